From an optimization exercise on the open Yosys and OpenROAD flow, aimed at small area; shortcuts taken in it are not production practice.
In this exercise RTL edits were held to simulation tests only and were not proved equivalent to the original.
Order is by start time. A run may have started before the one above it ended, and the first run may already hold edits.
Not every run is shown, and edits may drop behaviour that the tests do not exercise.

<file path="flow/config.mk">
export PLATFORM = sky130hd
export DESIGN_NAME = Datapath
export DESIGN_NICKNAME = Datapath
export VERILOG_FILES = /design/flow/design.v
export SDC_FILE = /design/flow/constraint.sdc
export NUM_CORES = 4
export LEC_CHECK = 0
export CAP_MARGIN = 20
export CORE_MARGIN = 2
export CORE_UTILIZATION = 40
export SLEW_MARGIN = 20
</file>
<file path="flow/constraint.sdc">
create_clock -name core_clock -period 55.0 [get_ports {clk}]
set_input_delay 11.0000 -clock core_clock [delete_from_list [all_inputs] [get_ports {clk}]]
set_output_delay 11.0000 -clock core_clock [all_outputs]
set_load 0.01 [all_outputs]
</file>
<file path="flow/design.v">
`timescale 1ns / 1ps
module Mul16(
input [15:0] a,
input [15:0] b,
output [15:0] p
);
assign p = a * b;
endmodule
module Div16(
input [15:0] a,
input [15:0] b,
output [15:0] q
);
assign q = (b == 16'd0) ? 16'hFFFF : (a / b);
endmodule
`timescale 1ns / 1ps
module Datapath(
input clk,
input reset,
output [15:0] PC_F,
output [15:0] PC_D,
output [15:0] PC_Alu,
output [3:0] rd,
output [15:0] ALU_Result,Mem_Output,Data_Write,
input [18:0] imem_data,
input [15:0] dmem_rdata,
output [7:0] dmem_addr,
output [15:0] dmem_wdata,
output [1:0] dmem_be,
output dmem_re
);
localparam [18:0] BUBBLE = 19'h0000A;    
reg [15:0] pcf;                  
reg [18:0] ir_d;                 
reg        dv;                   
reg [18:0] ir_e;                 
reg        xv;                   
reg [15:0] res_m;                
reg [7:0]  addr_m;
reg [3:0]  rd_m;
reg        we_m, ld_m, st_m;
reg [1:0]  var_m;
reg [15:0] wd_w;                 
reg [3:0]  rd_w;
reg        w0_w;                 
reg [15:0] r0;
wire [15:0] pcm3 = pcf - 16'd3;
wire [15:0] pcm6 = pcm3 - 16'd3;
wire [2:0] op_d = ir_d[18:16];
wire [3:0] fn_d = ir_d[3:0];
wire re1_d = (op_d == 3'd0 && !(fn_d == 4'd10 || fn_d == 4'd11 || fn_d == 4'd12)) ||
             (op_d == 3'd1 && ir_d[0]) || op_d == 3'd2 || op_d == 3'd3 || op_d == 3'd5;
wire re2_d = (op_d == 3'd0 && !(fn_d == 4'd4 || fn_d == 4'd5 || fn_d == 4'd9)) ||
             op_d == 3'd2 || op_d == 3'd3 || op_d == 3'd5;
wire [2:0] op_e  = ir_e[18:16];
wire [3:0] fn_e  = ir_e[3:0];
wire [3:0] rs2_e = ir_e[15:12];
wire [3:0] rs1_e = ir_e[11:8];
wire [3:0] rdx_e = ir_e[7:4];
wire r_e    = (op_e == 3'd0);
wire ld_e   = (op_e == 3'd1) && !ir_e[0];
wire st_e   = (op_e == 3'd1) && ir_e[0];
wire beq_e  = (op_e == 3'd2);
wire bne_e  = (op_e == 3'd3);
wire j_e    = (op_e == 3'd4);
wire call_e = j_e && (ir_e[1:0] == 2'b01);
wire ret_e  = j_e && (ir_e[1:0] == 2'b10);
wire re1_e = (r_e && !(fn_e == 4'd10 || fn_e == 4'd11 || fn_e == 4'd12)) ||
             st_e || beq_e || bne_e || op_e == 3'd5;
wire re2_e = (r_e && !(fn_e == 4'd4 || fn_e == 4'd5 || fn_e == 4'd9)) ||
             beq_e || bne_e || op_e == 3'd5;
wire stall = ld_e && ((re1_d && ir_d[11:8] == rdx_e) || (re2_d && ir_d[15:12] == rdx_e));
wire taken;
wire [15:0] target;
wire [255:0] rf;                 
wire [15:0] wbv;                 
assign rf[15:0] = 16'd0;
genvar k;
generate
for (k = 1; k < 16; k = k + 1) begin : g_rf
    reg [15:0] q;
    reg        v;                
    always @(posedge clk)
        if (we_m && rd_m == k)
            q <= wbv;
    always @(posedge clk or posedge reset)
        if (reset)
            v <= 1'b0;
        else if (we_m && rd_m == k)
            v <= 1'b1;
    assign rf[16*k +: 16] = v ? q : k;
end
endgenerate
always @(posedge clk or posedge reset)
    if (reset)
        r0 <= 16'd0;
    else if (w0_w)
        r0 <= wd_w;
wire [15:0] rd1 = (rs1_e == 4'd0) ? r0 : rf[16*rs1_e +: 16];
wire [15:0] rd2 = (rs2_e == 4'd0) ? r0 : rf[16*rs2_e +: 16];
wire fm1 = we_m && (rd_m == rs1_e) && (rs1_e != 4'd0);
wire fm2 = we_m && (rd_m == rs2_e) && (rs2_e != 4'd0);
wire [15:0] a = re1_e ? (fm1 ? res_m : rd1) : 16'd0;
wire [15:0] b = re2_e ? (fm2 ? res_m : rd2) : 16'd0;
wire sub = (fn_e == 4'd1) || (fn_e == 4'd5);
wire cin = (fn_e == 4'd1) || (fn_e == 4'd4);
wire [15:0] sum = a + (sub ? ~b : b) + {15'd0, cin};
wire [15:0] prod, quot;
Mul16 MU(a, b, prod);
Div16 DU(a, b, quot);
reg [15:0] rres;
always @(*)
    case (fn_e)
    4'd0, 4'd1, 4'd4, 4'd5: rres = sum;
    4'd2:  rres = prod;
    4'd3:  rres = quot;
    4'd6:  rres = a & b;
    4'd7:  rres = a | b;
    4'd8:  rres = a ^ b;
    4'd9:  rres = ~a;
    4'd11: rres = {b[7:6],b[3:2],b[9:8],b[13:12],b[1:0],b[15:14],b[5:4],b[11:10]};
    4'd12: rres = {b[5:4],b[9:8],b[1:0],b[11:10],b[15:14],b[3:2],b[13:12],b[7:6]};
    default: rres = 16'd0;
    endcase
wire [15:0] result = r_e ? rres : (call_e ? pcm3 : 16'd0);
wire eq = (a == b);
assign taken = (beq_e && eq) || (bne_e && !eq) || j_e;
reg  [3:0]  sp;
reg         emp, ful;
wire [255:0] sk;                 
assign sk[15:0] = 16'd0;
wire push = call_e && !ful;
wire pop  = ret_e && !emp;
wire [3:0] tp = sp + 4'd1;
wire [15:0] sout = (pop && sp != 4'd15) ? sk[16*tp +: 16] : 16'd0;
always @(posedge clk or posedge reset)
    if (reset) begin
        sp <= 4'd15; emp <= 1'b1; ful <= 1'b0;
    end else if (push) begin
        sp <= sp - 4'd1; emp <= 1'b0; ful <= (sp == 4'd0);
    end else if (pop) begin
        sp <= sp + 4'd1; emp <= (sp == 4'd0); ful <= 1'b0;
    end
generate
for (k = 1; k < 16; k = k + 1) begin : g_sk
    reg [15:0] q;
    reg        v;                
    always @(posedge clk)
        if (push && sp == k)
            q <= pcm3;
    always @(posedge clk or posedge reset)
        if (reset)
            v <= 1'b0;
        else if (push && sp == k)
            v <= 1'b1;
    assign sk[16*k +: 16] = v ? q : 16'd0;
end
endgenerate
assign target = ret_e ? sout : (j_e ? {2'b00, ir_e[15:2]} : {8'd0, ir_e[7:0]});
always @(posedge clk or posedge reset)
    if (reset) begin
        pcf <= 16'd0;
        ir_d <= 19'd0; dv <= 1'b0;
        ir_e <= 19'd0; xv <= 1'b0;
    end else begin
        if (!stall)
            pcf <= taken ? target : pcf + 16'd3;
        if (taken) begin
            ir_d <= 19'd0; dv <= 1'b0;
        end else if (!stall) begin
            ir_d <= imem_data; dv <= 1'b1;
        end
        if (taken || stall) begin
            ir_e <= BUBBLE; xv <= 1'b0;
        end else begin
            ir_e <= ir_d; xv <= dv;
        end
    end
always @(posedge clk or posedge reset)
    if (reset) begin
        rd_m <= 4'd0; we_m <= 1'b0; ld_m <= 1'b0; st_m <= 1'b0;
        wd_w <= 16'd0; rd_w <= 4'd0; w0_w <= 1'b0;
    end else begin
        rd_m <= rdx_e; we_m <= r_e || ld_e; ld_m <= ld_e; st_m <= st_e;
        wd_w <= we_m ? wbv : 16'd0; rd_w <= rd_m; w0_w <= we_m && (rd_m == 4'd0);
    end
always @(posedge clk) begin
    res_m  <= st_e ? a : result;
    addr_m <= st_e ? {ir_e[15:12], ir_e[7:4]} : ir_e[15:8];
    var_m  <= ir_e[2:1];
end
reg [15:0] mout;
always @(*)
    if (!ld_m)
        mout = 16'd0;
    else
        case (var_m)
        2'b00: mout = {8'd0, dmem_rdata[7:0]};
        2'b01: mout = {{8{dmem_rdata[7]}}, dmem_rdata[7:0]};
        2'b10: mout = dmem_rdata;
        default: mout = 16'd0;
        endcase
assign wbv = ld_m ? mout : res_m;
assign PC_F = pcf;
assign PC_D = dv ? pcm3 : 16'd0;
assign PC_Alu = xv ? pcm6 : 16'd0;
assign rd = rd_w;
assign ALU_Result = result;
assign Mem_Output = mout;
assign Data_Write = wd_w;
assign dmem_addr = addr_m;
assign dmem_wdata = res_m;
assign dmem_be = st_m ? ((var_m == 2'b00) ? 2'b01 : (var_m == 2'b10) ? 2'b11 : 2'b00) : 2'b00;
assign dmem_re = ld_m;
endmodule
</file>
<file path="flow/run.sh">
#!/bin/bash
# synth_recipe.tcl (not shown) runs the flow's synth.tcl, then flattens the netlist and writes it again
# the make line also repeats each setting of config.mk as NAME=value (left out here)
make -C /OpenROAD-flow-scripts/flow DESIGN_CONFIG=/design/flow/config.mk WORK_HOME=/design/flow/orfs CLKGATE_MAP_FILE= SYNTH_SCRIPT=/design/flow/synth_recipe.tcl finish
</file>
==> out/metrics.yaml, run 1 <==
logic_synthesis:
  yosysWarnings: 1
  synthArstFlopShare_pct: 21.2
  syn-num-nets: 4535
  synth.area.top_cells: "edfxtp_1 33%, dfrtp_1 7.6%, ha_1 7.1%"
  synth_edf_count: 480
  syn_inst: 4173
  synth_cell_types: 121
  syn_area_per_cell_sq_um: 10.3
  netlist_area_sq_um: 43100
  synth_top_family_by_area: "compound AO/OA/AOI/OAI gates"
  synth-seq-cells: 642
  yosys.area.top_type: "edfxtp_1"
  synthAdderAreaFrac_pct: 10.9
  ys.flop_type: "edfxtp_1"
  synthXorXnorAreaFrac_pct: 3.43
  synth-compound-area-share_pct: 17.8
  synth_simple_gate_area_share_pct: 15.3
  seq_area_frac_synth_pct: 42.6
  post-synth-top-area-fraction_pct: 33.5
  synthMuxAreaShare_pct: 5.29
finish:
  mostFrequentLayoutCells: "480 x edfxtp_1, 428 x nand2_1, 257 x nor2_1"
  area_growth_pct: 12.5
  nets: 4611
  layout_commonest_cell: "edfxtp_1"
  drive_gt1_share_pct: 11.4
  fillCellCount: 10051
critical_path:
  crit_path_start_kind: "register"
  crit_type: "reg2out"
  worst_r2r_path_depth: 156
  required_ps: 44000
  crit_buf_inv: 9
  slowest_delay_ps: 820
  cp_slowest_cell: "and4_1"
  rr_startpoint: "ir_e[12]"
  timing.rr.end: "res_m[0]"
  crit_path_end_kind: "output pin"
  crit_arrival_ps: 41010
  crit_top_cell: "o21a_1"
  reg2reg_slack_ps: 14700
  cpLargestDelayFamily: "compound AO/OA/AOI/OAI gates"
  crit_path_max_fanout: 70
route:
  drtPass1Iterations: 8
  drtIter0Drc: 4230
  avgRoutedWirePerCell_um: 28.1
  via_count: 35898
  via_per_inst: 6.29
  wl_mm: 160
  antenna_left: 0
  drc: 0
floorplanning:
  placeableCoreArea_sq_um: 107000
  num_rows: 120
  io_pins: 164
  start_util_pct: 40.3
  die_w_um: 332
  die-area_sq_um: 110000
  die_y_um: 332
worst_hold_path:
  hold_end: "addr_m[7]"
  hold_path.class: "reg2reg"
  whs_path_depth: 0
  min_from: "ir_e[15]"
sta:
  tns_ps: 0
  fmax_mhz: 19.2
  tightest_slew_ps: 1240
  rsz0062_at_grt: "no"
  finalHoldViolCount: 0
  fin_crit_sh_pct: 94.6
  fin_skew_ps: 32.7
  finalCriticalPeriod_ps: 52010
  slew_viol_final: 0
  slew_headroom_pct: 17.0
  setup_violations: 0
clocking:
  clock_latency_ps: 660
  clk_path_buf_depth: 3
  h-tree-depth: 2
  clk_pin_slew_ps: 70
  ctsHoldBuffers: 0
  cts_tree: "done"
  cts_buffers: 59
  clock_sinks: 642
  root_buffer: "clkbuf_16"
  cts_setup_buffers: 0
  cts_resized: 0
global_routing:
  grt_first_pass_wirelength_mm: 234
  grt_max_degree: 82
  grt_usage_pct: 28.4
  antenna_found_initial: 12
  grt.overflow.total: 0
  grt_pass1_vias: 34297
placement:
  dp_hpwl_mm: 113
  io_buffers: 163
  routabilityCongestion: 0.984
run_status:
  run_status: "complete, no violations"
job:
  cap_violations: 0
[state kept, by name (all words and copies together) (netlist names), 2 cells and up]
signal  cells
rd_w        4
addr_m      8
ir_e       19
sp          4
g_sk.q    240
pcf        16
ir_d       19
var_m       2
g_sk.v     15
rd_m        4
res_m      16
r0         16
g_rf.q    240
g_rf.v     15
wd_w       16
[cell families after synthesis]
| kind of cell | count (synthesis) |
|---|---|
| AO/OA/AOI/OAI | 1102 |
| multiplexers | 138 |
| XOR/XNOR | 159 |
| flip-flops | 642 |
| buffers and inverters | 480 |
| adder cells (fa/ha/maj) | 325 |
| AND/OR/NAND/NOR | 1327 |
[metrics by stage]
step                utilization [%]  setup WS, ps  std cells  cell area [sq um]  hold WS [ps]
finish                         45.3          2990       5704              48500           391
global route                   45.3          7.84       5702              48500           400
CTS                            45.3          3410       5701              48400           389
detailed placement             43.3          4270       5590              46300           378
global placement               43.3          5040       5590              46300           359
floorplan                         -         12350       4173              43100           342
[worst max-delay path by stage]
stage                     depth (start not counted)      from             to  slack [ps]
after global placement                          157  ir_e[12]  ALU_Result[0]        5040
final                                           156  ir_e[12]  ALU_Result[0]        2990
after floorplan                                 159  ir_e[12]  ALU_Result[0]       12350
after detailed placement                        157  ir_e[12]  ALU_Result[0]        4270
after global routing                            155  ir_e[12]  ALU_Result[0]           8
after CTS                                       157  ir_e[12]  ALU_Result[0]        3410
[final cells by class]
cell class	instances	area, sq um	area share, %
timing repair buffer	276	2500	5.16
inverter	219	837	1.73
clock buffer	75	1630	3.36
multi-input combinational	3051	22900	47.2
tap	1403	1760	3.62
antenna	2	5.00	0.0103
clock inverter	36	498	1.03
sequential	642	18400	37.9
[Yosys cell counts, types with 82 or more instances]
cell type / count
edfxtp_1: 480
ha_1: 243
inv_1: 204
xnor2_1: 98
dfrtp_1: 131
a21oi_1: 207
and2_1: 87
nor3_1: 88
fa_1: 82
a221oi_1: 89
nor2_1: 265
o21ai_0: 199
nand2_1: 428
clkbuf_1: 155
nand3_1: 108
[routing by layer]
metal / track usage (%) / routed length (um)
met1: 39.8 / 66900
met2: 41.8 / 67700
met3: 7.77 / 19200
met4: 9.99 / 6180
met5: 0.738 / 143
Power of run 1 is not shown: default switching activity piles up to over one toggle a cycle in this logic, so the estimate is an artifact.
==> run 2: changes to the inputs <==
--- a/flow/design.v
+++ b/flow/design.v
@@ -96,8 +96,22 @@
         r0 <= 16'd0;
     else if (w0_w)
         r0 <= wd_w;
-wire [15:0] rd1 = (rs1_e == 4'd0) ? r0 : rf[16*rs1_e +: 16];
-wire [15:0] rd2 = (rs2_e == 4'd0) ? r0 : rf[16*rs2_e +: 16];
+wire [3:0]  rs2_d = ir_d[15:12];
+wire [15:0] sel1 = 16'd1 << rs1_e;
+wire [15:0] sel2 = 16'd1 << rs2_d;
+reg  [15:0] rd1, rd2_rf, rd2;
+integer ri;
+always @(*) begin
+    rd1 = {16{sel1[0]}} & r0;
+    rd2_rf = {16{sel2[0]}} & (w0_w ? wd_w : r0);
+    for (ri = 1; ri < 16; ri = ri + 1) begin
+        rd1 = rd1 | ({16{sel1[ri]}} & rf[16*ri +: 16]);
+        rd2_rf = rd2_rf | ({16{sel2[ri]}} & rf[16*ri +: 16]);
+    end
+end
+wire bm2 = we_m && (rd_m == rs2_d) && (rs2_d != 4'd0);
+always @(posedge clk)
+    rd2 <= bm2 ? wbv : rd2_rf;
 wire fm1 = we_m && (rd_m == rs1_e) && (rs1_e != 4'd0);
 wire fm2 = we_m && (rd_m == rs2_e) && (rs2_e != 4'd0);
 wire [15:0] a = re1_e ? (fm1 ? res_m : rd1) : 16'd0;
@@ -132,7 +146,14 @@
 wire push = call_e && !ful;
 wire pop  = ret_e && !emp;
 wire [3:0] tp = sp + 4'd1;
-wire [15:0] sout = (pop && sp != 4'd15) ? sk[16*tp +: 16] : 16'd0;
+wire [15:0] selt = pop ? (16'd1 << tp) : 16'd0;     
+reg  [15:0] sout;
+integer si;
+always @(*) begin
+    sout = 16'd0;
+    for (si = 1; si < 16; si = si + 1)
+        sout = sout | ({16{selt[si]}} & sk[16*si +: 16]);
+end
 always @(posedge clk or posedge reset)
     if (reset) begin
         sp <= 4'd15; emp <= 1'b1; ful <= 1'b0;
@@ -144,16 +165,20 @@
 generate
 for (k = 1; k < 16; k = k + 1) begin : g_sk
     reg [15:0] q;
-    reg        v;                
     always @(posedge clk)
         if (push && sp == k)
             q <= pcm3;
-    always @(posedge clk or posedge reset)
-        if (reset)
-            v <= 1'b0;
-        else if (push && sp == k)
-            v <= 1'b1;
-    assign sk[16*k +: 16] = v ? q : 16'd0;
+    if (k == 1) begin : g_v
+        reg v;
+        always @(posedge clk or posedge reset)
+            if (reset)
+                v <= 1'b0;
+            else if (push && sp == k)
+                v <= 1'b1;
+        assign sk[16*k +: 16] = v ? q : 16'd0;
+    end else begin : g_nv
+        assign sk[16*k +: 16] = q;
+    end
 end
 endgenerate
 assign target = ret_e ? sout : (j_e ? {2'b00, ir_e[15:2]} : {8'd0, ir_e[7:0]});
@@ -161,7 +186,7 @@
     if (reset) begin
         pcf <= 16'd0;
         ir_d <= 19'd0; dv <= 1'b0;
-        ir_e <= 19'd0; xv <= 1'b0;
+        ir_e <= BUBBLE; xv <= 1'b0;
     end else begin
         if (!stall)
             pcf <= taken ? target : pcf + 16'd3;
==> run 2 against run 1 <==
Against the previous run: worst hold slack improved by 88 ps; non-clock buffer count rose by 29; die area fell by 4.9%; routed wire length rose by 4.8%; sequential share of layout area rose by 1.3 points; sequential cell count rose by 2; critical endpoint unchanged; largest cell class unchanged.
==> out/metrics.yaml, run 2 <==
sta:
  tightest_slew_ps: 1170  # -67.4 ps
  tns_ps: 0  # unchanged
  fin_crit_sh_pct: 86.9  # -7.7 points
  finalCriticalPeriod_ps: 47790  # -4220 ps
  rsz0062_at_grt: "no"
  slew_headroom_pct: 22.0  # +5.1 points
  fin_skew_ps: 26.8  # -5.82 ps
  setup_violations: 0  # unchanged
  fmax_mhz: 20.9  # +8.8%
  slew_viol_final: 0  # unchanged
  finalHoldViolCount: 0  # unchanged
floorplanning:
  num_rows: 117  # -2.5%
  io_pins: 164  # unchanged
  placeableCoreArea_sq_um: 102000  # -5.0%
  die-area_sq_um: 105000  # -4.9%
  die_w_um: 324  # -2.5%
  start_util_pct: 40.3  # about the same
  die_y_um: 324  # -2.5%
route:
  via_count: 35940  # +0.12%
  wl_mm: 168  # +4.8%
  drc: 0  # unchanged
  avgRoutedWirePerCell_um: 29.8  # +6.0%
  drtIter0Drc: 5252  # +24%
  via_per_inst: 6.37  # +1.3%
  drtPass1Iterations: 8  # unchanged
  antenna_left: 0  # unchanged
logic_synthesis:
  synth_edf_count: 480  # unchanged
  synth_cell_types: 109  # -9.9%
  synth-seq-cells: 644  # +0.31%
  netlist_area_sq_um: 40900  # -5.0%
  syn_inst: 4064  # -2.6%
  synth_most_common_cell: "edfxtp_1"
  syn-num-nets: 4427  # -2.4%
  ys.flop_type: "edfxtp_1"
  synth.top_cells.by_count: "480 x edfxtp_1, 461 x nand2_1, 276 x nor2_1"
  seq_area_frac_synth_pct: 44.7  # +2.2 points
  synthArstFlopShare_pct: 18.9  # -2.2 points
  synth.area.top_cells: "edfxtp_1 35%, ha_1 7.5%, dfrtp_1 7.0%"
  yosysWarnings: 1  # unchanged
  syn_area_per_cell_sq_um: 10.1  # -2.4%
  yosys.area.top_type: "edfxtp_1"
  post-synth-top-area-fraction_pct: 35.2  # +1.8 points
critical_path:
  crit_path_end_kind: "output pin"
  cp_slowest_cell: "dfrtp_1"
  rr_startpoint: "we_m"
  path_depth: 136  # -13%
  crit_path_max_fanout: 26  # -63%
  timing.rr.end: "res_m[0]"
  worst_r2r_path_depth: 135  # -13%
  crit_buf_inv: 6  # -3
  crit_arrival_ps: 36790  # -4220 ps
  crit_type: "reg2out"
  required_ps: 44000  # about the same
  crit_path_start_kind: "register"
  cpLargestDelayFamily: "compound AO/OA/AOI/OAI gates"
  slowest_delay_ps: 1090  # +270 ps
  reg2reg_slack_ps: 19430  # +4730 ps
  crit_top_cell: "o21a_1"
placement:
  io_buffers: 163  # unchanged
  dp_hpwl_mm: 114  # +0.35%
  routabilityCongestion: 0.980  # -0.44%
finish:
  seqCellArea_sq_um: 18300  # -0.22%
  drive_gt1_share_pct: 9.81  # -1.6 points
  multi_input_area_sq_um: 20900  # -8.6%
  area_growth_pct: 14.3
  layout_commonest_cell: "edfxtp_1"
  mostFrequentLayoutCells: "480 x edfxtp_1, 461 x nand2_1, 260 x nor2_1"
  fillCellCount: 9604  # -4.4%
  nets: 4582  # -0.63%
  fin_util_pct: 46.1  # +0.73 points
  reg_top3: "g_rf.q (240), g_sk.q (240)"
global_routing:
  grt.overflow.total: 0  # unchanged
  antenna_found_initial: 9  # -3
  grt_max_degree: 64  # -22%
  grt_first_pass_wirelength_mm: 239  # +2.0%
  grt_pass1_vias: 33765  # -1.6%
  grt_usage_pct: 31.4  # +3.0 points
run_status:
  run_status: "complete, no violations"
worst_hold_path:
  min_from: "g_sk[1].g_v.v"
  hold_end: "g_sk[1].g_v.v"
  whs_path_depth: 1  # +1
  hold_path.class: "reg2reg"
clocking:
  clock_sinks: 644  # +0.31%
  cts_setup_buffers: 0  # unchanged
  clk_path_buf_depth: 3  # unchanged
  cts_tree: "done"
  root_buffer: "clkbuf_16"
  clk_pin_slew_ps: 70  # about the same
  cts_buffers: 66  # +12%
  ctsHoldBuffers: 0  # unchanged
  h-tree-depth: 3  # +1
  clock_latency_ps: 630  # -30 ps
  cts_resized: 0  # unchanged
job:
  cap_violations: 0  # unchanged
## run 2: area by class of cell
class                           count  area share, %
Tap cell                         1368           3.66
Inverter                          243           1.96
Timing Repair Buffer              305           5.76
Clock buffer                       81           3.80
Antenna cell                        2         0.0107
Sequential cell                   644           39.1
Clock inverter                     37          0.992
Multi-Input combinational cell   2959           44.7
## run 2: kinds of logic after synthesis
family / synth area share [%]
xor+xnor: 3.58
compound gates: 18.3
fa+ha+maj: 11.5
simple gates: 15.5
mux: 1.84
buf+inv: 4.57
flops: 44.7
## run 2: worst reg2reg max path: cells and delay by family, from the launching register on
family,cells,cell delay [ps]
compound gates,76,18230
simple gates,33,7910
fa+ha+maj,16,4940
mux,5,1870
buf+inv,5,1350
flops,1,1090
## run 2: layer usage
| layer | share of wire [%] | track usage (%) |
|---|---|---|
| met5 | 0.034 | 0 |
| met4 | 4.9 | 13.4 |
| met3 | 13 | 8.42 |
| met2 | 42 | 46.5 |
| met1 | 40 | 43.2 |
## run 2: how the worst max path moves through the flow
stage,start,endpoint,slack (ps)
2_1_floorplan,ir_e[3],ALU_Result[0],15560
3_3_place_gp,we_m,ALU_Result[0],9670
3_5_place_dp,we_m,ALU_Result[0],8750
4_1_cts,we_m,ALU_Result[0],7990
5_1_grt,we_m,ALU_Result[0],4830
6_report,we_m,ALU_Result[0],7210
## run 2: through the flow
stage                     cells  hold WS [ps]  area (sq um)  setup WS, ps
after floorplan            4064           355         40900         15560
after global placement     5519           454         44600          9670
after detailed placement   5519           459         44600          8750
after CTS                  5637           475         46800          7990
after global routing       5637           488         46800          4830
final                      5639           479         46800          7210
Power of run 2 is left out for the same reason.
==> run 3: changes to the inputs <==
--- a/flow/config.mk
+++ b/flow/config.mk
@@ -7,5 +7,5 @@
 export LEC_CHECK = 0
 export CAP_MARGIN = 20
 export CORE_MARGIN = 2
-export CORE_UTILIZATION = 40
+export CORE_UTILIZATION = 60
 export SLEW_MARGIN = 20
==> run 3 against run 2 <==
Against the previous run: still clean; non-clock buffer count decreased by 20; utilization increased by 22 points; global-route usage increased by 15 points; clock-buffer cell count increased by 6; sequential share of layout area increased by 0.68 points; critical path depth unchanged; register-to-register slack improved by 450 ps; worst hold slack got worse by 11 ps; area after synthesis unchanged; largest cell class unchanged.
==> out/metrics.yaml, run 3 <==
logic_synthesis:
  syn-num-nets: 4427  # unchanged
  synth_edf_count: 480  # unchanged
  synth_most_common_cell: "edfxtp_1"
  seq_area_frac_synth_pct: 44.7  # unchanged
  syn_area_per_cell_sq_um: 10.1  # unchanged
  ys.flop_type: "edfxtp_1"
  synth.top_cells.by_count: "480 x edfxtp_1, 461 x nand2_1, 276 x nor2_1"
  post-synth-top-area-fraction_pct: 35.2  # unchanged
  synthArstFlopShare_pct: 18.9  # unchanged
  yosysWarnings: 1  # unchanged
  netlist_area_sq_um: 40900  # unchanged
  syn_inst: 4064  # unchanged
  yosys.area.top_type: "edfxtp_1"
  synth_cell_types: 109  # unchanged
  synth-seq-cells: 644  # unchanged
  synth.area.top_cells: "edfxtp_1 35%, ha_1 7.5%, dfrtp_1 7.0%"
route:
  wl_mm: 164  # -2.2%
  drtIter0Drc: 6197  # +18%
  drtPass1Iterations: 12  # +4
  avgRoutedWirePerCell_um: 32.0  # +7.6%
  antenna_left: 0  # unchanged
  via_per_inst: 7.29  # +14%
  drc: 0  # unchanged
  via_count: 37365  # +4.0%
sta:
  tightest_slew_ps: 1300  # +132 ps
  slew_headroom_pct: 13.0  # -9.0 points
  finalCriticalPeriod_ps: 47270  # -521 ps
  finalHoldWorstSlack_ps: 469  # -10.6 ps
  finalHoldViolCount: 0  # unchanged
  rsz0062_at_grt: "no"
  tns_ps: 0  # unchanged
  setup_violations: 0  # unchanged
  fin_skew_ps: 40.2  # +13.4 ps
  layout_setup_ws_ps: 7730  # +521 ps
  fmax_mhz: 21.2  # +1.1%
  slew_viol_final: 0  # unchanged
  fin_crit_sh_pct: 85.9  # -0.95 points
floorplanning:
  die-area_sq_um: 70300  # -33%
  die_y_um: 265  # -18%
  placeableCoreArea_sq_um: 67400  # -34%
  io_pins: 164  # unchanged
  start_util_pct: 60.7  # +20 points
  die_w_um: 265  # -18%
  num_rows: 95  # -19%
finish:
  area_growth_pct: 12.4
  mostFrequentLayoutCells: "480 x edfxtp_1, 460 x nand2_1, 256 x nor2_1"
  layoutNonFillerInstCount: 5126  # -9.1%
  layout_commonest_cell: "edfxtp_1"
  reg_top3: "g_rf.q (240), g_sk.q (240)"
  drive_gt1_share_pct: 9.48  # -0.33 points
  nets: 4562  # -0.44%
critical_path:
  crit_type: "reg2out"
  crit_path_start_kind: "register"
  slowest_delay_ps: 1100  # about the same
  cp_slowest_cell: "dfrtp_1"
  required_ps: 44000  # about the same
  cpLargestDelayFamily: "compound AO/OA/AOI/OAI gates"
  crit_path_end_kind: "output pin"
  crit_top_cell: "o21a_1"
  crit_arrival_ps: 36270  # -520 ps
  crit_path_max_fanout: 28  # +7.7%
  crit_buf_inv: 7  # +1
global_routing:
  grt.overflow.total: 0  # unchanged
  grt_usage_pct: 45.9  # +15 points
  grt_pass1_vias: 36562  # +8.3%
  grt_max_degree: 73  # +14%
  antenna_found_initial: 6  # -3
  grt_first_pass_wirelength_mm: 237  # -0.92%
clocking:
  clock_latency_ps: 650  # +20 ps
  cts_resized: 0  # unchanged
  cts_buffers: 66  # unchanged
  cts_tree: "done"
  root_buffer: "clkbuf_16"
  clock_sinks: 644  # unchanged
  ctsHoldBuffers: 0  # unchanged
  cts_setup_buffers: 0  # unchanged
  h-tree-depth: 3  # unchanged
  clk_path_buf_depth: 3  # unchanged
  clk_pin_slew_ps: 60  # about the same
placement:
  routabilityCongestion: 1.06  # +7.8%
  io_buffers: 163  # unchanged
  placed_cells: 5002  # -9.4%
  dp_hpwl_mm: 110  # -3.3%
  pre_cts_ws_ps: 9520  # +771 ps
run_status:
  run_status: "complete, no violations"
worst_hold_path:
  hold_path.class: "reg2reg"
job:
  cap_violations: 0  # unchanged
run 3: per-layer routing:
layer,GRT usage (%),up-vias,part of all wire [%],routed length [um]
met2,68.0,3378,42,69100
met3,17.5,981,16,26700
met1,56.6,17627,34,55000
met5,0,-,0.019,32
li1,-,15373,-,-
met4,29.2,6,8.1,13300
run 3: layout make-up:
type | count | area [sq um]
fill | 5114 | 21400
multi-input combinational | 2959 | 20900
sequential | 644 | 18300
timing repair buffer | 285 | 2560
clock buffer | 87 | 1800
tap | 873 | 1090
inverter | 243 | 917
clock inverter | 31 | 384
antenna | 4 | 10.0
run 3: logic make-up (layout without fill, tap and decap cells):
| logic type | after synthesis | count (layout) | share of synthesized area, % |
|---|---|---|---|
| XOR/XNOR | 161 | 161 | 3.58 |
| AND/OR/NAND/NOR | 1323 | 1323 | 15.5 |
| other | 0 | 4 | 0 |
| buffers and inverters | 461 | 646 | 4.57 |
| AO/OA/AOI/OAI | 1081 | 1081 | 18.3 |
| multiplexers | 68 | 68 | 1.84 |
| adder cells (fa/ha/maj) | 326 | 326 | 11.5 |
| flip-flops | 644 | 644 | 44.7 |
run 3: worst paths after layout:
kind / start / to / slack [ps] / cells past startpoint
max in group asynchronous: reset / pcf[7] / 42730 / 3
hold reg to reg: g_sk[1].g_v.v / g_sk[1].g_v.v / 470 / 1
setup / recovery: we_m / ALU_Result[0] / 7730 / 136
setup reg to reg: we_m / res_m[0] / 19880 / 135
hold / removal: g_sk[1].g_v.v / g_sk[1].g_v.v / 470 / 1
min in group asynchronous: reset / g_rf[9].v / 10830 / 2
run 3: through the flow:
step                      utilization (%)  instance area, sq um
after global placement               64.9                 43800
after floorplan                         -                 40900
after CTS                            68.2                 46000
after detailed placement             64.9                 43800
after global routing                 68.3                 46000
final                                68.3                 46000
Power of run 3 is left out for the same reason.
==> run 4: changes to the inputs <==
==> flow/flow/run.sh (new file) <==
#!/bin/bash
# The standard layout (standard.sh, standard synthesis unchanged) with two
# changes to how it is made:
#  * port buffers use the smallest buffer, sky130_fd_sc_hd__buf_1, instead of the
#    resizer's default choice (every input and output port still gets a buffer);
#  * clock tree synthesis inserts no dummy loads.
# make's full output goes to flow_make.log in this folder; the ORFS step logs are
# under orfs/logs/.
set -euo pipefail
bash standard.sh \
  "BUFFER_PORTS_ARGS=-buffer_cell sky130_fd_sc_hd__buf_1" \
  "CTS_ARGS=-sink_clustering_enable -repair_clock_nets -dont_use_dummy_load" \
  finish > flow_make.log 2>&1
==> flow/standard.sh (new file) <==
#!/bin/bash
# synth_recipe.tcl (not shown) runs the flow's synth.tcl, then flattens the netlist and writes it again
# the make line also repeats each setting of config.mk as NAME=value (left out here)
make -C /OpenROAD-flow-scripts/flow DESIGN_CONFIG=/design/flow/config.mk WORK_HOME=/design/flow/orfs CLKGATE_MAP_FILE= SYNTH_SCRIPT=/design/flow/synth_recipe.tcl "${@:-finish}"
--- a/flow/config.mk
+++ b/flow/config.mk
@@ -7,5 +7,5 @@
 export LEC_CHECK = 0
 export CAP_MARGIN = 20
 export CORE_MARGIN = 2
-export CORE_UTILIZATION = 60
+export CORE_UTILIZATION = 40
 export SLEW_MARGIN = 20
removed: flow/run.sh
==> run 4 against run 3 <==
Against the previous run: synthesized cell count unchanged; critical path type unchanged; largest cell class unchanged; area after synthesis did not move; setup slack better by 450 ps; still clean on timing, DRC and antenna; via count fell by 3.6%; fmax rose by 0.96%; clock skew up 20 ps; critical path depth fell by 2; sequential share of layout area grew 0.70 points; first-iteration DRC count is 13% lower.
==> out/metrics.yaml, run 4 <==
finish:
  mostFrequentLayoutCells: "480 x edfxtp_1, 461 x nand2_1, 260 x nor2_1"
  area_growth_pct: 10.5
  drive_gt1_share_pct: 9.26  # -0.22 points
  fillCellCount: 9793  # +91%
  nets: 4587  # +0.55%
  reg_top3: "g_rf.q (240), g_sk.q (240)"
  layout_commonest_cell: "edfxtp_1"
  antenna_cells: 0  # -4
logic_synthesis:
  syn_inst: 4064  # unchanged
  yosys.area.top_type: "edfxtp_1"
  synth_edf_count: 480  # unchanged
  syn-num-nets: 4427  # unchanged
  synth_cell_types: 109  # unchanged
  synthArstFlopShare_pct: 18.9  # unchanged
  post-synth-top-area-fraction_pct: 35.2  # unchanged
  netlist_area_sq_um: 40900  # unchanged
  synth-seq-cells: 644  # unchanged
  synth.area.top_cells: "edfxtp_1 35%, ha_1 7.5%, dfrtp_1 7.0%"
  ys.flop_type: "edfxtp_1"
  seq_area_frac_synth_pct: 44.7  # unchanged
  synth_most_common_cell: "edfxtp_1"
  yosysWarnings: 1  # unchanged
  syn_area_per_cell_sq_um: 10.1  # unchanged
  synth.top_cells.by_count: "480 x edfxtp_1, 461 x nand2_1, 276 x nor2_1"
floorplanning:
  start_util_pct: 40.3  # -20 points
  die_w_um: 324  # +22%
  num_rows: 117  # +23%
  die-area_sq_um: 105000  # +49%
  io_pins: 164  # unchanged
  placeableCoreArea_sq_um: 102000  # +51%
  die_y_um: 324  # +22%
worst_hold_path:
  min_from: "ir_d[6]"
  hold_path.class: "reg2reg"
clocking:
  cts_buffers: 66  # unchanged
  clock_sinks: 644  # unchanged
  cts_tree: "done"
  ctsHoldBuffers: 0  # unchanged
  h-tree-depth: 3  # unchanged
  cts_setup_buffers: 0  # unchanged
  clock_latency_ps: 630  # -20 ps
  cts_resized: 0  # unchanged
  clk_path_buf_depth: 3  # unchanged
  clk_pin_slew_ps: 60  # about the same
  root_buffer: "clkbuf_16"
global_routing:
  grt_pass1_vias: 33485  # -8.4%
  grt.overflow.total: 0  # unchanged
  grt_max_degree: 67  # -8.2%
  grt_first_pass_wirelength_mm: 238  # +0.44%
  antenna_found_initial: 14  # +8
  grt_usage_pct: 31.5  # -14 points
route:
  drc: 0  # unchanged
  antenna_left: 0  # unchanged
  drtPass1Iterations: 8  # -4
  via_count: 36028  # -3.6%
  drtIter0Drc: 5411  # -13%
  wl_mm: 169  # +2.7%
  avgRoutedWirePerCell_um: 30.2  # -5.8%
  met3_length_mm: 20.9  # -22%
  via_per_inst: 6.45  # -12%
  highest_layer: "met5"
  drt-met1-wl_mm: 66.8  # +21%
  route.met2.wl_mm: 71.3  # +3.1%
critical_path:
  crit_path_end_kind: "output pin"
  rr_startpoint: "we_m"
  crit_type: "reg2out"
  crit_path_max_fanout: 28  # unchanged
  crit_buf_inv: 7  # unchanged
  required_ps: 44000  # about the same
  cpLargestDelayFamily: "compound AO/OA/AOI/OAI gates"
  crit_path_start_kind: "register"
  slowest_delay_ps: 1040  # -60 ps
  startpoint: "we_m"
  cp_slowest_cell: "dfrtp_1"
  crit_top_cell: "o21a_1"
  crit_arrival_ps: 35820  # -450 ps
sta:
  fin_crit_sh_pct: 85.1  # -0.82 points
  tightest_slew_ps: 1180  # -120 ps
  setup_violations: 0  # unchanged
  tns_ps: 0  # unchanged
  finalHoldViolCount: 0  # unchanged
  slew_headroom_pct: 21.0  # +8.1 points
  slew_viol_final: 0  # unchanged
  rsz0062_at_grt: "no"
  finalCriticalPeriod_ps: 46820  # -449 ps
  fmax_mhz: 21.4  # +0.96%
  fin_skew_ps: 59.8  # +19.6 ps
placement:
  routabilityCongestion: 0.980  # -7.3%
  io_buffers: 163  # unchanged
  dp_hpwl_mm: 114  # +3.8%
run_status:
  run_status: "complete, no violations"
job:
  cap_violations: 0  # unchanged
run 4: cell count changes in the layout (fill, tap and decap cells not counted), moves of 5 or more:
cell             previous run  this run
buf_4                     120       145
buf_1                       0       163
clkdlybuf4s50_1           163         0
clkinv_1                   12         5
clkbuf_1                   17         0
bufinv_16                   5         0
clkinv_2                    7         0
run 4: path summary, 6_finish.rpt:
check / depth (start not counted) / endpoint / slack (ps)
max: 134 / ALU_Result[0] / 8180
min: 1 / ir_e[6] / 450
max reg2reg: 133 / res_m[0] / 20070
min reg2reg: 1 / ir_e[6] / 450
max in group asynchronous: 3 / pcf[14] / 43050
min in group asynchronous: 2 / ir_d[17] / 10470
run 4: layer usage:
layer	up-vias	GRT usage, %
met4	8	15.3
met5	-	0.417
li1	15372	-
met3	580	7.50
met2	2518	46.6
met1	17550	43.1
run 4: kinds of logic after synthesis:
| logic type | count (synthesis) | share of synthesized area [%] |
|---|---|---|
| and+or+nand+nor | 1323 | 15.5 |
| AOI/OAI and AO/OA | 1081 | 18.3 |
| DFF | 644 | 44.7 |
| buffers and inverters | 461 | 4.57 |
| adders and majority gates | 326 | 11.5 |
| xor gates and xnor gates | 161 | 3.58 |
| muxes | 68 | 1.84 |
run 4: final cells by class:
| cell class | count | area [sq um] | share of cell area, % |
|---|---|---|---|
| Timing Repair Buffer | 310 | 1720 | 3.81 |
| Tap cell | 1368 | 1710 | 3.78 |
| Clock buffer | 66 | 1650 | 3.65 |
| Sequential cell | 644 | 18300 | 40.5 |
| Multi-Input combinational cell | 2959 | 20900 | 46.2 |
| Inverter | 243 | 917 | 2.03 |
run 4: per-stage QoR:
stage               util, %  hold slack (ps)  setup slack, ps  instance area (sq um)  cells
global route           44.5              475             5370                  45200   5590
finish                 44.5              447             8180                  45200   5590
global placement       42.8              452            10490                  43500   5521
floorplan                 -              355            15560                  40900   4064
CTS                    44.5              448             8920                  45200   5587
detailed placement     42.8              456             9700                  43500   5521
run 4: worst register-to-register path: cells and delay by family (launching register included):
family                   cells  cell delay (ps)
AO/OA/AOI/OAI               80            18090
buffers and inverters        6             1400
multiplexers                 6             2320
adder cells (fa/ha/maj)     16             5050
AND/OR/NAND/NOR             25             6840
flip-flops                   1             1040
Power of run 4 is left out for the same reason.
==> run 5: changes to the inputs <==
--- a/flow/design.v
+++ b/flow/design.v
@@ -120,6 +120,7 @@
 wire cin = (fn_e == 4'd1) || (fn_e == 4'd4);
 wire [15:0] sum = a + (sub ? ~b : b) + {15'd0, cin};
 wire [15:0] prod, quot;
+wire [15:0] axb = a ^ b;      
 Mul16 MU(a, b, prod);
 Div16 DU(a, b, quot);
 reg [15:0] rres;
@@ -130,14 +131,14 @@
     4'd3:  rres = quot;
     4'd6:  rres = a & b;
     4'd7:  rres = a | b;
-    4'd8:  rres = a ^ b;
+    4'd8:  rres = axb;
     4'd9:  rres = ~a;
     4'd11: rres = {b[7:6],b[3:2],b[9:8],b[13:12],b[1:0],b[15:14],b[5:4],b[11:10]};
     4'd12: rres = {b[5:4],b[9:8],b[1:0],b[11:10],b[15:14],b[3:2],b[13:12],b[7:6]};
     default: rres = 16'd0;
     endcase
 wire [15:0] result = r_e ? rres : (call_e ? pcm3 : 16'd0);
-wire eq = (a == b);
+wire eq = ~|axb;
 assign taken = (beq_e && eq) || (bne_e && !eq) || j_e;
 reg  [3:0]  sp;
 reg         emp, ful;
==> flow/flow/run.sh (replaced) <==
#!/bin/bash
# The standard layout (standard.sh, standard synthesis unchanged) with two
# changes to how it is made:
#  * port buffers use the smallest buffer, sky130_fd_sc_hd__buf_1, instead of the
#    resizer's default choice (every input and output port still gets a buffer);
#  * clock tree synthesis inserts no dummy loads and uses clkbuf_8 below a clkbuf_16 root.
# make's full output goes to flow_make.log in this folder; the ORFS step logs are
# under orfs/logs/.
set -euo pipefail
bash standard.sh \
  "BUFFER_PORTS_ARGS=-buffer_cell sky130_fd_sc_hd__buf_1" \
  "CTS_ARGS=-sink_clustering_enable -repair_clock_nets -dont_use_dummy_load -buf_list sky130_fd_sc_hd__clkbuf_8 -root_buf sky130_fd_sc_hd__clkbuf_16" \
  finish > flow_make.log 2>&1
==> run 5 against run 4 <==
Against the previous run: first-iteration DRC count is 10% lower; final area is 0.99% lower; die area is 0.91% lower; worst hold slack better by 9.8 ps; clock-buffer cell count grew 32; area after synthesis is 0.92% lower; cell count fell by 1.1%; utilization increased by 0.13 points; critical endpoint unchanged; fmax is 1.7% lower; critical path type unchanged; clock skew shrank 19 ps; largest cell class unchanged; still clean; setup slack worse by 800 ps.
==> out/metrics.yaml, run 5 <==
placement:
  io_buffers: 163  # unchanged
  pre_cts_ws_ps: 8660  # -1040 ps
  dp_hpwl_mm: 112  # -1.7%
  placed_cells: 5430  # -1.6%
  routabilityCongestion: 1.02  # +3.6%
run_status:
  run_status: "complete, no violations"
finish:
  mostFrequentLayoutCells: "480 x edfxtp_1, 442 x nand2_1, 244 x ha_1"
  nets: 4536  # -1.1%
  area_growth_pct: 10.4  # about the same
  layoutNonFillerInstCount: 5531  # -1.1%
  drive_gt1_share_pct: 10.7  # +1.5 points
  fillCellCount: 9534  # -2.6%
  reg_top3: "g_rf.q (240), g_sk.q (240)"
  layout_commonest_cell: "edfxtp_1"
worst_hold_path:
  whs_path_depth: 0  # -1
  hold_path.class: "reg2reg"
  min_from: "ir_e[15]"
  hold_end: "addr_m[7]"
logic_synthesis:
  synth.top_cells.by_count: "480 x edfxtp_1, 443 x nand2_1, 246 x nor2_1"
  syn-num-nets: 4351  # -1.7%
  synth_edf_count: 480  # unchanged
  yosys.area.top_type: "edfxtp_1"
  synth-seq-cells: 644  # unchanged
  synth.area.top_cells: "edfxtp_1 36%, ha_1 7.5%, dfrtp_1 7.1%"
  ys.flop_type: "edfxtp_1"
  synth_most_common_cell: "edfxtp_1"
  netlist_area_sq_um: 40600  # -0.92%
  synthArstFlopShare_pct: 18.9  # unchanged
  seq_area_frac_synth_pct: 45.2  # +0.41 points
  post-synth-top-area-fraction_pct: 35.5  # +0.33 points
  yosysWarnings: 1  # unchanged
  syn_area_per_cell_sq_um: 10.2  # +0.97%
  synth_cell_types: 105  # -3.7%
  syn_inst: 3988  # -1.9%
clocking:
  clk_pin_slew_ps: 60  # about the same
  root_buffer: "clkbuf_16"
  clock_latency_ps: 620  # about the same
  h-tree-depth: 3  # unchanged
  clk_path_buf_depth: 3  # unchanged
  clock_sinks: 644  # unchanged
  cts_resized: 0  # unchanged
  cts_setup_buffers: 0  # unchanged
  ctsHoldBuffers: 0  # unchanged
  cts_buffers: 98  # +48%
  cts_tree: "done"
sta:
  finalCriticalPeriod_ps: 47610  # +797 ps
  setup_violations: 0  # unchanged
  slew_viol_final: 0  # unchanged
  fin_skew_ps: 41.2  # -18.7 ps
  rsz0062_at_grt: "no"
  fin_crit_sh_pct: 86.6  # +1.4 points
  tightest_slew_ps: 1220  # +35.4 ps
  slew_headroom_pct: 18.1  # -2.9 points
  fmax_mhz: 21.0  # -1.7%
  tns_ps: 0  # unchanged
  layout_setup_ws_ps: 7390  # -797 ps
  finalHoldViolCount: 0  # unchanged
critical_path:
  crit_path_end_kind: "output pin"
  crit_arrival_ps: 36610  # +790 ps
  crit_path_max_fanout: 27  # -3.6%
  crit_type: "reg2out"
  crit_top_cell: "o21a_1"
  crit_path_start_kind: "register"
  timing.rr.end: "res_m[0]"
  slowest_delay_ps: 900  # -140 ps
  worst_r2r_path_depth: 140  # +5.3%
  reg2reg_slack_ps: 18720  # -1350 ps
  rr_startpoint: "ir_e[0]"
  cp_slowest_cell: "o311ai_4"
  required_ps: 44000  # about the same
floorplanning:
  die_y_um: 322  # -0.45%
  die_w_um: 322  # -0.45%
  start_util_pct: 40.4  # +0.15 points
  io_pins: 164  # unchanged
  placeableCoreArea_sq_um: 100000  # -1.3%
  die-area_sq_um: 104000  # -0.91%
  num_rows: 116  # -0.85%
route:
  drtIter0Drc: 4857  # -10%
  wl_mm: 167  # -0.88%
  via_per_inst: 6.42  # -0.42%
  via_count: 35498  # -1.5%
  avgRoutedWirePerCell_um: 30.2  # +0.17%
  antenna_left: 0  # unchanged
  drc: 0  # unchanged
  drtPass1Iterations: 10  # +2
global_routing:
  antenna_found_initial: 8  # -6
  grt_pass1_vias: 34225  # +2.2%
  grt.overflow.total: 0  # unchanged
  grt_max_degree: 64  # -4.5%
  grt_first_pass_wirelength_mm: 238  # about the same
  grt_usage_pct: 31.6  # +0.13 points
job:
  cap_violations: 0  # unchanged
-- run 5: cell types whose count changed after synthesis, sizes merged, moves of 17 or more --
cell,change
a211oi,-18
nor3,+31
clkbuf,+22
nor2b,+20
nand2,-17
nor2,-34
nor4,+17
buf,-17
nand3,-17
-- run 5: worst max-delay path by stage --
| stage | from | end | slack, ps | depth (start not counted) |
|---|---|---|---|---|
| finish | ir_e[0] | ALU_Result[0] | 7390 | 140 |
| CTS | ir_e[0] | ALU_Result[0] | 7870 | 140 |
| floorplan | rd_m[3] | ALU_Result[0] | 13410 | 146 |
| global route | ir_e[0] | ALU_Result[0] | 4220 | 141 |
| global placement | ir_e[3] | ALU_Result[0] | 9660 | 140 |
| detailed placement | ir_e[3] | ALU_Result[0] | 8660 | 140 |
-- run 5: cell type report --
type / instances / area [sq um] / share of cell area (%)
inverters: 232 / 876 / 1.96
clock buffers: 98 / 1450 / 3.24
multi-input cells: 2889 / 20700 / 46.3
diodes: 3 / 7.51 / 0.0168
well taps: 1357 / 1700 / 3.79
repair buffers: 308 / 1700 / 3.80
flip-flops and latches: 644 / 18300 / 40.9
-- run 5: per-layer routing --
layer	share of wire, %	global-route usage (%)	up-vias
met3	12	9.62	697
li1	-	-	15123
met1	39	41.1	17185
met5	0.085	0.556	-
met2	43	47.5	2483
met4	5.9	16.0	10
-- run 5: worst max-delay path: cells and delay by family, from the launching register on --
family	cells	cell delay, ps
muxes	6	2010
buffers and inverters	7	1600
AOI/OAI and AO/OA	85	20810
adders and majority gates	16	5010
and+or+nand+nor	26	5820
DFF	1	710
-- run 5: cells by family (layout without fill, tap and decap cells) --
family                   count (synthesis)  after routing  share of synthesized area, %
AND/OR/NAND/NOR                       1310           1310                          15.7
AO/OA/AOI/OAI                         1000           1000                          17.1
flip-flops                             644            644                          45.2
buffers and inverters                  455            638                          4.44
adder cells (fa/ha/maj)                326            326                          11.6
XOR/XNOR                               161            161                          3.54
multiplexers                            92             92                          2.49
other                                    0              3                             0
-- run 5: stage by stage --
stage	utilization (%)	hold WS, ps	cell area, sq um
CTS	44.6	459	44800
detailed placement	43.2	452	43300
global route	44.6	473	44800
global placement	43.2	438	43300
floorplan	-	349	40600
finish	44.6	457	44800
Power of run 5 is left out for the same reason.
==> run 6: changes to the inputs <==
==> flow/flow/run.sh (replaced) <==
#!/bin/bash
# The standard layout (standard.sh, standard synthesis unchanged) with these
# changes to how it is made:
#  * port buffers use the smallest buffer, sky130_fd_sc_hd__buf_1, instead of the
#    resizer's default choice (every input and output port still gets a buffer);
#  * clock tree synthesis inserts no dummy loads and uses clkbuf_8 below a clkbuf_16 root;
#  * timing-driven global placement does not keep its trial buffering (GPL_KEEP_OVERFLOW=0),
#    and after global routing non-critical gates are downsized (RECOVER_POWER=100).
# make's full output goes to flow_make.log in this folder; the ORFS step logs are
# under orfs/logs/.
set -euo pipefail
bash standard.sh \
  "BUFFER_PORTS_ARGS=-buffer_cell sky130_fd_sc_hd__buf_1" \
  "CTS_ARGS=-sink_clustering_enable -repair_clock_nets -dont_use_dummy_load -buf_list sky130_fd_sc_hd__clkbuf_8 -root_buf sky130_fd_sc_hd__clkbuf_16" \
  "GPL_KEEP_OVERFLOW=0" \
  "RECOVER_POWER=100" \
  finish > flow_make.log 2>&1
==> run 6 against run 5 <==
Against the previous run: the layout now fails its checks (max-capacitance violations, max-slew violations); clock-buffer cell count down 2; first-iteration DRC count increased by 14%; worst hold slack got worse by 8.7 ps; sequential share of layout area is 0.35 points higher; highest routed layer unchanged.
==> out/metrics.yaml, run 6 <==
logic_synthesis:
  synth.top_cells.by_count: "480 x edfxtp_1, 443 x nand2_1, 246 x nor2_1"
  synth-seq-cells: 644  # unchanged
  syn_inst: 3988  # unchanged
  syn-num-nets: 4351  # unchanged
  synth_most_common_cell: "edfxtp_1"
  synth-compound-area-share_pct: 17.1  # unchanged
  post-synth-top-area-fraction_pct: 35.5  # unchanged
  synth_top_family_by_area: "compound AO/OA/AOI/OAI gates"
  ys.flop_type: "edfxtp_1"
  synth.area.top_cells: "edfxtp_1 36%, ha_1 7.5%, dfrtp_1 7.1%"
  synthArstFlopShare_pct: 18.9  # unchanged
  synthXorXnorAreaFrac_pct: 3.54  # unchanged
  syn_area_per_cell_sq_um: 10.2  # unchanged
  yosys.area.top_type: "edfxtp_1"
  synthMuxAreaShare_pct: 2.49  # unchanged
  synth_simple_gate_area_share_pct: 15.7  # unchanged
  yosysWarnings: 1  # unchanged
  synthAdderAreaFrac_pct: 11.6  # unchanged
  synth_edf_count: 480  # unchanged
  synth_cell_types: 105  # unchanged
  seq_area_frac_synth_pct: 45.2  # unchanged
  netlist_area_sq_um: 40600  # unchanged
critical_path:
  cpLargestDelayFamily: "compound AO/OA/AOI/OAI gates"
  cp_slowest_cell: "a211oi_1"
  slowest_delay_ps: 1500  # +600 ps
  crit_top_cell: "o21a_1"
  crit_path_end_kind: "output pin"
  crit_path_start_kind: "register"
  crit_arrival_ps: 39480  # +2870 ps
  crit_path_max_fanout: 24  # -11%
  crit_buf_inv: 8  # +1
  required_ps: 44000  # about the same
  reg2reg_slack_ps: 15910  # -2810 ps
  crit_type: "reg2out"
placement:
  io_buffers: 163  # unchanged
  dp_hpwl_mm: 113  # +0.97%
  dpl_cell_area_sq_um: 43700  # +0.81%
  pre_cts_ws_ps: 7800  # -864 ps
  routabilityCongestion: 1.02  # +0.22%
global_routing:
  grt_use_met1_pct: 40.7  # -0.41 points
  use_met2_pct: 45.8  # -1.7 points
  grt_usage_pct: 30.7  # -0.85 points
  grt_pass1_vias: 33665  # -1.6%
  use_met3_pct: 9.41  # -0.21 points
  antenna_found_initial: 6  # -2
  grt.overflow.total: 0  # unchanged
  grt_first_pass_wirelength_mm: 233  # -2.0%
  top_usage_layer: "met2"
  grt_max_degree: 90  # +41%
clocking:
  clk_path_buf_depth: 3  # unchanged
  ctsHoldBuffers: 0  # unchanged
  cts_resized: 0  # unchanged
  h-tree-depth: 3  # unchanged
  cts_setup_buffers: 0  # unchanged
  clk_pin_slew_ps: 50  # about the same
  clock_sinks: 644  # unchanged
  clock_latency_ps: 630  # about the same
  root_buffer: "clkbuf_16"
  cts_buffers: 96  # -2.0%
  cts_tree: "done"
floorplanning:
  num_rows: 116  # unchanged
  start_util_pct: 40.4  # unchanged
  die_w_um: 322  # unchanged
  die-area_sq_um: 104000  # unchanged
  placeableCoreArea_sq_um: 100000  # unchanged
  io_pins: 164  # unchanged
  die_y_um: 322  # unchanged
finish:
  multi_input_area_sq_um: 20800  # +0.18%
  area_growth_pct: 9.45
  fin_util_pct: 44.3  # -0.38 points
  seqCellArea_sq_um: 18300  # about the same
  fin_area_sq_um: 44400  # -0.84%
  nets: 4492  # -0.97%
  fillCellCount: 9548  # +0.15%
  mostFrequentLayoutCells: "480 x edfxtp_1, 440 x nand2_1, 244 x ha_1"
  reg_top3: "g_rf.q (240), g_sk.q (240)"
  drive_gt1_share_pct: 8.09  # -2.6 points
  layout_commonest_cell: "edfxtp_1"
job:
  cap_violations: 15  # +15
sta:
  tns_ps: 0  # unchanged
  setup_violations: 0  # unchanged
  rsz0062_at_grt: "no"
  tightest_slew_ps: 5710  # +4490 ps
  fin_skew_ps: 54.0  # +12.8 ps
  finalHoldViolCount: 0  # unchanged
  slew_viol_final: 336  # +336
  layout_setup_ws_ps: 4520  # -2870 ps
  slew_headroom_pct: -280  # -300 points
  fmax_mhz: 19.8  # -5.7%
  fin_crit_sh_pct: 91.8  # +5.2 points
  finalCriticalPeriod_ps: 50480  # +2870 ps
route:
  drc: 0  # unchanged
  wl_mm: 163  # -2.4%
  antenna_left: 0  # unchanged
  drtIter0Drc: 5552  # +14%
  via_count: 35363  # -0.38%
  drtPass1Iterations: 9  # -1
  avgRoutedWirePerCell_um: 29.7  # -1.6%
  via_per_inst: 6.45  # +0.44%
worst_hold_path:
  hold_path.class: "reg2reg"
run_status:
  run_status: "finished with violations"
  so_faults: "max-capacitance violations, max-slew violations"
run 6: area by class of cell:
type / instances / share of cell area (%)
inverters: 232 / 1.96
flip-flops and latches: 644 / 41.3
diodes: 2 / 0.0113
clock buffers: 96 / 3.20
repair buffers: 266 / 2.97
well taps: 1357 / 3.82
multi-input cells: 2889 / 46.8
run 6: through the flow:
step                std cells  hold WS, ps
floorplan                3988          349
global placement         5285          407
detailed placement       5387          426
CTS                      5483          441
global route             5484          469
finish                   5486          448
run 6: logic make-up after synthesis:
logic type | count (synthesis)
xor+xnor | 161
simple gates | 1310
fa+ha+maj | 326
buf+inv | 455
compound gates | 1000
flops | 644
mux | 92
run 6: routing by layer:
metal / wire (um) / vias up
met2: 69300 / 2627
met1: 62900 / 17011
li1: - / 15025
met5: 71 / -
met3: 21700 / 690
met4: 9170 / 10
run 6: worst reg2reg max path, delay by kind of cell (launching register included):
kind                       cells  cell delay (ps)
buffers and inverters          7             1770
DFF                            1              850
adders and majority gates     15             4710
and+or+nand+nor               24             7010
AOI/OAI and AO/OA             85            22980
muxes                          5             1660
run 6: worst paths after layout:
path,endpoint,depth (start not counted),startpoint
min reg2reg,addr_m[7],0,ir_e[15]
max in group asynchronous,pcf[2],3,reset
min,addr_m[7],0,ir_e[15]
min in group asynchronous,ir_d[11],2,reset
max,ALU_Result[0],136,we_m
max reg2reg,res_m[0],136,we_m
Power of run 6 is left out for the same reason.
==> run 7: changes to the inputs <==
==> flow/flow/run.sh (replaced) <==
#!/bin/bash
# The standard layout (standard.sh, standard synthesis unchanged) with these
# changes to how it is made:
#  * port buffers use the smallest buffer, sky130_fd_sc_hd__buf_1, instead of the
#    resizer's default choice (every input and output port still gets a buffer);
#  * clock tree synthesis inserts no dummy loads and uses clkbuf_8 below a clkbuf_16 root;
#  * after global routing, non-critical gates are downsized (RECOVER_POWER=100).
# make's full output goes to flow_make.log in this folder; the ORFS step logs are
# under orfs/logs/.
set -euo pipefail
bash standard.sh \
  "BUFFER_PORTS_ARGS=-buffer_cell sky130_fd_sc_hd__buf_1" \
  "CTS_ARGS=-sink_clustering_enable -repair_clock_nets -dont_use_dummy_load -buf_list sky130_fd_sc_hd__clkbuf_8 -root_buf sky130_fd_sc_hd__clkbuf_16" \
  "RECOVER_POWER=100" \
  finish > flow_make.log 2>&1
==> run 7 against run 6 <==
Against the previous run: still fails the layout checks on max-capacitance violations, max-slew violations; utilization is 0.062 points higher; worst hold slack hardly changed; register-to-register slack better by 720 ps; fmax is 1.6% higher; cell count is 0.78% higher; sequential share of layout area is 0.064 points lower; critical path type unchanged; highest routed layer unchanged.
==> out/metrics.yaml, run 7 <==
run_status:
  run_status: "finished with violations"
  so_faults: "max-capacitance violations, max-slew violations"
floorplanning:
  die-area_sq_um: 104000  # unchanged
  die_y_um: 322  # unchanged
  die_w_um: 322  # unchanged
  placeableCoreArea_sq_um: 100000  # unchanged
  start_util_pct: 40.4  # unchanged
  num_rows: 116  # unchanged
  io_pins: 164  # unchanged
clocking:
  cts_setup_buffers: 0  # unchanged
  cts_buffers: 98  # +2.1%
  clock_sinks: 644  # unchanged
  root_buffer: "clkbuf_16"
  cts_tree: "done"
  clk_pin_slew_ps: 50  # about the same
  clock_latency_ps: 620  # about the same
  h-tree-depth: 3  # unchanged
  clk_path_buf_depth: 3  # unchanged
  cts_resized: 0  # unchanged
  ctsHoldBuffers: 0  # unchanged
route:
  drtIter0Drc: 4912  # -12%
  drtPass1Iterations: 10  # +1
  via_per_inst: 6.39  # -0.83%
  antenna_left: 0  # unchanged
  drc: 0  # unchanged
  wl_mm: 167  # +2.4%
  avgRoutedWirePerCell_um: 30.2  # +1.6%
  via_count: 35345  # -0.051%
sta:
  setup_violations: 0  # unchanged
  finalCriticalPeriod_ps: 49710  # -775 ps
  finalHoldViolCount: 0  # unchanged
  fin_crit_sh_pct: 90.4  # -1.4 points
  tightest_slew_ps: 4030  # -1680 ps
  fin_skew_ps: 42.4  # -11.6 ps
  fmax_mhz: 20.1  # +1.6%
  slew_headroom_pct: -168  # +110 points
  tns_ps: 0  # unchanged
  slew_viol_final: 680  # +100%
  rsz0062_at_grt: "no"
critical_path:
  crit_arrival_ps: 38710  # -770 ps
  crit_top_cell: "o21a_1"
  required_ps: 44000  # about the same
  crit_path_max_fanout: 27  # +13%
  crit_buf_inv: 8  # unchanged
  crit_type: "reg2out"
  crit_path_end_kind: "output pin"
  cp_slowest_cell: "or2_0"
  crit_path_start_kind: "register"
  slowest_delay_ps: 1610  # +110 ps
  cpLargestDelayFamily: "compound AO/OA/AOI/OAI gates"
global_routing:
  grt_usage_pct: 31.6  # +0.85 points
  grt_first_pass_wirelength_mm: 238  # +2.0%
  use_met3_pct: 9.62  # +0.21 points
  antenna_found_initial: 8  # +2
  grt_pass1_vias: 34225  # +1.7%
  grt_max_degree: 64  # -29%
  use_met2_pct: 47.5  # +1.7 points
  grt_use_met1_pct: 41.1  # +0.41 points
  top_usage_layer: "met2"
  grt.overflow.total: 0  # unchanged
logic_synthesis:
  syn-num-nets: 4351  # unchanged
  post-synth-top-area-fraction_pct: 35.5  # unchanged
  yosysWarnings: 1  # unchanged
  seq_area_frac_synth_pct: 45.2  # unchanged
  synth_cell_types: 105  # unchanged
  syn_area_per_cell_sq_um: 10.2  # unchanged
  synthArstFlopShare_pct: 18.9  # unchanged
  yosys.area.top_type: "edfxtp_1"
  synth.top_cells.by_count: "480 x edfxtp_1, 443 x nand2_1, 246 x nor2_1"
  synth_most_common_cell: "edfxtp_1"
  synth_edf_count: 480  # unchanged
  netlist_area_sq_um: 40600  # unchanged
  synth.area.top_cells: "edfxtp_1 36%, ha_1 7.5%, dfrtp_1 7.1%"
  ys.flop_type: "edfxtp_1"
  syn_inst: 3988  # unchanged
  synth-seq-cells: 644  # unchanged
finish:
  nets: 4536  # +0.98%
  layout_commonest_cell: "edfxtp_1"
  mostFrequentLayoutCells: "480 x edfxtp_1, 443 x nand2_1, 244 x ha_1"
  drive_gt1_share_pct: 8.63  # +0.54 points
  reg_top3: "g_rf.q (240), g_sk.q (240)"
  area_growth_pct: 9.60
job:
  cap_violations: 34  # +19
placement:
  dp_hpwl_mm: 112  # -0.96%
  routabilityCongestion: 1.02  # -0.22%
  io_buffers: 163  # unchanged
worst_hold_path:
  hold_path.class: "reg2reg"
run 7: cell counts after synthesis:
No cell type changed its count.
run 7: logic make-up (layout without fill, tap and decap cells):
logic type               count (synthesis)  count (layout)  synth area share (%)
AND/OR/NAND/NOR                       1310            1310                  15.7
AO/OA/AOI/OAI                         1000            1000                  17.1
flip-flops                             644             644                  45.2
buffers and inverters                  455             638                  4.44
adder cells (fa/ha/maj)                326             326                  11.6
XOR/XNOR                               161             161                  3.54
multiplexers                            92              92                  2.49
other                                    0               1                     0
run 7: layout make-up:
type,instances,area (sq um)
fill,9602,55800
multi-input combinational,2889,20600
sequential,644,18300
tap,1357,1700
timing repair buffer,308,1520
clock buffer,98,1450
inverter,232,872
antenna,1,2.50
run 7: path summary, 6_finish.rpt:
check	slack (ps)	start	end	cells after the start
worst max-delay path	5290	we_m	ALU_Result[0]	139
worst min-delay path	450	ir_e[15]	addr_m[7]	0
worst max register to register	16630	we_m	res_m[0]	139
worst min register to register	450	ir_e[15]	addr_m[7]	0
max in group asynchronous	38930	reset	wd_w[5]	3
min in group asynchronous	11250	reset	rd_w[3]	2
run 7: worst register-to-register path, delay by kind of cell, from the launching register on:
kind	cells	cell delay, ps
AND/OR/NAND/NOR	30	7760
multiplexers	6	2250
adder cells (fa/ha/maj)	16	4980
buffers and inverters	7	2730
AO/OA/AOI/OAI	80	20220
flip-flops	1	320
run 7: routing by layer:
| layer | share of wire (%) | routed length [um] |
|---|---|---|
| met4 | 5.8 | 9730 |
| met5 | 0.12 | 198 |
| met3 | 12 | 20600 |
| met2 | 43 | 71300 |
| met1 | 39 | 65200 |
run 7: per-stage QoR:
stage	worst slack (ps)	utilization [%]	area, sq um	hold WS [ps]	instances
floorplan	13410	-	40600	349	3988
global placement	9660	43.2	43300	438	5430
global route	2120	44.3	44500	473	5528
detailed placement	8660	43.2	43300	452	5430
CTS	7870	44.6	44800	459	5528
finish	5290	44.3	44500	448	5529
Power of run 7 is left out for the same reason.
==> run 8: changes to the inputs <==
==> flow/flow/run.sh (replaced) <==
#!/bin/bash
# The standard layout (standard.sh, standard synthesis unchanged) with these
# changes to how it is made:
#  * port buffers use the smallest buffer, sky130_fd_sc_hd__buf_1, instead of the
#    resizer's default choice (every input and output port still gets a buffer);
#  * clock tree synthesis inserts no dummy loads and uses clkbuf_8 below a clkbuf_16 root;
#  * after global routing, non-critical gates are downsized (RECOVER_POWER=100), then
#    slew and capacitance are repaired again (flow/post_grt.tcl, run as ORFS's
#    POST_GLOBAL_ROUTE hook).
# make's full output goes to flow_make.log in this folder; the ORFS step logs are
# under orfs/logs/.
set -euo pipefail
bash standard.sh \
  "BUFFER_PORTS_ARGS=-buffer_cell sky130_fd_sc_hd__buf_1" \
  "CTS_ARGS=-sink_clustering_enable -repair_clock_nets -dont_use_dummy_load -buf_list sky130_fd_sc_hd__clkbuf_8 -root_buf sky130_fd_sc_hd__clkbuf_16" \
  "RECOVER_POWER=100" \
  "POST_GLOBAL_ROUTE_TCL=$(pwd)/flow/post_grt.tcl" \
  finish > flow_make.log 2>&1
==> flow/flow/post_grt.tcl (new file) <==
# POST_GLOBAL_ROUTE hook: power recovery (RECOVER_POWER) downsizes gates without
# regard to slew and capacitance limits, so repair those again, legalize, and
# re-route the changed nets incrementally before the guides are written again.
global_route -start_incremental
repair_design -verbose -cap_margin $::env(CAP_MARGIN) -slew_margin $::env(SLEW_MARGIN)
detailed_placement
global_route -end_incremental
estimate_parasitics -global_routing
report_check_types -max_slew -max_capacitance -violators
write_guides $::env(RESULTS_DIR)/route.guide
==> run 8 against run 7 <==
Against the previous run: now clean on timing, DRC and antenna; area after synthesis unchanged; setup slack improved by 1700 ps; sequential share of layout area is 0.35 points lower; sequential cell count unchanged; synthesized cell count stayed put; via count is the same; critical path depth unchanged; die area unchanged; non-clock buffer count is 15 higher; clock-buffer cell count is the same; register-to-register slack gained 1700 ps; critical path type unchanged; highest routed layer unchanged.
==> out/metrics.yaml, run 8 <==
worst_hold_path:
  hold_path.class: "reg2reg"
  whs_path_depth: 0  # unchanged
  hold_end: "addr_m[7]"
  min_from: "ir_e[15]"
floorplanning:
  start_util_pct: 40.4  # unchanged
  die_y_um: 322  # unchanged
  io_pins: 164  # unchanged
  die_w_um: 322  # unchanged
  placeableCoreArea_sq_um: 100000  # unchanged
  die-area_sq_um: 104000  # unchanged
  num_rows: 116  # unchanged
logic_synthesis:
  syn_area_per_cell_sq_um: 10.2  # unchanged
  synthArstFlopShare_pct: 18.9  # unchanged
  ys.flop_type: "edfxtp_1"
  synth.area.top_cells: "edfxtp_1 36%, ha_1 7.5%, dfrtp_1 7.1%"
  syn-num-nets: 4351  # unchanged
  synth-seq-cells: 644  # unchanged
  synth_most_common_cell: "edfxtp_1"
  yosysWarnings: 1  # unchanged
  synth_cell_types: 105  # unchanged
  post-synth-top-area-fraction_pct: 35.5  # unchanged
  netlist_area_sq_um: 40600  # unchanged
  synth_edf_count: 480  # unchanged
  synth.top_cells.by_count: "480 x edfxtp_1, 443 x nand2_1, 246 x nor2_1"
  yosys.area.top_type: "edfxtp_1"
  seq_area_frac_synth_pct: 45.2  # unchanged
  syn_inst: 3988  # unchanged
finish:
  nets: 4551  # +0.33%
  area_growth_pct: 10.6
  reg_top3: "g_rf.q (240), g_sk.q (240)"
  drive_gt1_share_pct: 9.91  # +1.3 points
  layoutNonFillerInstCount: 5544  # +0.27%
  mostFrequentLayoutCells: "480 x edfxtp_1, 443 x nand2_1, 244 x ha_1"
  layout_commonest_cell: "edfxtp_1"
  fin_area_sq_um: 44800  # +0.86%
  fillCellCount: 9553  # -0.51%
clocking:
  clock_sinks: 644  # unchanged
  ctsHoldBuffers: 0  # unchanged
  cts_setup_buffers: 0  # unchanged
  clk_pin_slew_ps: 60  # about the same
  clk_path_buf_depth: 3  # unchanged
  cts_resized: 0  # unchanged
  cts_tree: "done"
  cts_buffers: 98  # unchanged
  clock_latency_ps: 620  # about the same
  root_buffer: "clkbuf_16"
  h-tree-depth: 3  # unchanged
critical_path:
  reg2reg_slack_ps: 18370  # +1740 ps
  crit_path_max_fanout: 27  # unchanged
  required_ps: 44000  # about the same
  crit_path_start_kind: "register"
  crit_arrival_ps: 36970  # -1740 ps
  rr_startpoint: "ir_e[0]"
  cp_slowest_cell: "o311ai_4"
  worst_r2r_path_depth: 139  # unchanged
  slowest_delay_ps: 900  # -710 ps
  timing.rr.end: "res_m[0]"
  crit_top_cell: "o21a_1"
  crit_type: "reg2out"
  crit_path_end_kind: "output pin"
route:
  avgRoutedWirePerCell_um: 30.1  # -0.24%
  drtIter0Drc: 5048  # +2.8%
  drtPass1Iterations: 9  # -1
  antenna_left: 0  # unchanged
  drc: 0  # unchanged
  via_count: 35345  # unchanged
  wl_mm: 167  # about the same
  via_per_inst: 6.38  # -0.27%
global_routing:
  grt_pass1_vias: 34225  # unchanged
  grt.overflow.total: 0  # unchanged
  grt_first_pass_wirelength_mm: 238  # unchanged
  grt_max_degree: 64  # unchanged
  grt_usage_pct: 31.6  # unchanged
  antenna_found_initial: 8  # unchanged
placement:
  placed_cells: 5430  # unchanged
  routabilityCongestion: 1.02  # unchanged
  dpl_cell_area_sq_um: 43300  # unchanged
  io_buffers: 163  # unchanged
  dp_hpwl_mm: 112  # unchanged
sta:
  finalCriticalPeriod_ps: 47970  # -1740 ps
  setup_violations: 0  # unchanged
  slew_viol_final: 0  # -100%
  fmax_mhz: 20.8  # +3.6%
  fin_skew_ps: 43.6  # +1.23 ps
  finalHoldViolCount: 0  # unchanged
  tns_ps: 0  # unchanged
  tightest_slew_ps: 1240  # -2790 ps
  slew_headroom_pct: 17.2  # +190 points
  fin_crit_sh_pct: 87.2  # -3.2 points
job:
  cap_violations: 0  # -100%
run_status:
  run_status: "complete, no violations"
==> run 8: area by class of cell <==
class | count | area, sq um | area share (%)
Inverter | 232 | 875 | 1.95
Clock buffer | 98 | 1450 | 3.23
Multi-Input combinational cell | 2889 | 20700 | 46.1
Timing Repair Buffer | 323 | 1830 | 4.08
Sequential cell | 644 | 18300 | 40.8
Antenna cell | 1 | 2.50 | 0.00558
Tap cell | 1357 | 1700 | 3.79
==> run 8: worst max-delay path by stage <==
stage | start | end | slack, ps
final | ir_e[0] | ALU_Result[0] | 7030
after CTS | ir_e[0] | ALU_Result[0] | 7870
after detailed placement | ir_e[3] | ALU_Result[0] | 8660
after global placement | ir_e[3] | ALU_Result[0] | 9660
after floorplan | rd_m[3] | ALU_Result[0] | 13410
==> run 8: worst max-delay path, delay by kind of cell, from the launching register on <==
kind / cells / cell delay [ps]
fa+ha+maj: 16 / 5070
simple gates: 27 / 5810
flops: 1 / 700
buf+inv: 8 / 1770
mux: 5 / 1930
compound gates: 83 / 21010
==> run 8: cell families (layout without fill, tap and decap cells) <==
family                   Yosys count  in the layout  synth area share, %
AO/OA/AOI/OAI                   1000           1000                 17.1
flip-flops                       644            644                 45.2
adder cells (fa/ha/maj)          326            326                 11.6
AND/OR/NAND/NOR                 1310           1310                 15.7
multiplexers                      92             92                 2.49
other                              0              1                    0
XOR/XNOR                         161            161                 3.54
buffers and inverters            455            653                 4.44
==> run 8: per-stage QoR <==
stage | hold slack, ps | worst slack (ps) | utilization, %
after floorplan | 349 | 13410 | -
after global placement | 438 | 9660 | 43.2
after detailed placement | 452 | 8660 | 43.2
after CTS | 459 | 7870 | 44.6
final | 450 | 7030 | 44.7
==> run 8: per-layer routing <==
metal | track usage (%) | wire (um)
met1 | 41.1 | 65400
met2 | 47.5 | 71400
met3 | 9.62 | 20600
met4 | 16.0 | 9510
met5 | 0.556 | 213
Power of run 8 is left out for the same reason.
==> run 9: changes to the inputs <==
==> flow/flow/run.sh (replaced) <==
#!/bin/bash
# The standard layout (standard.sh, standard synthesis unchanged) with these
# changes to how it is made:
#  * port buffers use the smallest buffer, sky130_fd_sc_hd__buf_1, instead of the
#    resizer's default choice (every input and output port still gets a buffer);
#  * clock tree synthesis inserts no dummy loads and uses clkbuf_8 below a clkbuf_16 root;
#  * global placement is not timing-driven (GPL_TIMING_DRIVEN=0), and the synthesis
#    buffers are removed before it (flow/pre_gpl.tcl, ORFS's PRE_GLOBAL_PLACE hook).
# make's full output goes to flow_make.log in this folder; the ORFS step logs are
# under orfs/logs/.
set -euo pipefail
bash standard.sh \
  "BUFFER_PORTS_ARGS=-buffer_cell sky130_fd_sc_hd__buf_1" \
  "CTS_ARGS=-sink_clustering_enable -repair_clock_nets -dont_use_dummy_load -buf_list sky130_fd_sc_hd__clkbuf_8 -root_buf sky130_fd_sc_hd__clkbuf_16" \
  "GPL_TIMING_DRIVEN=0" \
  "PRE_GLOBAL_PLACE_TCL=$(pwd)/flow/pre_gpl.tcl" \
  finish > flow_make.log 2>&1
==> flow/flow/pre_gpl.tcl (new file) <==
# PRE_GLOBAL_PLACE hook: with timing-driven placement off, remove the synthesis buffers
# before placement (as timing-driven placement does); repair_design re-buffers as needed.
remove_buffers
removed: flow/flow/post_grt.tcl
==> run 9 against run 8 <==
Against the previous run: synthesized cell count is the same; utilization increased by 0.26 points; setup slack lost 2600 ps; routed wire length shrank 4.6%; final area rose by 0.57%; fmax is 5.2% lower; non-clock buffer count decreased by 64; clock skew fell by 2.4 ps; first-iteration DRC count rose by 2.3%; critical path type unchanged.
==> out/metrics.yaml, run 9 <==
clocking:
  clock_sinks: 644  # unchanged
  cts_tree: "done"
  root_buffer: "clkbuf_16"
  h-tree-depth: 3  # unchanged
  ctsHoldBuffers: 0  # unchanged
  cts_setup_buffers: 0  # unchanged
  cts_resized: 0  # unchanged
  clk_pin_slew_ps: 70  # about the same
  clk_path_buf_depth: 3  # unchanged
  cts_buffers: 97  # -1.0%
  clock_latency_ps: 620  # about the same
logic_synthesis:
  syn_inst: 3988  # unchanged
  synth_most_common_cell: "edfxtp_1"
  yosysWarnings: 1  # unchanged
  synthMuxAreaShare_pct: 2.49  # unchanged
  synth_edf_count: 480  # unchanged
  synthAdderAreaFrac_pct: 11.6  # unchanged
  synth-seq-cells: 644  # unchanged
  syn-num-nets: 4351  # unchanged
  synth-compound-area-share_pct: 17.1  # unchanged
  synthXorXnorAreaFrac_pct: 3.54  # unchanged
  netlist_area_sq_um: 40600  # unchanged
  post-synth-top-area-fraction_pct: 35.5  # unchanged
  ys.flop_type: "edfxtp_1"
  synth_cell_types: 105  # unchanged
  synth.top_cells.by_count: "480 x edfxtp_1, 443 x nand2_1, 246 x nor2_1"
  yosys.area.top_type: "edfxtp_1"
  synth_top_family_by_area: "compound AO/OA/AOI/OAI gates"
  seq_area_frac_synth_pct: 45.2  # unchanged
  synth_simple_gate_area_share_pct: 15.7  # unchanged
  syn_area_per_cell_sq_um: 10.2  # unchanged
  synthArstFlopShare_pct: 18.9  # unchanged
  synth.area.top_cells: "edfxtp_1 36%, ha_1 7.5%, dfrtp_1 7.1%"
sta:
  fin_crit_sh_pct: 92.0  # +4.8 points
  slew_headroom_pct: 10.9  # -6.2 points
  tns_ps: 0  # unchanged
  rsz0062_at_grt: "no"
  finalHoldViolCount: 0  # unchanged
  tightest_slew_ps: 1330  # +92.6 ps
  fin_skew_ps: 41.2  # -2.41 ps
  setup_violations: 0  # unchanged
  finalCriticalPeriod_ps: 50610  # +2640 ps
  fmax_mhz: 19.8  # -5.2%
  slew_viol_final: 0  # unchanged
floorplanning:
  num_rows: 116  # unchanged
  placeableCoreArea_sq_um: 100000  # unchanged
  die-area_sq_um: 104000  # unchanged
  io_pins: 164  # unchanged
  start_util_pct: 40.4  # unchanged
  die_y_um: 322  # unchanged
  die_w_um: 322  # unchanged
global_routing:
  grt_usage_pct: 30.1  # -1.5 points
  antenna_found_initial: 5  # -3
  grt.overflow.total: 0  # unchanged
  grt_max_degree: 88  # +38%
  grt_pass1_vias: 33388  # -2.4%
  grt_first_pass_wirelength_mm: 228  # -3.9%
critical_path:
  required_ps: 44000  # about the same
  cp_slowest_cell: "o41ai_1"
  crit_arrival_ps: 39610  # +2640 ps
  crit_path_end_kind: "output pin"
  crit_top_cell: "o21a_1"
  crit_path_start_kind: "register"
  worst_r2r_path_depth: 138  # -0.72%
  startpoint: "ir_e[3]"
  crit_path_max_fanout: 27  # unchanged
  reg2reg_slack_ps: 15860  # -2510 ps
  rr_startpoint: "ir_e[3]"
  slowest_delay_ps: 860  # -40 ps
  timing.rr.end: "res_m[0]"
  crit_type: "reg2out"
  crit_end: "ALU_Result[0]"
route:
  drtIter0Drc: 5163  # +2.3%
  drtPass1Iterations: 6  # -3
  via_per_inst: 6.39  # +0.26%
  antenna_left: 0  # unchanged
  via_count: 35048  # -0.84%
  wl_mm: 159  # -4.6%
  avgRoutedWirePerCell_um: 29.1  # -3.5%
  drc: 0  # unchanged
placement:
  routabilityCongestion: 0.978  # -3.7%
  dp_hpwl_mm: 111  # -1.4%
  io_buffers: 163  # unchanged
worst_hold_path:
  hold_path.class: "reg2reg"
  whs_path_depth: 0  # unchanged
finish:
  mostFrequentLayoutCells: "480 x edfxtp_1, 442 x nand2_1, 244 x ha_1"
  drive_gt1_share_pct: 10.8  # +0.88 points
  fin_util_pct: 45.0  # +0.26 points
  nets: 4486  # -1.4%
  layout_commonest_cell: "edfxtp_1"
  area_growth_pct: 11.2
  reg_top3: "g_rf.q (240), g_sk.q (240)"
job:
  cap_violations: 0  # unchanged
run_status:
  run_status: "complete, no violations"
run 9: cell count changes in the layout (fill, tap and decap cells not counted), moves of 16 or more:
cell / previous run / this run
nor2_1: 237 / 214
clkbuf_2: 24 / 0
nor2_4: 5 / 21
and2_1: 41 / 64
buf_4: 102 / 41
clkbuf_1: 23 / 0
buf_8: 0 / 17
and2_0: 23 / 0
run 9: layer usage:
layer	track usage [%]	part of all wire (%)
met5	0.139	0.0075
met2	44.8	43
met3	8.09	12
met4	14.5	5.2
met1	40.6	40
run 9: cell families (layout without fill, tap and decap cells):
group | after synthesis | in the layout
xor+xnor | 161 | 161
fa+ha+maj | 326 | 326
compound gates | 1000 | 1000
mux | 92 | 92
flops | 644 | 644
buf+inv | 455 | 588
other cells | 0 | 5
simple gates | 1310 | 1310
run 9: per-stage QoR:
| step | cells | cell area, sq um | worst slack (ps) | hold slack [ps] |
|---|---|---|---|---|
| 6_report | 5483 | 45100 | 4390 | 455 |
| 5_1_grt | 5478 | 45100 | 2190 | 476 |
| 4_1_cts | 5477 | 45100 | 4870 | 456 |
| 3_5_place_dp | 5380 | 43600 | 5620 | 436 |
| 3_3_place_gp | 5285 | 41900 | -488 | 426 |
| 2_1_floorplan | 3988 | 40600 | 13410 | 349 |
run 9: area by class of cell:
type	instances	area [sq um]
fillers	9435	55200
inverters	232	878
repair buffers	259	1750
well taps	1357	1700
flip-flops and latches	644	18300
clock buffers	97	1440
multi-input cells	2889	21000
diodes	5	12.5
run 9: how the worst min path moves through the flow:
stage	from	end	slack, ps
after CTS	ir_e[15]	addr_m[7]	460
after detailed placement	ir_e[15]	addr_m[7]	440
after floorplan	rd_m[3]	rd_w[3]	350
after global routing	ir_e[15]	addr_m[7]	480
final	ir_e[15]	addr_m[7]	460
after global placement	ir_e[15]	addr_m[7]	430
run 9: worst max-delay path, delay by kind of cell, from the launching register on:
| family | cells | cell delay [ps] |
|---|---|---|
| compound gates | 79 | 21820 |
| simple gates | 29 | 7400 |
| fa+ha+maj | 16 | 5090 |
| mux | 6 | 2220 |
| buf+inv | 8 | 1550 |
| flops | 1 | 840 |
Power of run 9 is left out for the same reason.
==> run 10: changes to the inputs <==
--- a/flow/design.v
+++ b/flow/design.v
@@ -96,22 +96,18 @@
         r0 <= 16'd0;
     else if (w0_w)
         r0 <= wd_w;
-wire [3:0]  rs2_d = ir_d[15:12];
 wire [15:0] sel1 = 16'd1 << rs1_e;
-wire [15:0] sel2 = 16'd1 << rs2_d;
-reg  [15:0] rd1, rd2_rf, rd2;
+wire [15:0] sel2 = 16'd1 << rs2_e;
+reg  [15:0] rd1, rd2;
 integer ri;
 always @(*) begin
     rd1 = {16{sel1[0]}} & r0;
-    rd2_rf = {16{sel2[0]}} & (w0_w ? wd_w : r0);
+    rd2 = {16{sel2[0]}} & r0;
     for (ri = 1; ri < 16; ri = ri + 1) begin
         rd1 = rd1 | ({16{sel1[ri]}} & rf[16*ri +: 16]);
-        rd2_rf = rd2_rf | ({16{sel2[ri]}} & rf[16*ri +: 16]);
-    end
-end
-wire bm2 = we_m && (rd_m == rs2_d) && (rs2_d != 4'd0);
-always @(posedge clk)
-    rd2 <= bm2 ? wbv : rd2_rf;
+        rd2 = rd2 | ({16{sel2[ri]}} & rf[16*ri +: 16]);
+    end
+end
 wire fm1 = we_m && (rd_m == rs1_e) && (rs1_e != 4'd0);
 wire fm2 = we_m && (rd_m == rs2_e) && (rs2_e != 4'd0);
 wire [15:0] a = re1_e ? (fm1 ? res_m : rd1) : 16'd0;
@@ -187,7 +183,7 @@
     if (reset) begin
         pcf <= 16'd0;
         ir_d <= 19'd0; dv <= 1'b0;
-        ir_e <= BUBBLE; xv <= 1'b0;
+        ir_e <= 19'd0; xv <= 1'b0;
     end else begin
         if (!stall)
             pcf <= taken ? target : pcf + 16'd3;
==> flow/flow/run.sh (replaced) <==
#!/bin/bash
# The standard layout (standard.sh, standard synthesis unchanged) with two
# changes to how it is made:
#  * port buffers use the smallest buffer, sky130_fd_sc_hd__buf_1, instead of the
#    resizer's default choice (every input and output port still gets a buffer);
#  * clock tree synthesis inserts no dummy loads and uses clkbuf_8 below a clkbuf_16 root.
# make's full output goes to flow_make.log in this folder; the ORFS step logs are
# under orfs/logs/.
set -euo pipefail
bash standard.sh \
  "BUFFER_PORTS_ARGS=-buffer_cell sky130_fd_sc_hd__buf_1" \
  "CTS_ARGS=-sink_clustering_enable -repair_clock_nets -dont_use_dummy_load -buf_list sky130_fd_sc_hd__clkbuf_8 -root_buf sky130_fd_sc_hd__clkbuf_16" \
  finish > flow_make.log 2>&1
--- a/flow/config.mk
+++ b/flow/config.mk
@@ -7,5 +7,5 @@
 export LEC_CHECK = 0
 export CAP_MARGIN = 20
 export CORE_MARGIN = 2
-export CORE_UTILIZATION = 40
+export CORE_UTILIZATION = 60
 export SLEW_MARGIN = 20
removed: flow/flow/pre_gpl.tcl
==> run 10 against run 9 <==
Against the previous run: global-route usage is 16 points higher; cell count shrank 7.1%; sequential share of layout area fell by 0.17 points; routed wire length increased by 2.6%; area after synthesis increased by 1.5%; clock skew increased by 75 ps; non-clock buffer count grew 34; critical path type unchanged; die area shrank 32%; fmax shrank 0.65%; setup slack worse by 330 ps; sequential cell count is 16 lower.
==> out/metrics.yaml, run 10 <==
worst_hold_path:
  hold_path.class: "reg2reg"
  whs_path_depth: 1  # +1
  hold_end: "ir_e[5]"
  min_from: "ir_d[5]"
critical_path:
  crit_top_cell: "o21a_1"
  startpoint: "ir_e[15]"
  cp_slowest_cell: "o311ai_0"
  crit_path_max_fanout: 29  # +7.4%
  crit_arrival_ps: 39940  # +330 ps
  required_ps: 44000  # about the same
  crit_path_start_kind: "register"
  rr_startpoint: "ir_e[15]"
  timing.rr.end: "res_m[0]"
  crit_type: "reg2out"
  worst_r2r_path_depth: 151  # +9.4%
  slowest_delay_ps: 950  # +90 ps
  reg2reg_slack_ps: 15480  # -380 ps
  crit_path_end_kind: "output pin"
sta:
  tightest_slew_ps: 1220  # -112 ps
  tns_ps: 0  # unchanged
  slew_headroom_pct: 18.4  # +7.5 points
  fin_crit_sh_pct: 92.6  # +0.60 points
  finalCriticalPeriod_ps: 50940  # +330 ps
  rsz0062_at_grt: "no"
  fin_skew_ps: 116  # +75.0 ps
  slew_viol_final: 0  # unchanged
  setup_violations: 0  # unchanged
  finalHoldViolCount: 0  # unchanged
  fmax_mhz: 19.6  # -0.65%
logic_synthesis:
  synth.top_cells.by_count: "480 x edfxtp_1, 365 x nand3_1, 254 x nand2_1"
  syn_inst: 4075  # +2.2%
  yosys.area.top_type: "edfxtp_1"
  syn_area_per_cell_sq_um: 10.1  # -0.64%
  post-synth-top-area-fraction_pct: 35.0  # -0.54 points
  synth.area.top_cells: "edfxtp_1 35%, ha_1 7.4%, dfrtp_1 7.1%"
  synth_edf_count: 480  # unchanged
  synth_cell_types: 108  # +2.9%
  synth_most_common_cell: "edfxtp_1"
  synthArstFlopShare_pct: 19.4  # +0.48 points
  yosysWarnings: 1  # unchanged
  seq_area_frac_synth_pct: 43.7  # -1.5 points
  netlist_area_sq_um: 41200  # +1.5%
  syn-num-nets: 4438  # +2.0%
  ys.flop_type: "edfxtp_1"
  synth-seq-cells: 628  # -2.5%
clocking:
  cts_tree: "done"
  cts_resized: 0  # unchanged
  clock_sinks: 628  # -2.5%
  cts_buffers: 100  # +3.1%
  ctsHoldBuffers: 0  # unchanged
  h-tree-depth: 3  # unchanged
  root_buffer: "clkbuf_16"
  clk_pin_slew_ps: 60  # about the same
  cts_setup_buffers: 0  # unchanged
  clk_path_buf_depth: 3  # unchanged
  clock_latency_ps: 650  # +30 ps
finish:
  drive_gt1_share_pct: 9.65  # -1.2 points
  area_growth_pct: 8.03
  nets: 4574  # +2.0%
  reg_top3: "g_rf.q (240), g_sk.q (240)"
  multi_input_area_sq_um: 21400  # +2.1%
  seqCellArea_sq_um: 18000  # -1.8%
  layout_commonest_cell: "edfxtp_1"
  antenna_cells: 0  # -5
  fillCellCount: 5372  # -43%
  mostFrequentLayoutCells: "480 x edfxtp_1, 363 x nand3_1, 254 x nand2_1"
floorplanning:
  start_util_pct: 60.4  # +20 points
  io_pins: 164  # unchanged
  die_w_um: 266  # -18%
  die_y_um: 266  # -18%
  num_rows: 96  # -17%
  placeableCoreArea_sq_um: 68200  # -32%
  die-area_sq_um: 70800  # -32%
placement:
  io_buffers: 163  # unchanged
  routabilityCongestion: 1.03  # +5.5%
  dp_hpwl_mm: 113  # +2.4%
run_status:
  run_status: "complete, no violations"
global_routing:
  antenna_found_initial: 2  # -3
  grt.overflow.total: 0  # unchanged
  grt_max_degree: 64  # -27%
  grt_pass1_vias: 36764  # +10%
  grt_first_pass_wirelength_mm: 237  # +3.9%
  grt_usage_pct: 45.6  # +16 points
route:
  wl_mm: 164  # +2.6%
  drtPass1Iterations: 10  # +4
  via_per_inst: 7.39  # +16%
  drc: 0  # unchanged
  antenna_left: 0  # unchanged
  drtIter0Drc: 6046  # +17%
  via_count: 37646  # +7.4%
  avgRoutedWirePerCell_um: 32.1  # +10%
job:
  cap_violations: 0  # unchanged
## run 10: logic make-up (layout without fill, tap and decap cells)
logic type	count (synthesis)	in the layout	share of synthesized area, %
compound gates	926	926	16.3
xor+xnor	145	145	3.08
fa+ha+maj	326	326	11.4
buf+inv	488	622	4.73
flops	628	628	43.7
mux	58	58	1.59
simple gates	1504	1504	19.2
## run 10: layer usage
layer	vias up	wire length, um	track usage (%)
met2	3285	69700	67.9
li1	15470	-	-
met3	842	23800	14.0
met1	18047	57600	58.3
met5	-	34	0
met4	2	12300	28.3
## run 10: worst max path at each step
| stage | to | slack [ps] |
|---|---|---|
| 6_report | ALU_Result[0] | 4060 |
| 4_1_cts | ALU_Result[0] | 5130 |
| 3_3_place_gp | ALU_Result[0] | 7460 |
| 5_1_grt | ALU_Result[0] | 1150 |
| 2_1_floorplan | ALU_Result[0] | 11860 |
| 3_5_place_dp | ALU_Result[0] | 5940 |
## run 10: final cells by class
cell class / instances / share of cell area, %
clock buffer: 100 / 3.32
multi-input combinational: 2959 / 48.2
timing repair buffer: 293 / 3.62
sequential: 628 / 40.4
tap: 882 / 2.48
inverter: 229 / 1.94
## run 10: stage by stage
step                      cells  hold slack, ps  setup slack (ps)  utilization [%]  cell area [sq um]
after global placement     4989             458              7460             63.0              43000
final                      5091             499              4060             65.2              44500
after CTS                  5090             500              5130             65.2              44500
after detailed placement   4990             485              5940             63.0              43000
after floorplan            4075             342             11860                -              41200
after global routing       5091             519              1150             65.2              44500
## run 10: critical path, delay by kind of cell, from the launching register on
kind	cells	cell delay, ps
DFF	1	350
buffers and inverters	10	1640
adders and majority gates	15	4570
AOI/OAI and AO/OA	92	23070
muxes	4	1430
and+or+nand+nor	29	8060
Power of run 10 is left out for the same reason.

## what the ideal ports hide
In the flow no input, the clock included, has a driving cell. The finished layouts below were timed again as built, in two steps. Step 1: set_driving_cell puts a clkbuf_16 on clk and a buf_2 on each other input, an assumption about the parent block. Step 2 times the ports against the registers' clock, not the clock port: input delays grow and output delays shrink by t, the midpoint of the rising clock arrivals with the driver on. Slacks: no drivers / after step 1 / after step 2; pairs: no drivers / after step 1.
| run | t (ns) | setup WS [ns] | worst hold slack (ns) | worst data-port slew with drivers (ns) |
|---|---|---|---|---|
| run 1 | 0.712 | 2.988 / 2.919 / 3.631 | 0.391 / 0.391 / 0.391 | 0.05 |
| run 2 | 0.684 | 7.212 / 7.142 / 7.826 | 0.479 / 0.479 / 0.479 | 0.04 |
| run 3 | 0.689 | 7.734 / 7.671 / 8.360 | 0.469 / 0.469 / 0.469 | 0.04 |
| run 4 | 0.665 | 8.182 / 8.114 / 8.779 | 0.447 / 0.447 / 0.447 | 0.03 |
| run 5 | 0.663 | 7.386 / 7.322 / 7.985 | 0.457 / 0.457 / 0.457 | 0.04 |
| run 6 | 0.665 | 4.516 / 4.453 / 5.118 | 0.448 / 0.448 / 0.448 | 0.04 |
| run 7 | 0.666 | 5.291 / 5.228 / 5.894 | 0.448 / 0.448 / 0.448 | 0.04 |
| run 8 | 0.664 | 7.031 / 6.966 / 7.630 | 0.450 / 0.450 / 0.450 | 0.04 |
| run 9 | 0.666 | 4.386 / 4.318 / 4.984 | 0.455 / 0.455 / 0.455 | 0.04 |
| run 10 | 0.673 | 4.057 / 3.983 / 4.656 | 0.499 / 0.499 / 0.499 | 0.06 |
